What follows belongs to an exercise in optimizing a design on an open flow for small area; a production flow would make more cautious choices. Where RTL was checked, it was by simulation tests only, not by an equivalence proof against the original. Order is by start time. A run may have started before the one above it ended, and the first run may already hold edits. Not every run is shown, and edits may drop behaviour that the tests do not exercise. No functional check of the RTL was part of runs 2 and 3. No activity file was given, so power comes from the tool's default toggle rates.

--- design/flow/config.mk ---
export PLATFORM = sky130hd
export DESIGN_NAME = ALU_microprocessor
export DESIGN_NICKNAME = ALU_microprocessor
export VERILOG_FILES = /design/flow/design.v
export SDC_FILE = /design/flow/constraint.sdc
export NUM_CORES = 4
export LEC_CHECK = 0
export CAP_MARGIN = 20
export CORE_MARGIN = 2
export CORE_UTILIZATION = 40
export SLEW_MARGIN = 20
--- design/flow/constraint.sdc ---
create_clock -name core_clock -period 7.0 [get_ports {alu_clk}]
set_input_delay 1.4000 -clock core_clock [delete_from_list [all_inputs] [get_ports {alu_clk}]]
set_output_delay 1.4000 -clock core_clock [all_outputs]
set_load 0.01 [all_outputs]
--- design/flow/design.v ---
`timescale 1ns / 1ps
module ALU_microprocessor (
  input      [ 5:0]   alu_ctrl  ,
  input      [31:0]   in_1      ,
  input      [31:0]   in_2      ,
  input               alu_clk   ,
  output reg [31:0]   alu_rslt  ,
  output     [ 4:0]   alu_checks             
);
reg             N;                           
reg             Z;                           
reg             C;                           
reg             V;                           
reg             P;                           
always @(posedge alu_clk) begin
  case(alu_ctrl)
    5'd0 :  begin   
      {C,alu_rslt} = in_1 + in_2;            
      Z            = (alu_rslt==32'b0);
      N            = alu_rslt[31];
      V            = in_1[31]&&(in_2[31])&&(!alu_rslt[31]) || (!in_1[31])&&(!in_2[31])&&alu_rslt[31];
      P            = ^alu_rslt;
    end
    5'd1 :  begin   
      {C,alu_rslt} = in_1 + (-in_2);         
      C            = !C;
      Z            = (alu_rslt==32'b0);
      N            = alu_rslt[31];
      V            = in_1[31]&&(!in_2[31])&&(!alu_rslt[31]) || (!in_1[31])&&(in_2[31])&&alu_rslt[31];
      P            = ^alu_rslt;
    end
    5'd2 :  begin
      alu_rslt = in_1;                       
      Z        = (alu_rslt==32'b0);
      N        = alu_rslt[31];
      V        = 0;    
      C        = 0;
      P        = ^alu_rslt;
    end
     5'd3 :  begin
      alu_rslt = in_2;                       
      Z        = (alu_rslt==32'b0);
      N        = alu_rslt[31];
      V        = 0;    
      C        = 0;
      P        = ^alu_rslt;
    end
     5'd4 :  begin
      {C,alu_rslt} = in_1 + 1;               
      Z        = (alu_rslt==32'b0);
      N        = alu_rslt[31];
      V        = 0;
      P        = ^alu_rslt;    
    end
    5'd5 :  begin
      {C,alu_rslt} = in_2 + 1;               
      Z        = (alu_rslt==32'b0);
      N        = alu_rslt[31];
      V        = 0;   
      P        = ^alu_rslt; 
    end
    5'd6 :  begin
      alu_rslt = in_1 - 1;                   
      Z        = (alu_rslt==32'b0);
      N        = alu_rslt[31];
      V        = 0;    
      C        = alu_rslt[31];
      P        = ^alu_rslt;
    end
    5'd7 :  begin
      alu_rslt = in_2 - 1;                   
      Z        = (alu_rslt==32'b0);
      N        = alu_rslt[31];
      V        = 0;    
      C        = alu_rslt[31];
      P        = ^alu_rslt;
    end
    5'd8 :  begin   
      alu_rslt = in_1 & in_2;                
      Z        = (alu_rslt==32'b0);
      N        = alu_rslt[31];
      C        = 0;                          
      V        = 0;                          
      P        = ^alu_rslt;
    end
    5'd9 :  begin  
      alu_rslt = in_1 | in_2;                
      Z        = (alu_rslt==32'b0);
      N        = alu_rslt[31];
      V        = 0;                          
      C        = 0;                          
      P        = ^alu_rslt;
    end
    5'd10:  begin  
      alu_rslt = ~(in_1 & in_2);             
      Z        = (alu_rslt==32'b0);
      N        = alu_rslt[31];
      V        = 0;                          
      C        = 0;                          
      P        = ^alu_rslt;
    end
    5'd11:  begin  
      alu_rslt = ~(in_1 | in_2);             
      Z        = (alu_rslt==32'b0);
      N        = alu_rslt[31];
      V        = 0;                          
      C        = 0;                          
      P        = ^alu_rslt;
    end
    5'd12:  begin  
      alu_rslt = ~(in_1 ^ in_2);             
      Z        = (alu_rslt==32'b0);
      N        = alu_rslt[31];
      V        = 0;                          
      C        = 0;                          
      P        = ^alu_rslt;
    end
    5'd13:  begin  
      alu_rslt = in_1 ^ in_2;                
      Z        = (alu_rslt==32'b0);
      N        = alu_rslt[31];
      V        = 0;                          
      C        = 0;                          
      P        = ^alu_rslt;
    end
    5'd14:  begin  
      alu_rslt = ~in_1;                      
      Z        = (alu_rslt==32'b0);
      N        = alu_rslt[31];
      V        = 0;                          
      C        = 0;                          
      P        = ^alu_rslt;
    end
    5'd15:  begin  
      alu_rslt = ~in_2;                      
      Z        = (alu_rslt==32'b0);
      N        = alu_rslt[31];
      V        = 0;                          
      C        = 0;                          
      P        = ^alu_rslt;
    end
    5'd16:  begin
      alu_rslt = in_1 << 1;                  
      Z        = (alu_rslt==32'b0);
      N        = alu_rslt[31];
      V        = 0;                          
      C        = alu_rslt[31];
      P        = ^alu_rslt;
    end
    5'd17:  begin
      alu_rslt = in_2 << 1;                  
      Z        = (alu_rslt==32'b0);
      N        = alu_rslt[31];
      V        = 0;                          
      C        = alu_rslt[31];
      P        = ^alu_rslt;
    end
    5'd18:  begin
      alu_rslt = in_1 >> 1;                  
      Z        = (alu_rslt==32'b0);
      N        = alu_rslt[31];
      V        = 0;                          
      C        = alu_rslt[0];
      P        = ^alu_rslt;
    end
    5'd19:  begin
      alu_rslt = in_1 >> 1;                  
      Z        = (alu_rslt==32'b0);
      N        = alu_rslt[31];
      V        = 0;                          
      C        = alu_rslt[0];
      P        = ^alu_rslt;
    end
    5'd20:  begin
      alu_rslt = {in_1[30:0], in_1[31]};     
      Z        = (alu_rslt==32'b0);
      N        = 0;                          
      V        = 0;                          
      C        = 0;                          
      P        = ^alu_rslt;
    end
    5'd21:  begin
      alu_rslt = {in_2[30:0], in_2[31]};     
      Z        = (alu_rslt==32'b0);
      N        = 0;                          
      V        = 0;                          
      C        = 0;                          
      P        = ^alu_rslt;
    end
    5'd22:  begin
      alu_rslt = {in_1[0], in_1[31:1]};      
      Z        = (alu_rslt==32'b0);
      N        = 0;                          
      V        = 0;                          
      C        = 0;                          
      P        = ^alu_rslt;
    end
    5'd23:  begin
      alu_rslt = {in_2[0], in_2[31:1]};      
      Z        = (alu_rslt==32'b0);
      N        = 0;                          
      V        = 0;                          
      C        = 0;                          
      P        = ^alu_rslt;
    end
    default:  begin                          
      alu_rslt = 0; 
      {P,N,Z,C,V}= 5'b00100;                    
    end
  endcase  
end  
assign alu_checks = {P,V,Z,C,N};               
endmodule  
--- design/flow/run.sh ---
#!/bin/bash
# synth_recipe.tcl (not shown) runs the flow's synth.tcl, then flattens the netlist and writes it again
# the make line also repeats each setting of config.mk as NAME=value (left out here)
make -C /OpenROAD-flow-scripts/flow DESIGN_CONFIG=/design/flow/config.mk WORK_HOME=/design/flow/orfs CLKGATE_MAP_FILE= SYNTH_SCRIPT=/design/flow/synth_recipe.tcl finish
==> impl_metrics.csv, run 1 <==
group,metric,value,unit
status,outcome,"no timing/DRC/antenna violations",
clock_network,cts_tree,"yes",
timing,relSlewSlack,21.1,%
power_and_ir_drop,p_per_area,161,nW/um^2
synth,seq_area_frac_synth,4.10,%
clock_network,cts_sinks,37,
timing,finalSetupViolCount,0,
clock_network,cts_resized,0,
grt,grt_start_max_net_pins,34,
detailed_routing,vias,20302,
timing,worst_pin_slew,1180,ps
detailed_routing,via_per_inst,6.57,
critical_path,crit_type,"input port to register",
layout,design_area,20800,um^2
placed_design,dp_hpwl,88.7,mm
grt,grt_pass1_vias,19267,
timing,fmax,149,MHz
synth,netlist_instances,2342,
floorplan,die-height,216,um
layout,finalNonFillerCells,3088,
grt,grt_pass1_wl,146,mm
synth,synth_area,18100,um^2
synth,synthArstFlopShare,0,%
critical_path,cp-startpoint,"in_2[1]",
detailed_routing,route.detailed.drc,0,
detailed_routing,first_pass_iters,10,
clock_network,holdBufCountCts,0,
floorplan,core,44400,um^2
clock_network,cts_max_path_buffers,2,
clock_network,clk_pin_slew,80,ps
layout,fin_util,46.7,%
timing,rsz0062_at_grt,"false",
clock_network,h-tree-depth,2,
layout,fillCellCount,4533,
floorplan,die_w,216,um
timing,hold_viol,0,
timing,fin_crit_sh,95.8,%
timing,fin_tns_setup,0,ps
detailed_routing,wl_per_cell,34.4,um
clock_network,cts-root-buf,"clkbuf_16",
placed_design,placedInstanceArea,20600,um^2
job,maxCapViolCount,0,
synth,synth_seq_cells,37,
clock_network,post_cts_buffers,0,
synth,yosysUniqueCellTypes,95,
critical_path,start_kind,"input port",
synth,ys.flop_type,"dfxtp_1",
layout,nets,3004,
timing,min_period,6700,ps
grt,antenna_found_initial,6,
detailed_routing,drt_iter0_drc,3062,
critical_path,cp.arrival,6900,ps
min_path,hold_path.class,"input port to register",
grt,overflow,0,
placed_design,place.gp.congestion,1.04,
floorplan,ioPinCount,108,
layout,drive_gt1_share,8.74,%
clock_network,cts_buffers,5,
detailed_routing,wl,106,mm
critical_path,critPathMaxFanout,8,
placed_design,dp_cells,3079,
power_and_ir_drop,vdd_drop_max,141,uV
critical_path,required,7190,ps
placed_design,pre_cts_ws,207,ps
critical_path,critPathCapture,"P$_DFF_P_",
power_and_ir_drop,finalPower,3.34,mW
placed_design,place.port_buffers,107,
synth,synth.avg_cell_area,7.71,um^2
floorplan,rows,77,
grt,grt_usage,44.0,%
layout,syn_to_final_growth,14.9,%
critical_path,endpoint_kind,"register",
timing,drv_slew,0,
floorplan,initial_core_util,40.7,%
power_and_ir_drop,power_leakage,8.73,nW
floorplan,dieArea,46900,um^2
synth,synth_edf_count,0,
synth,yosysWarnings,1,
detailed_routing,ant_nets,0,
timing,fin_ws,295,ps
timing,holdWs,1730,ps
==> final cells by class <==
| type | instances | area [um^2] | share of cell area, % |
|---|---|---|---|
| antenna | 1 | 2.50 | 0.0121 |
| clock buffer | 6 | 139 | 0.669 |
| clock inverter | 2 | 13.8 | 0.0663 |
| inverter | 186 | 698 | 3.36 |
| multi-input combinational | 1996 | 16100 | 77.8 |
| sequential | 37 | 741 | 3.57 |
| tap | 592 | 741 | 3.57 |
| timing repair buffer | 268 | 2270 | 10.9 |
==> worst min-delay path by stage <==
| stage | start | end | slack (ps) | cells past startpoint |
|---|---|---|---|---|
| 3_3_place_gp | alu_ctrl[1] | alu_rslt[1]$_DFF_P_ | 2040 | 4 |
| 3_5_place_dp | alu_ctrl[1] | alu_rslt[1]$_DFF_P_ | 2050 | 4 |
| 2_1_floorplan | in_1[1] | alu_rslt[1]$_DFF_P_ | 1540 | 2 |
| 5_1_grt | alu_ctrl[1] | alu_rslt[1]$_DFF_P_ | 1730 | 4 |
| 6_report | alu_ctrl[1] | alu_rslt[1]$_DFF_P_ | 1730 | 4 |
| 4_1_cts | alu_ctrl[1] | alu_rslt[1]$_DFF_P_ | 1730 | 4 |
==> metal layers <==
layer / share of wire, % / vias to the layer above / global-route usage, %
met5: 0.021 / - / 0
met4: 6.0 / 4 / 22.1
met3: 13 / 264 / 14.0
met2: 41 / 1509 / 65.2
met1: 40 / 9788 / 57.1
li1: - / 8737 / -
==> state kept, by name, indices dropped and copies added, names as in the netlist <==
signal and flops:
alu_rslt 32, C 1, N 1, P 1
V 1, Z 1
==> cells in the final DEF (no fill, tap or decap), types with 43 or more instances in the layout <==
| master | n |
|---|---|
| nand3_1 | 59 |
| ha_1 | 437 |
| nand2_1 | 170 |
| a21oi_1 | 103 |
| inv_1 | 175 |
| o21ai_0 | 103 |
| clkdlybuf4s50_1 | 105 |
| o22ai_1 | 43 |
| buf_4 | 161 |
| nor3_1 | 45 |
| nor2_1 | 130 |
| nand4_1 | 75 |
| xnor2_1 | 379 |
==> critical path, cell delays in order <==
cell and delay (ps):
clkdlybuf4s50_1 650, buf_4 200, inv_1 200, ha_1 560
a211o_1 180, o211ai_1 110, o31ai_1 620, o211ai_1 230
a21oi_1 320, nor2b_1 120, o21ai_0 260, xnor2_1 200
ha_1 280, xnor2_1 200, xnor2_1 160, xnor2_1 160
xnor2_1 140, a32oi_1 210, o21ai_0 130, nor4_1 400
o211ai_2 160
==> cell families (layout without fill, tap and decap cells) <==
kind of cell,Yosys count,in the layout,share of synthesized area [%]
adders and majority gates,439,439,30.5
xor gates and xnor gates,409,409,20.0
AOI/OAI and AO/OA,522,522,20.7
muxes,28,28,1.55
and+or+nand+nor,598,598,16.3
other,0,1,0
DFF,37,37,4.10
buffers and inverters,309,462,6.87
==> power breakdown <==
part / internal [mW] / leakage [nW] / switching [mW] / total, mW
sequential: 0.238 / 0.308 / 0.00856 / 0.246
clock: 0.143 / 0.0768 / 0.131 / 0.275
combinational: 1.14 / 8.34 / 1.68 / 2.81
total: 1.52 / 8.73 / 1.82 / 3.34
==> synth_stat cells (37+ instances only) <==
cell type  number  area share, %
o22ai_1        43            1.5
dfxtp_1        37            4.1
o221ai_1       38            1.8
inv_1         175            3.6
nand3_1        59            1.6
nor2_1        133            2.8
nand2_1       170            3.5
ha_1          437             30
a21oi_1       103            2.9
clkbuf_1       64            1.3
o21ai_0       103            2.9
nand4_1        75            2.6
xnor2_1       379             18
nor3_1         47            1.3
==> run 2, diff against run 1 <==
==> design/flow/design.v (replaced) <==
module ALU_microprocessor (
  input      [ 5:0]   alu_ctrl  ,
  input      [31:0]   in_1      ,
  input      [31:0]   in_2      ,
  input               alu_clk   ,
  output     [31:0]   alu_rslt  ,
  output     [ 4:0]   alu_checks
);
  wire [31:0] a = in_1, b = in_2;
  wire [5:0] op = alu_ctrl;
  reg [3:0] pt; reg xa, xb, ra, rb, rora, rorb, c_one, c_a31, c_b31, c_a1, c_b1;
  reg csel_c, csel_r31, csel_r0, vsel;
  always @* begin
    pt = 4'b0000; xa = 0; xb = 0; ra = 0; rb = 0; rora = 0; rorb = 0;
    c_one = 0; c_a31 = 0; c_b31 = 0; c_a1 = 0; c_b1 = 0;
    csel_c = 0; csel_r31 = 0; csel_r0 = 0; vsel = 0;
    case (op)
      6'd0: begin pt = 4'b0110; xa = 1; csel_c = 1; vsel = 1; end
      6'd1: begin pt = 4'b1001; xa = 1; c_one = 1; csel_c = 1; vsel = 1; end
      6'd2: pt = 4'b1100;
      6'd3: pt = 4'b1010;
      6'd4: begin pt = 4'b1100; xa = 1; c_one = 1; csel_c = 1; end
      6'd5: begin pt = 4'b1010; xb = 1; c_one = 1; csel_c = 1; end
      6'd6: begin pt = 4'b0011; xa = 1; csel_r31 = 1; end
      6'd7: begin pt = 4'b0101; xb = 1; csel_r31 = 1; end
      6'd8: pt = 4'b1000;
      6'd9: pt = 4'b1110;
      6'd10: pt = 4'b0111;
      6'd11: pt = 4'b0001;
      6'd12: pt = 4'b1001;
      6'd13: pt = 4'b0110;
      6'd14: pt = 4'b0011;
      6'd15: pt = 4'b0101;
      6'd16: begin xa = 1; csel_r31 = 1; end
      6'd17: begin xb = 1; csel_r31 = 1; end
      6'd18, 6'd19: begin ra = 1; c_a1 = 1; csel_r0 = 1; end
      6'd20: begin xa = 1; c_a31 = 1; end
      6'd21: begin xb = 1; c_b31 = 1; end
      6'd22: begin ra = 1; rora = 1; c_a1 = 1; end
      6'd23: begin rb = 1; rorb = 1; c_b1 = 1; end
      default: ;
    endcase
  end
  wire [31:0] s, pp, gg;    
  wire [32:0] c;             
  wire [32:0] cr;            
  assign c[0] = c_one | (c_a31 & a[31]) | (c_b31 & b[31]) | (c_a1 & a[1]) | (c_b1 & b[1]);
  wire [31:0] an = {1'b0, rora & a[0], a[31:2]};
  wire [31:0] bn = {1'b0, rorb & b[0], b[31:2]};
  wire [3:0] ptn = ~pt;
  genvar i;
  generate for (i = 0; i < 32; i = i + 1) begin : gb
    if (i % 2 == 0) begin : ev
      alu_bit_e u (.a(a[i]), .b(b[i]), .an(an[i]), .bn(bn[i]), .pt(pt), .xa(xa), .xb(xb),
                   .ra(ra), .rb(rb), .c(c[i]), .s(s[i]), .p(pp[i]), .g(gg[i]));
      alu_cc_e k (.p(pp[i]), .g(gg[i]), .c(c[i]), .cn(cr[i+1]));
    end else begin : od
      alu_bit_o u (.a(a[i]), .b(b[i]), .an(an[i]), .bn(bn[i]), .ptn(ptn), .xa(xa), .xb(xb),
                   .ra(ra), .rb(rb), .cn(c[i]), .s(s[i]), .pn(pp[i]), .gn(gg[i]));
      alu_cc_o k (.pn(pp[i]), .gn(gg[i]), .cn(c[i]), .c(cr[i+1]));
    end
  end endgenerate
  wire [22:11] gc10;
  assign gc10[11] = ~gg[10];
  alu_cc_o gk10_11 (.pn(pp[11]), .gn(gg[11]), .cn(gc10[11]), .c(gc10[12]));
  alu_cc_e gk10_12 (.p(pp[12]), .g(gg[12]), .c(gc10[12]), .cn(gc10[13]));
  alu_cc_o gk10_13 (.pn(pp[13]), .gn(gg[13]), .cn(gc10[13]), .c(gc10[14]));
  alu_cc_e gk10_14 (.p(pp[14]), .g(gg[14]), .c(gc10[14]), .cn(gc10[15]));
  alu_cc_o gk10_15 (.pn(pp[15]), .gn(gg[15]), .cn(gc10[15]), .c(gc10[16]));
  alu_cc_e gk10_16 (.p(pp[16]), .g(gg[16]), .c(gc10[16]), .cn(gc10[17]));
  alu_cc_o gk10_17 (.pn(pp[17]), .gn(gg[17]), .cn(gc10[17]), .c(gc10[18]));
  alu_cc_e gk10_18 (.p(pp[18]), .g(gg[18]), .c(gc10[18]), .cn(gc10[19]));
  alu_cc_o gk10_19 (.pn(pp[19]), .gn(gg[19]), .cn(gc10[19]), .c(gc10[20]));
  alu_cc_e gk10_20 (.p(pp[20]), .g(gg[20]), .c(gc10[20]), .cn(gc10[21]));
  alu_cc_o gk10_21 (.pn(pp[21]), .gn(gg[21]), .cn(gc10[21]), .c(gc10[22]));
  wire pb10 = pp[10] & ~pp[11] & pp[12] & ~pp[13] & pp[14] & ~pp[15] & pp[16] & ~pp[17] & pp[18] & ~pp[19] & pp[20] & ~pp[21];
  assign c[1] = cr[1];
  assign c[2] = cr[2];
  assign c[3] = cr[3];
  assign c[4] = cr[4];
  assign c[5] = cr[5];
  assign c[6] = cr[6];
  assign c[7] = cr[7];
  assign c[8] = cr[8];
  assign c[9] = cr[9];
  assign c[10] = cr[10];
  assign c[11] = cr[11];
  assign c[12] = cr[12];
  assign c[13] = cr[13];
  assign c[14] = cr[14];
  assign c[15] = cr[15];
  assign c[16] = cr[16];
  assign c[17] = cr[17];
  assign c[18] = cr[18];
  assign c[19] = cr[19];
  assign c[20] = cr[20];
  assign c[21] = cr[21];
  alu_sk_t sk10 (.p(pb10), .g(gc10[22]), .c(c[10]), .co(c[22]));
  assign c[23] = cr[23];
  assign c[24] = cr[24];
  assign c[25] = cr[25];
  assign c[26] = cr[26];
  assign c[27] = cr[27];
  assign c[28] = cr[28];
  assign c[29] = cr[29];
  assign c[30] = cr[30];
  assign c[31] = cr[31];
  assign c[32] = cr[32];
  wire [31:0] rn = s;
  wire Cn = (csel_c & c[32]) | (csel_r31 & rn[31]) | (csel_r0 & rn[0]);
  wire Vn = vsel & ~(c[32] ^ c[31]);
  wire Nn = (op < 6'd20) & rn[31];
  reg [31:0] r; reg C, V, N;
  always @(posedge alu_clk) begin r <= rn; C <= Cn; V <= Vn; N <= Nn; end
  assign alu_rslt = r;
  wire par, zer;
  alu_par32 up (.r(r), .par(par));
  alu_zero32 uz (.r(r), .z(zer));
  assign alu_checks = {par, V, zer, C, N};
endmodule
module alu_bit_e (
  input a, b, an, bn,
  input [3:0] pt,
  input xa, xb, ra, rb, c,
  output s, p, g
);
  assign p = a ? (b ? pt[3] : pt[2]) : (b ? pt[1] : pt[0]);
  wire x = (a & xa) | (b & xb) | (an & ra) | (bn & rb);
  assign g = x & ~p;
  assign s = p ^ c;
endmodule
module alu_bit_o (
  input a, b, an, bn,
  input [3:0] ptn,
  input xa, xb, ra, rb, cn,
  output s, pn, gn
);
  assign pn = a ? (b ? ptn[3] : ptn[2]) : (b ? ptn[1] : ptn[0]);
  wire x = (a & xa) | (b & xb) | (an & ra) | (bn & rb);
  assign gn = ~(x & pn);
  assign s = pn ^ cn;
endmodule
module alu_par32 (input [31:0] r, output par);
  assign par = ^r;
endmodule
module alu_zero32 (input [31:0] r, output z);
  assign z = ~|r;
endmodule
module alu_cc_e (input p, g, c, output cn);
  assign cn = ~(g | (p & c));
endmodule
module alu_cc_o (input pn, gn, cn, output c);
  assign c = ~(gn & (pn | cn));
endmodule
module alu_sk_t (input p, g, c, output co);
  assign co = g | (p & c);
endmodule
module alu_sk_n (input p, gn, cn, output con);
  assign con = gn & (~p | cn);
endmodule
--- a/design/flow/config.mk
+++ b/design/flow/config.mk
@@ -9,3 +9,4 @@
 export CORE_MARGIN = 2
 export CORE_UTILIZATION = 40
 export SLEW_MARGIN = 20
+export SYNTH_HIERARCHICAL = 1
==> impl_metrics.csv, run 2 <==
group,metric,value,unit
synth,yosysUniqueCellTypes,44,
floorplan,ioPinCount,108,
detailed_routing,wl,12.4,mm
timing,drv_slew,0,
job,maxCapViolCount,0,
layout,diodes,0,
layout,largest_register_ffs,32,
placed_design,dp_hpwl,9.47,mm
synth,yosys-top-cells-count,"35 x dfxtp_1, 35 x xor2_1, 32 x a22oi_1, 32 x mux4_2, 30 x xnor2_1",
synth,synth_area_leader_cell,"mux4_2",
detailed_routing,wl_per_cell,19.3,um
synth,synth_seq_cells,35,
detailed_routing,via_per_inst,5.88,
layout,layout_commonest_cell,"clkdlybuf4s50_1",
min_path,hold_path.class,"input port to register",
clock_network,cts-root-buf,"clkbuf_8",
placed_design,dp_cells,620,
critical_path,critPathCapture,"C$_DFF_P_",
grt,grt_usage,24.8,%
critical_path,start_kind,"input port",
synth,ys.flop_type,"dfxtp_1",
synth,seq_area_frac_synth,19.4,%
synth,netlist_instances,358,
timing,holdWs,1500,ps
synth,synth.avg_cell_area,10.1,um^2
grt,grt_start_max_net_pins,22,
clock_network,cts_buffers,5,
critical_path,endpoint_kind,"register",
timing,relSlewSlack,58.3,%
placed_design,place.port_buffers,107,
detailed_routing,vias,3766,
power_and_ir_drop,vdd_drop_max,150,uV
layout,fillCellCount,751,
synth,yosysWarnings,7,
critical_path,cp-startpoint,"alu_ctrl[3]",
timing,hold_viol,0,
floorplan,rows,34,
timing,fin_ws,343,ps
synth,synth_area,3610,um^2
floorplan,die-height,99.0,um
critical_path,critPathMaxFanout,8,
detailed_routing,first_pass_iters,5,
timing,fin_tns_setup,0,ps
layout,drive_gt1_share,33.8,%
floorplan,initial_core_util,41.4,%
synth,synth.area.top_cells,"mux4_2 20%, dfxtp_1 19%, xor2_1 8.5%",
synth,synth_edf_count,0,
clock_network,holdBufCountCts,0,
layout,multi_input_area,2950,um^2
critical_path,crit_buf_inv,4,
critical_path,cp_top_family,"compound AO/OA/AOI/OAI gates",
layout,regArea,701,um^2
grt,grt_pass1_wl,19.2,mm
placed_design,place.gp.congestion,0.912,
synth,yosysTopAreaCellShare,19.9,%
grt,overflow,0,
floorplan,dieArea,9810,um^2
timing,fin_crit_sh,95.1,%
synth,synthArstFlopShare,0,%
critical_path,required,7210,ps
floorplan,die_w,99.0,um
placed_design,pre_cts_ws,-116,ps
layout,nets,609,
timing,worst_pin_slew,623,ps
clock_network,clk_pin_slew,70,ps
layout,syn_to_final_growth,52.6,%
floorplan,core,8720,um^2
detailed_routing,ant_nets,0,
clock_network,cts_max_path_buffers,2,
critical_path,cpMaxStageDelayCell,"clkdlybuf4s50_1",
power_and_ir_drop,power_leakage,2.05,nW
clock_network,h-tree-depth,2,
critical_path,critPathMaxStageDelay,680,ps
grt,antenna_found_initial,0,
layout,finalNonFillerCells,640,
critical_path,cp.arrival,6870,ps
timing,fmax,150,MHz
clock_network,cts_tree,"yes",
layout,final_cell_mix,"105 x clkdlybuf4s50_1, 65 x buf_4, 35 x dfxtp_1, 35 x xor2_1",
critical_path,crit_type,"input port to register",
status,outcome,"no timing/DRC/antenna violations",
detailed_routing,route.detailed.drc,0,
clock_network,cts_sinks,35,
detailed_routing,drt_iter0_drc,174,
timing,min_period,6660,ps
timing,finalSetupViolCount,0,
critical_path,cp_num_cells,32,
grt,grt_pass1_vias,3731,
power_and_ir_drop,p_per_area,180,nW/um^2
[run 2: what timing repair did]
action                                  CTS  global route
gates resized for setup                   0            35
endpoints found under the setup margin    0             6
setup buffers                             0            14
[run 2: tightest hold or removal path, cell delays in order]
cell,delay (ps)
dlymetal6s2s_1,110
buf_4,170
nor2_1,50
[run 2: stage by stage]
step	area [um^2]	total power, mW	util [%]
global route	5520	1.05	63.2
CTS	5310	0.979	60.8
global placement	5200	0.795	59.7
finish	5520	0.992	63.2
detailed placement	5200	0.797	59.7
floorplan	3630	0.578	-
[run 2: logic make-up (layout without fill, tap and decap cells)]
group           Yosys count  after routing  share of synthesized area (%)
mux                      33             33                           20.2
other cells               1              2                          0.104
xor+xnor                 66             66                           16.2
buf+inv                  15            188                           2.84
compound gates          153            153                           30.4
fa+ha+maj                 6              6                           2.08
flops                    35             35                           19.4
simple gates             49             49                           8.76
[run 2: power by group]
group          switching, mW  total [mW]  internal, mW  leakage (nW)
Clock                 0.0749       0.179         0.104        0.0513
Combinational          0.247       0.554         0.307          1.71
Sequential            0.0302       0.259         0.229         0.290
[run 2: worst min-delay path by stage]
stage                           start        end  slack (ps)  depth (start not counted)
after global routing      alu_ctrl[1]  V$_DFF_P_        1530                          3
after global placement    alu_ctrl[1]  V$_DFF_P_        2120                          3
after CTS                 alu_ctrl[1]  V$_DFF_P_        1820                          3
after floorplan           alu_ctrl[1]  V$_DFF_P_        1470                          1
after detailed placement  alu_ctrl[1]  V$_DFF_P_        2120                          3
final                     alu_ctrl[1]  V$_DFF_P_        1500                          3
[run 2: area by class of cell]
type / count / share of cell area (%)
well taps: 108 / 2.45
repair buffers: 175 / 29.1
clock buffers: 6 / 1.32
inverters: 6 / 0.408
clock inverters: 1 / 0.544
flip-flops and latches: 35 / 12.7
multi-input cells: 309 / 53.4
[run 2: metal layers]
metal  track usage (%)  wire length [um]
met1              34.9              5380
met2              39.8              6060
met3              2.91               772
met4              7.90               165
met5                 0                 0
[run 2: modules after synthesis (local to each module, per instance)]
| module | times used | flip-flops and latches |
|---|---|---|
| ALU_microprocessor | 1 | 35 |
| alu_par32 | 1 | 0 |
| alu_zero32 | 1 | 0 |
| alu_bit_o | 16 | 0 |
| alu_bit_e | 16 | 0 |
| alu_cc_e | 21 | 0 |
| alu_sk_t | 1 | 0 |
| alu_cc_o | 21 | 0 |
==> run 3, diff against run 2 <==
==> design/flow/flow/run.sh (new file) <==
#!/bin/bash
set -euo pipefail
export BUFFER_PORTS_ARGS="-buffer_cell sky130_fd_sc_hd__buf_1"
bash standard.sh > standard_flow.log 2>&1
==> design/flow/standard.sh (new file) <==
#!/bin/bash
# synth_recipe.tcl (not shown) runs the flow's synth.tcl, then flattens the netlist and writes it again
# the make line also repeats each setting of config.mk as NAME=value (left out here)
make -C /OpenROAD-flow-scripts/flow DESIGN_CONFIG=/design/flow/config.mk WORK_HOME=/design/flow/orfs CLKGATE_MAP_FILE= SYNTH_SCRIPT=/design/flow/synth_recipe.tcl "${@:-finish}"
removed: design/flow/run.sh
==> impl_metrics.csv, run 3 <==
group,metric,value,unit
critical_path,cp.arrival,6780,ps
floorplan,core,8720,um^2
critical_path,crit_buf_inv,3,
floorplan,die_w,99.0,um
status,outcome,"no timing/DRC/antenna violations",
synth,yosys-top-cells-count,"35 x dfxtp_1, 35 x xor2_1, 32 x a22oi_1, 32 x mux4_2, 30 x xnor2_1",
floorplan,ioPinCount,108,
timing,finalSetupViolCount,0,
clock_network,holdBufCountCts,0,
synth,synth.avg_cell_area,10.1,um^2
layout,layout_commonest_cell,"buf_1",
layout,final_cell_mix,"106 x buf_1, 35 x dfxtp_1, 34 x xor2_1",
synth,synth_seq_cells,35,
floorplan,die-height,99.0,um
timing,fin_crit_sh,93.6,%
power_and_ir_drop,finalPower,0.839,mW
critical_path,cp_top_family,"compound AO/OA/AOI/OAI gates",
timing,worst_pin_slew,532,ps
critical_path,critPathCapture,"C$_DFF_P_",
synth,synth_area,3610,um^2
clock_network,cts_buffers,5,
layout,largest_register_ffs,32,
synth,synthArstFlopShare,0,%
layout,drive_gt1_share,25.9,%
timing,min_period,6550,ps
placed_design,dp_hpwl,8.78,mm
synth,seq_area_frac_synth,19.4,%
timing,hold_viol,0,
grt,grt_start_max_net_pins,19,
grt,overflow,0,
clock_network,cts-root-buf,"clkbuf_8",
timing,fmax,153,MHz
clock_network,cts_max_path_buffers,2,
floorplan,dieArea,9810,um^2
job,maxCapViolCount,0,
layout,syn_to_final_growth,24.1,%
grt,grt_pass1_wl,17.8,mm
placed_design,place.gp.congestion,0.941,
synth,netlist_instances,358,
critical_path,required,7220,ps
clock_network,clk_pin_slew,80,ps
detailed_routing,via_per_inst,6.09,
synth,ys.flop_type,"dfxtp_1",
grt,grt_pass1_vias,3551,
layout,nets,574,
critical_path,cp-startpoint,"alu_ctrl[1]",
detailed_routing,route.detailed.drc,0,
synth,synth.area.top_cells,"mux4_2 20%, dfxtp_1 19%, xor2_1 8.5%",
critical_path,critPathMaxStageDelay,480,ps
floorplan,initial_core_util,41.4,%
synth,yosysUniqueCellTypes,44,
detailed_routing,wl,11.3,mm
synth,synth_area_leader_cell,"mux4_2",
grt,antenna_found_initial,0,
detailed_routing,vias,3692,
layout,fin_util,51.4,%
grt,grt_usage,22.7,%
critical_path,cpMaxStageDelayCell,"mux4_2",
critical_path,crit_type,"input port to register",
clock_network,cts_tree,"yes",
synth,yosysTopAreaCellShare,19.9,%
timing,drv_slew,0,
layout,diodes,0,
detailed_routing,ant_nets,0,
detailed_routing,drt_iter0_drc,244,
clock_network,h-tree-depth,2,
floorplan,rows,34,
critical_path,critPathMaxFanout,5,
layout,fillCellCount,847,
placed_design,place.port_buffers,107,
power_and_ir_drop,p_per_area,187,nW/um^2
clock_network,cts_sinks,35,
power_and_ir_drop,power_leakage,1.55,nW
synth,yosysWarnings,7,
min_path,hold_path.class,"input port to register",
critical_path,cp_num_cells,34,
critical_path,endpoint_kind,"register",
critical_path,start_kind,"input port",
power_and_ir_drop,vdd_drop_max,66.0,uV
detailed_routing,first_pass_iters,5,
detailed_routing,wl_per_cell,18.7,um
synth,synth_edf_count,0,
timing,relSlewSlack,64.2,%
critical_path,cp_common_cell,"a21oi_2",
[run 3: how the worst min path moves through the flow]
stage,slack (ps),end,depth (start not counted),start
4_1_cts,1440,V$_DFF_P_,3,alu_ctrl[1]
3_3_place_gp,1750,V$_DFF_P_,3,alu_ctrl[1]
3_5_place_dp,1750,V$_DFF_P_,3,alu_ctrl[1]
6_report,1450,V$_DFF_P_,3,alu_ctrl[1]
5_1_grt,1510,V$_DFF_P_,3,alu_ctrl[1]
2_1_floorplan,1470,V$_DFF_P_,1,alu_ctrl[1]
[run 3: per-layer routing]
| metal | vias up | wire length (um) | GRT usage [%] |
|---|---|---|---|
| met1 | 1795 | 4770 | 31.6 |
| met3 | 13 | 869 | 2.98 |
| met2 | 176 | 5500 | 37.2 |
| li1 | 1708 | - | - |
| met4 | 0 | 195 | 6.01 |
| met5 | - | 0 | 0 |
[run 3: power breakdown]
part / switching [mW] / internal (mW) / total, mW
combinational: 0.235 / 0.195 / 0.430
clock: 0.0831 / 0.0693 / 0.152
sequential: 0.0288 / 0.228 / 0.257
total: 0.347 / 0.493 / 0.839
[run 3: layout make-up]
type	count	area (um^2)	share of cell area [%]
clock buffer	5	68.8	1.53
clock inverter	3	20.0	0.446
inverter	6	22.5	0.502
multi-input combinational	309	2890	64.4
timing repair buffer	140	651	14.5
sequential	35	701	15.6
tap	108	135	3.01
[run 3: Yosys stat by module, one instance, submodules excluded]
module | copies in the design | flip-flops and latches | cells inside | area, um^2
alu_bit_e | 16 | 0 | 5 | 51.3
ALU_microprocessor | 1 | 35 | 113 | 1270
alu_cc_o | 21 | 0 | 1 | 5.00
alu_sk_t | 1 | 0 | 1 | 7.51
alu_cc_e | 21 | 0 | 1 | 8.76
alu_zero32 | 1 | 0 | 11 | 72.6
alu_par32 | 1 | 0 | 31 | 272
alu_bit_o | 16 | 0 | 5 | 55.1
[run 3: logic make-up after synthesis]
kind of cell,count (synthesis),share of synthesized area [%]
AO/OA/AOI/OAI,153,30.4
XOR/XNOR,66,16.2
adder cells (fa/ha/maj),6,2.08
buffers and inverters,15,2.84
flip-flops,35,19.4
multiplexers,33,20.2
other,1,0.104
AND/OR/NAND/NOR,49,8.76
[run 3: timing repair]
action,4_1_cts,5_1_grt
setup endpoints to repair,0,4
setup buffers,0,3
gates resized for setup,0,10
[run 3: metrics by stage]
stage	setup WS [ps]	instance area, um^2	instances	setup TNS [ps]	hold WS (ps)
final	447	4480	606	0	1450
after global routing	-46.4	4480	606	-46.4	1510
after CTS	227	4410	603	0	1440
after detailed placement	-62.2	4320	595	-62.2	1750
after global placement	79.5	4320	595	0	1750
after floorplan	31.0	3630	359	0	1470
[run 3: tightest hold or removal path, stage by stage]
cell	delay, ps
buf_1	90
buf_4	160
nor2_1	50
==> run 4, diff against run 3 <==
==> design/flow/design.v (replaced) <==
module ALU_microprocessor (
  input      [ 5:0]   alu_ctrl  ,
  input      [31:0]   in_1      ,
  input      [31:0]   in_2      ,
  input               alu_clk   ,
  output     [31:0]   alu_rslt  ,
  output     [ 4:0]   alu_checks
);
  wire [31:0] a = in_1, b = in_2;
  wire [3:0] pt, ptn;
  wire xa, xb, l, ln, r, rn, rrot, rol, c_one, csel_c, csel_r31, csel_r0, vsel, lt20;
  alu_dec ud (.op(alu_ctrl), .pt(pt), .ptn(ptn), .xa(xa), .xb(xb), .l(l), .ln(ln), .r(r), .rn(rn),
              .rrot(rrot), .rol(rol), .c_one(c_one), .csel_c(csel_c), .csel_r31(csel_r31),
              .csel_r0(csel_r0), .vsel(vsel), .lt20(lt20));
  wire [31:0] s;
  wire [31:0] pp, gg;    
  wire [31:0] xs;        
  wire [32:0] c;         
  wire [32:0] cr;        
  assign c[0] = c_one | (rol & ~xs[31]) | (r & ~xs[1]);
  genvar i;
  generate for (i = 0; i < 32; i = i + 1) begin : gb
    if (i % 2 == 0) begin : ev
      wire nb = (i < 30) ? xs[i+2] : xs[0];
      wire rr = (i < 30) ? r : rrot;
      alu_bit_e u (.a(a[i]), .b(b[i]), .pt(pt), .xa(xa), .xb(xb), .l(l), .r(rr), .xnb(nb),
                   .c(c[i]), .x1(xs[i]), .s(s[i]), .p(pp[i]), .g(gg[i]));
      alu_cc_e k (.p(pp[i]), .g(gg[i]), .c(c[i]), .cn(cr[i+1]));
    end else begin : od
      wire nb = (i < 30) ? xs[i+2] : 1'b1;
      alu_bit_o u (.a(a[i]), .b(b[i]), .ptn(ptn), .xa(xa), .xb(xb), .ln(ln), .rn(rn), .x1nnb(nb),
                   .cn(c[i]), .x1n(xs[i]), .s(s[i]), .pn(pp[i]), .gn(gg[i]));
      alu_cc_o k (.pn(pp[i]), .gn(gg[i]), .cn(c[i]), .c(cr[i+1]));
    end
  end endgenerate
  wire [22:11] gc10;
  assign gc10[11] = ~gg[10];
  alu_cc_o gk10_11 (.pn(pp[11]), .gn(gg[11]), .cn(gc10[11]), .c(gc10[12]));
  alu_cc_e gk10_12 (.p(pp[12]), .g(gg[12]), .c(gc10[12]), .cn(gc10[13]));
  alu_cc_o gk10_13 (.pn(pp[13]), .gn(gg[13]), .cn(gc10[13]), .c(gc10[14]));
  alu_cc_e gk10_14 (.p(pp[14]), .g(gg[14]), .c(gc10[14]), .cn(gc10[15]));
  alu_cc_o gk10_15 (.pn(pp[15]), .gn(gg[15]), .cn(gc10[15]), .c(gc10[16]));
  alu_cc_e gk10_16 (.p(pp[16]), .g(gg[16]), .c(gc10[16]), .cn(gc10[17]));
  alu_cc_o gk10_17 (.pn(pp[17]), .gn(gg[17]), .cn(gc10[17]), .c(gc10[18]));
  alu_cc_e gk10_18 (.p(pp[18]), .g(gg[18]), .c(gc10[18]), .cn(gc10[19]));
  alu_cc_o gk10_19 (.pn(pp[19]), .gn(gg[19]), .cn(gc10[19]), .c(gc10[20]));
  alu_cc_e gk10_20 (.p(pp[20]), .g(gg[20]), .c(gc10[20]), .cn(gc10[21]));
  alu_cc_o gk10_21 (.pn(pp[21]), .gn(gg[21]), .cn(gc10[21]), .c(gc10[22]));
  wire pb10;
  alu_and12 pa10 (.x({~pp[21], pp[20], ~pp[19], pp[18], ~pp[17], pp[16], ~pp[15], pp[14], ~pp[13], pp[12], ~pp[11], pp[10]}), .y(pb10));
  assign c[1] = cr[1];
  assign c[2] = cr[2];
  assign c[3] = cr[3];
  assign c[4] = cr[4];
  assign c[5] = cr[5];
  assign c[6] = cr[6];
  assign c[7] = cr[7];
  assign c[8] = cr[8];
  assign c[9] = cr[9];
  assign c[10] = cr[10];
  assign c[11] = cr[11];
  assign c[12] = cr[12];
  assign c[13] = cr[13];
  assign c[14] = cr[14];
  assign c[15] = cr[15];
  assign c[16] = cr[16];
  assign c[17] = cr[17];
  assign c[18] = cr[18];
  assign c[19] = cr[19];
  assign c[20] = cr[20];
  assign c[21] = cr[21];
  alu_sk_t sk10 (.p(pb10), .g(gc10[22]), .c(c[10]), .co(c[22]));
  assign c[23] = cr[23];
  assign c[24] = cr[24];
  assign c[25] = cr[25];
  assign c[26] = cr[26];
  assign c[27] = cr[27];
  assign c[28] = cr[28];
  assign c[29] = cr[29];
  assign c[30] = cr[30];
  assign c[31] = cr[31];
  assign c[32] = cr[32];
  wire Cn = (csel_c & c[32]) | (csel_r31 & s[31]) | (csel_r0 & s[0]);
  wire Vn = vsel & ~(c[32] ^ c[31]);
  wire Nn = lt20 & s[31];
  reg [31:0] rq; reg C, V, N;
  always @(posedge alu_clk) begin rq <= s; C <= Cn; V <= Vn; N <= Nn; end
  wire par, zer;
  alu_par32 up (.r(rq), .par(par));
  alu_zero32 uz (.r(rq), .z(zer));
  assign alu_rslt = rq;
  assign alu_checks = {par, V, zer, C, N};
endmodule
module alu_dec (
  input [5:0] op,
  output [3:0] pt, ptn,
  output xa, xb, l, r, rrot, rol, c_one, csel_c, csel_r31, csel_r0, vsel,
  output ln, rn, lt20
);
  alu_dec_pt u0 (.op(op), .pt(pt));
  assign ptn = ~pt;
  alu_dec_lr u1 (.op(op), .l(l), .r(r));
  assign ln = ~l;
  assign rn = ~r;
  alu_dec_x u2 (.op(op), .xa(xa), .xb(xb));
  alu_dec_c u3 (.op(op), .rrot(rrot), .rol(rol), .c_one(c_one), .csel_c(csel_c), .csel_r31(csel_r31),
                .csel_r0(csel_r0), .vsel(vsel), .lt20(lt20));
endmodule
module alu_dec_pt (input [5:0] op, output reg [3:0] pt);
  always @* begin
    case (op)
      6'd0:  pt = 4'b0110;
      6'd1:  pt = 4'b1001;
      6'd2:  pt = 4'b1100;
      6'd3:  pt = 4'b1010;
      6'd4:  pt = 4'b1100;
      6'd5:  pt = 4'b1010;
      6'd6:  pt = 4'b0011;
      6'd7:  pt = 4'b0101;
      6'd8:  pt = 4'b1000;
      6'd9:  pt = 4'b1110;
      6'd10: pt = 4'b0111;
      6'd11: pt = 4'b0001;
      6'd12: pt = 4'b1001;
      6'd13: pt = 4'b0110;
      6'd14: pt = 4'b0011;
      6'd15: pt = 4'b0101;
      default: pt = 4'b0000;
    endcase
  end
endmodule
module alu_dec_lr (input [5:0] op, output l, output r);
  assign l = (op == 6'd0) | (op == 6'd1) | (op == 6'd6) | (op == 6'd7) | (op == 6'd16) |
             (op == 6'd17) | (op == 6'd20) | (op == 6'd21);
  assign r = (op == 6'd18) | (op == 6'd19) | (op == 6'd22) | (op == 6'd23);
endmodule
module alu_dec_x (input [5:0] op, output xa, output xb);
  assign xb = op[0] & (op[4] ? (~op[1] | op[2]) : (op[1] & op[2]));
  assign xa = ~xb;
endmodule
module alu_dec_c (
  input [5:0] op,
  output rrot, rol, c_one, csel_c, csel_r31, csel_r0, vsel, lt20
);
  assign rrot = (op == 6'd22) | (op == 6'd23);
  assign rol = (op == 6'd20) | (op == 6'd21);
  assign c_one = (op == 6'd1) | (op == 6'd4) | (op == 6'd5);
  assign csel_c = (op == 6'd0) | (op == 6'd1) | (op == 6'd4) | (op == 6'd5);
  assign csel_r31 = (op == 6'd6) | (op == 6'd7) | (op == 6'd16) | (op == 6'd17);
  assign csel_r0 = (op == 6'd18) | (op == 6'd19);
  assign vsel = (op == 6'd0) | (op == 6'd1);
  assign lt20 = ~(op[4] & op[2]);
endmodule
module alu_bit_e (
  input a, b,
  input [3:0] pt,
  input xa, xb, l, r, xnb, c,
  output x1, s, p, g
);
  assign p = a ? (b ? pt[3] : pt[2]) : (b ? pt[1] : pt[0]);
  assign x1 = (a & xa) | (b & xb);
  wire x = (x1 & l) | (xnb & r);
  assign g = x & ~p;
  assign s = p ^ c;
endmodule
module alu_bit_o (
  input a, b,
  input [3:0] ptn,
  input xa, xb, ln, rn, x1nnb, cn,
  output x1n, s, pn, gn
);
  assign pn = a ? (b ? ptn[3] : ptn[2]) : (b ? ptn[1] : ptn[0]);
  assign x1n = ~((a & xa) | (b & xb));
  wire x = ~((x1n | ln) & (x1nnb | rn));
  assign gn = ~(x & pn);
  assign s = pn ^ cn;
endmodule
module alu_cc_e (input p, g, c, output cn);
  assign cn = ~(g | (p & c));
endmodule
module alu_cc_o (input pn, gn, cn, output c);
  assign c = ~(gn & (pn | cn));
endmodule
module alu_sk_t (input p, g, c, output co);
  assign co = g | (p & c);
endmodule
module alu_sk_n (input p, gn, cn, output con);
  assign con = gn & (~p | cn);
endmodule
module alu_par32 (input [31:0] r, output par);
  assign par = ^r;
endmodule
module alu_zero32 (input [31:0] r, output z);
  assign z = ~|r;
endmodule
module alu_and12 (input [11:0] x, output y);
  assign y = &x;
endmodule
==> design/flow/flow/run.sh (replaced) <==
#!/bin/bash
# The standard layout (standard.sh) with two changes: every port gets a plain
# buf_1 as its buffer, and clock tree synthesis adds no dummy load cells.
set -euo pipefail
export BUFFER_PORTS_ARGS="-buffer_cell sky130_fd_sc_hd__buf_1"
export CTS_ARGS="-sink_clustering_enable -repair_clock_nets -dont_use_dummy_load -buf_list {sky130_fd_sc_hd__clkbuf_2 sky130_fd_sc_hd__clkbuf_4}"
bash standard.sh > standard_flow.log 2>&1
--- a/design/flow/config.mk
+++ b/design/flow/config.mk
@@ -8,5 +8,7 @@
 export CAP_MARGIN = 20
 export CORE_MARGIN = 2
 export CORE_UTILIZATION = 40
+export CTS_BUF_LIST = sky130_fd_sc_hd__clkbuf_2 sky130_fd_sc_hd__clkbuf_4
+export GPL_TIMING_DRIVEN = 0
 export SLEW_MARGIN = 20
 export SYNTH_HIERARCHICAL = 1
==> impl_metrics.csv, run 4 <==
group,metric,value,unit
status,outcome,"no timing/DRC/antenna violations",
layout,drive_gt1_share,26.7,%
floorplan,dieArea,9420,um^2
placed_design,dp_hpwl,7.63,mm
power_and_ir_drop,vdd_drop_max,116,uV
layout,final_cell_mix,"104 x buf_1, 36 x xor2_1, 35 x dfxtp_1",
detailed_routing,drt_iter0_drc,245,
clock_network,cts_max_path_buffers,2,
critical_path,cpMaxStageDelayCell,"mux4_2",
critical_path,cp_common_cell,"a21oi_2",
layout,nets,564,
synth,yosysUniqueCellTypes,43,
grt,grt_start_max_net_pins,33,
clock_network,cts-root-buf,"clkbuf_4",
floorplan,initial_core_util,41.7,%
detailed_routing,wl,10.1,mm
synth,yosys-top-cells-count,"36 x xor2_1, 35 x dfxtp_1, 32 x a22oi_1, 32 x mux4_2, 31 x xnor2_1",
clock_network,cts_sinks,35,
detailed_routing,route.detailed.drc,0,
layout,diodes,0,
critical_path,critPathMaxFanout,12,
detailed_routing,via_per_inst,5.86,
synth,synth_xor_area_share,16.9,%
synth,synth_fa_ha_area_share,1.45,%
detailed_routing,vias,3467,
clock_network,clk_pin_slew,80,ps
layout,syn_to_final_growth,24.2,%
grt,overflow,0,
timing,finalSetupViolCount,0,
timing,fmax,152,MHz
synth,synthMuxAreaShare,21.2,%
layout,fillCellCount,826,
power_and_ir_drop,power_leakage,1.54,nW
critical_path,crit_type,"input port to register",
synth,synth.area.top_cells,"mux4_2 21%, dfxtp_1 20%, xor2_1 9.1%",
synth,synth_edf_count,0,
job,maxCapViolCount,0,
synth,seq_area_frac_synth,20.2,%
synth,ys.flop_type,"dfxtp_1",
critical_path,crit_buf_inv,5,
grt,grt_pass1_vias,3223,
synth,synthArstFlopShare,0,%
placed_design,place.gp.congestion,0.903,
critical_path,critPathMaxStageDelay,550,ps
layout,multi_input_area,2750,um^2
synth,synth_area_leader_cell,"mux4_2",
detailed_routing,ant_nets,0,
layout,largest_register_ffs,32,
synth,synth_top_family_by_area,"compound AO/OA/AOI/OAI gates",
clock_network,holdBufCountCts,0,
power_and_ir_drop,p_per_area,181,nW/um^2
layout,regArea,701,um^2
floorplan,die-height,97.1,um
grt,grt_pass1_wl,16.1,mm
synth,synth.avg_cell_area,9.70,um^2
placed_design,placedInstanceArea,4020,um^2
floorplan,core,8300,um^2
timing,fin_crit_sh,93.7,%
grt,grt_usage,20.8,%
critical_path,endpoint_kind,"register",
layout,fin_util,51.8,%
critical_path,required,7210,ps
critical_path,start_kind,"input port",
synth,synth.most_common_cell,"xor2_1",
grt,antenna_found_initial,0,
timing,hold_viol,0,
min_path,hold_path.class,"input port to register",
critical_path,cp.arrival,6770,ps
detailed_routing,wl_per_cell,17.1,um
synth,netlist_instances,357,
detailed_routing,first_pass_iters,5,
timing,rsz0062_at_grt,"false",
clock_network,h-tree-depth,2,
timing,worst_pin_slew,518,ps
timing,relSlewSlack,65.4,%
critical_path,cp_top_family,"compound AO/OA/AOI/OAI gates",
clock_network,cts_buffers,5,
synth,synth_seq_cells,35,
synth,synth_compound_area_share,24.9,%
layout,design_area,4300,um^2
timing,drv_slew,0,
synth,yosysWarnings,8,
floorplan,ioPinCount,108,
clock_network,cts_tree,"yes",
timing,min_period,6560,ps
floorplan,die_w,97.1,um
floorplan,rows,33,
synth,synth_area,3460,um^2
placed_design,place.port_buffers,107,
layout,layout_commonest_cell,"buf_1",
synth,yosys.area_share.simple,11.7,%
synth,yosysTopAreaCellShare,20.8,%
-- run 4: changes by cell type after synthesis, moves of 14 or more --
cell	delta
a21oi_1	-18
a22o_1	-17
inv_1	+14
nand2_1	+20
nor2_1	+15
o21ai_0	-19
o22ai_1	+16
-- run 4: final cells by class --
cell class | instances | area share [%]
timing repair buffer | 125 | 12.6
inverter | 19 | 2.01
multi-input combinational | 297 | 64.0
tap | 105 | 3.05
buffer | 6 | 1.13
sequential | 35 | 16.3
clock buffer | 5 | 0.873
-- run 4: Yosys stat by module, one instance, submodules excluded, a selection --
module              copies in the design  flops+latches
alu_dec_pt                             1              0
alu_sk_t                               1              0
alu_dec_lr                             1              0
alu_bit_e                             16              0
alu_par32                              1              0
alu_cc_e                              21              0
alu_and12                              1              0
ALU_microprocessor                     1             35
alu_dec_c                              1              0
alu_cc_o                              21              0
alu_zero32                             1              0
-- run 4: metrics by stage --
stage	TNS [ps]	hold WS, ps	setup WS (ps)	instances	total power, mW
after floorplan	0	1580	33.4	357	0.565
after global placement	-17750	1830	-1690	569	0.671
after detailed placement	-18050	1830	-1710	570	0.677
after CTS	0	1500	6.25	585	0.777
after global routing	0	1520	19.7	592	0.834
final	0	1530	438	592	0.778
-- run 4: final timing paths --
| check | start | to | slack, ps | cells past startpoint |
|---|---|---|---|---|
| setup / recovery | alu_ctrl[1] | C$_DFF_P_ | 440 | 34 |
| hold / removal | alu_ctrl[1] | V$_DFF_P_ | 1530 | 3 |
-- run 4: logic make-up after synthesis --
kind of cell    count (synthesis)
mux                            33
other cells                     1
compound gates                116
buf+inv                        25
simple gates                   76
flops                          35
xor+xnor                       67
fa+ha+maj                       4
-- run 4: power by group --
part           leakage (nW)  internal, mW  switching, mW  total [mW]
Combinational          1.22         0.216          0.220       0.437
Clock                0.0230        0.0335         0.0561      0.0896
Sequential            0.289         0.226         0.0250       0.251
Total                  1.54         0.476          0.301       0.778
-- run 4: metal layers --
| layer | track usage, % | routed length [um] |
|---|---|---|
| met5 | 0 | 0 |
| met3 | 2.81 | 612 |
| met2 | 34.7 | 4850 |
| met4 | 5.42 | 145 |
| met1 | 28.4 | 4530 |
-- run 4: what timing repair did --
| item | 4_1_cts | 5_1_grt |
|---|---|---|
| gates resized for setup | 15 | 15 |
| pin swaps | 3 | 2 |
| setup endpoints to repair | 16 | 8 |
| setup buffers | 10 | 7 |
==> run 5, diff against run 4 <==
--- a/design/flow/design.v
+++ b/design/flow/design.v
@@ -80,16 +80,25 @@
   assign c[30] = cr[30];
   assign c[31] = cr[31];
   assign c[32] = cr[32];
-  wire Cn = (csel_c & c[32]) | (csel_r31 & s[31]) | (csel_r0 & s[0]);
-  wire Vn = vsel & ~(c[32] ^ c[31]);
-  wire Nn = lt20 & s[31];
-  reg [31:0] rq; reg C, V, N;
-  always @(posedge alu_clk) begin rq <= s; C <= Cn; V <= Vn; N <= Nn; end
-  wire par, zer;
-  alu_par32 up (.r(rq), .par(par));
-  alu_zero32 uz (.r(rq), .z(zer));
+  wire p31 = ~pp[31], g31 = ~gg[31];
+  wire c_ci0 = (csel_c & g31) | (csel_r31 & p31) | (csel_r0 & s[0]);           
+  wire c_ci1 = (csel_c & (g31 | p31)) | (csel_r31 & ~p31) | (csel_r0 & s[0]);  
+  wire v_ci0 = vsel & g31;
+  wire v_ci1 = vsel & ~(g31 | p31);
+  wire n_ci0 = lt20 & p31;
+  wire n_ci1 = lt20 & ~p31;
+  wire Cn, Vn, Nn;
+  alu_fsel fc (.cn(c[31]), .d0n(~c_ci0), .d1n(~c_ci1), .y(Cn));
+  alu_fsel fv (.cn(c[31]), .d0n(~v_ci0), .d1n(~v_ci1), .y(Vn));
+  alu_fsel fn (.cn(c[31]), .d0n(~n_ci0), .d1n(~n_ci1), .y(Nn));
+  reg [31:0] rq; reg [4:0] chk;
+  always @(posedge alu_clk) begin rq <= s; chk[3] <= Vn; chk[1] <= Cn; chk[0] <= Nn; end
+  alu_par32 up (.r(rq), .par(alu_checks[4]));
+  alu_zero32 uz (.r(rq), .z(alu_checks[2]));
   assign alu_rslt = rq;
-  assign alu_checks = {par, V, zer, C, N};
+  assign alu_checks[3] = chk[3];
+  assign alu_checks[1] = chk[1];
+  assign alu_checks[0] = chk[0];
 endmodule
 module alu_dec (
   input [5:0] op,
@@ -106,49 +115,37 @@
   alu_dec_c u3 (.op(op), .rrot(rrot), .rol(rol), .c_one(c_one), .csel_c(csel_c), .csel_r31(csel_r31),
                 .csel_r0(csel_r0), .vsel(vsel), .lt20(lt20));
 endmodule
-module alu_dec_pt (input [5:0] op, output reg [3:0] pt);
-  always @* begin
-    case (op)
-      6'd0:  pt = 4'b0110;
-      6'd1:  pt = 4'b1001;
-      6'd2:  pt = 4'b1100;
-      6'd3:  pt = 4'b1010;
-      6'd4:  pt = 4'b1100;
-      6'd5:  pt = 4'b1010;
-      6'd6:  pt = 4'b0011;
-      6'd7:  pt = 4'b0101;
-      6'd8:  pt = 4'b1000;
-      6'd9:  pt = 4'b1110;
-      6'd10: pt = 4'b0111;
-      6'd11: pt = 4'b0001;
-      6'd12: pt = 4'b1001;
-      6'd13: pt = 4'b0110;
-      6'd14: pt = 4'b0011;
-      6'd15: pt = 4'b0101;
-      default: pt = 4'b0000;
-    endcase
-  end
+module alu_dec_pt (input [5:0] op, output [3:0] pt);
+  assign pt[3] = (op == 6'd1) | (op == 6'd2) | (op == 6'd3) | (op == 6'd4) | (op == 6'd5) |
+                 (op == 6'd8) | (op == 6'd9) | (op == 6'd12);
+  assign pt[2] = (op == 6'd0) | (op == 6'd2) | (op == 6'd4) | (op == 6'd7) | (op == 6'd9) |
+                 (op == 6'd10) | (op == 6'd13) | (op == 6'd15);
+  assign pt[1] = (op == 6'd0) | (op == 6'd3) | (op == 6'd5) | (op == 6'd6) | (op == 6'd9) |
+                 (op == 6'd10) | (op == 6'd13) | (op == 6'd14);
+  assign pt[0] = (op == 6'd1) | (op == 6'd6) | (op == 6'd7) | (op == 6'd10) | (op == 6'd11) |
+                 (op == 6'd12) | (op == 6'd14) | (op == 6'd15);
 endmodule
 module alu_dec_lr (input [5:0] op, output l, output r);
-  assign l = (op == 6'd0) | (op == 6'd1) | (op == 6'd6) | (op == 6'd7) | (op == 6'd16) |
-             (op == 6'd17) | (op == 6'd20) | (op == 6'd21);
-  assign r = (op == 6'd18) | (op == 6'd19) | (op == 6'd22) | (op == 6'd23);
+  assign l = ~op[5] & ~op[3] & ~(op[4] & op[1]);
+  assign r = ~op[5] & op[4] & ~op[3] & op[1];
 endmodule
 module alu_dec_x (input [5:0] op, output xa, output xb);
-  assign xb = op[0] & (op[4] ? (~op[1] | op[2]) : (op[1] & op[2]));
+  assign xb = (op[0] & op[2]) | (op[0] & op[1] & ~op[4]) | (op[0] & ~op[1] & op[4]);
   assign xa = ~xb;
 endmodule
 module alu_dec_c (
   input [5:0] op,
   output rrot, rol, c_one, csel_c, csel_r31, csel_r0, vsel, lt20
 );
-  assign rrot = (op == 6'd22) | (op == 6'd23);
-  assign rol = (op == 6'd20) | (op == 6'd21);
-  assign c_one = (op == 6'd1) | (op == 6'd4) | (op == 6'd5);
-  assign csel_c = (op == 6'd0) | (op == 6'd1) | (op == 6'd4) | (op == 6'd5);
-  assign csel_r31 = (op == 6'd6) | (op == 6'd7) | (op == 6'd16) | (op == 6'd17);
-  assign csel_r0 = (op == 6'd18) | (op == 6'd19);
-  assign vsel = (op == 6'd0) | (op == 6'd1);
+  wire lo3 = ~op[5] & ~op[4] & ~op[3];    
+  wire hi = ~op[5] & op[4] & ~op[3];      
+  assign rrot = hi & op[2] & op[1];
+  assign rol = hi & op[2] & ~op[1];
+  assign c_one = lo3 & ~op[1] & (op[2] | op[0]);
+  assign csel_c = lo3 & ~op[1];
+  assign csel_r31 = (lo3 & op[2] & op[1]) | (hi & ~op[2] & ~op[1]);
+  assign csel_r0 = hi & ~op[2] & op[1];
+  assign vsel = lo3 & ~op[2] & ~op[1];
   assign lt20 = ~(op[4] & op[2]);
 endmodule
 module alu_bit_e (
@@ -187,6 +184,9 @@
 module alu_sk_n (input p, gn, cn, output con);
   assign con = gn & (~p | cn);
 endmodule
+module alu_fsel (input cn, d0n, d1n, output y);
+  assign y = ~(cn ? d0n : d1n);
+endmodule
 module alu_par32 (input [31:0] r, output par);
   assign par = ^r;
 endmodule
--- a/design/flow/config.mk
+++ b/design/flow/config.mk
@@ -7,8 +7,7 @@
 export LEC_CHECK = 0
 export CAP_MARGIN = 20
 export CORE_MARGIN = 2
-export CORE_UTILIZATION = 40
+export CORE_UTILIZATION = 65
 export CTS_BUF_LIST = sky130_fd_sc_hd__clkbuf_2 sky130_fd_sc_hd__clkbuf_4
-export GPL_TIMING_DRIVEN = 0
 export SLEW_MARGIN = 20
 export SYNTH_HIERARCHICAL = 1
==> impl_metrics.csv, run 5 <==
group,metric,value,unit
detailed_routing,route.detailed.drc,0,
synth,yosysUniqueCellTypes,34,
timing,worst_pin_slew,602,ps
min_path,holdCritStartpoint,"in_1[1]",
power_and_ir_drop,p_per_area,190,nW/um^2
min_path,min_path_cells,3,
floorplan,rows,26,
timing,fin_tns_setup,0,ps
synth,synth_seq_cells,35,
layout,largest_register_ffs,32,
timing,hold_viol,0,
detailed_routing,wl_per_cell,17.4,um
layout,nets,542,
timing,fmax,151,MHz
layout,layout_commonest_cell,"buf_1",
critical_path,endpoint_kind,"register",
grt,antenna_found_initial,0,
critical_path,required,7200,ps
grt,grt_usage,31.5,%
detailed_routing,drt_iter0_drc,309,
critical_path,cp.arrival,6820,ps
layout,drive_gt1_share,21.1,%
grt,busiest_layer,"met2",
synth,yosysWarnings,7,
detailed_routing,wl,9.36,mm
placed_design,place.port_buffers,107,
timing,fin_crit_sh,94.5,%
floorplan,die-height,75.9,um
synth,ys.flop_type,"dfxtp_1",
grt,grt_start_max_net_pins,24,
synth,synth.avg_cell_area,9.79,um^2
timing,rsz0062_at_grt,"false",
layout,fillCellCount,386,
synth,yosysTopAreaCellShare,21.5,%
critical_path,start_kind,"input port",
grt,met3_usage,3.04,%
grt,use_met1,44.8,%
min_path,holdPathEnd,"rq[1]$_DFF_P_",
floorplan,core,5040,um^2
synth,netlist_instances,343,
grt,overflow,0,
floorplan,die_w,75.9,um
floorplan,dieArea,5760,um^2
status,outcome,"no timing/DRC/antenna violations",
power_and_ir_drop,finalPower,0.762,mW
critical_path,crit_type,"input port to register",
clock_network,cts_max_path_buffers,2,
min_path,hold_path.class,"input port to register",
clock_network,clk_pin_slew,90,ps
timing,min_period,6610,ps
detailed_routing,ant_nets,0,
layout,final_cell_mix,"104 x buf_1, 37 x xor2_1, 35 x dfxtp_1",
timing,relSlewSlack,59.5,%
job,maxCapViolCount,0,
grt,grt_pass1_vias,2925,
clock_network,cts_sinks,35,
synth,synth.most_common_cell,"xor2_1",
power_and_ir_drop,vdd_drop_max,174,uV
clock_network,cts-root-buf,"clkbuf_4",
synth,synth.area.top_cells,"mux4_2 21%, dfxtp_1 21%, xor2_1 9.6%",
power_and_ir_drop,power_leakage,1.44,nW
synth,synth_area,3360,um^2
floorplan,initial_core_util,66.6,%
grt,use_met2,51.1,%
layout,multi_input_area,2600,um^2
synth,seq_area_frac_synth,20.9,%
detailed_routing,vias,3501,
clock_network,cts_tree,"yes",
timing,drv_slew,0,
synth,synth_area_leader_cell,"mux4_2",
synth,synth_edf_count,0,
critical_path,critPathMaxFanout,23,
layout,regArea,701,um^2
placed_design,dp_hpwl,7.52,mm
floorplan,ioPinCount,108,
synth,synthArstFlopShare,0,%
layout,syn_to_final_growth,19.2,%
synth,yosys-top-cells-count,"37 x xor2_1, 35 x dfxtp_1, 32 x a22oi_1, 32 x mux4_2, 30 x xnor2_1",
placed_design,place.gp.congestion,0.951,
grt,grt_pass1_wl,13.6,mm
clock_network,cts_buffers,5,
timing,finalSetupViolCount,0,
detailed_routing,first_pass_iters,5,
layout,diodes,0,
clock_network,h-tree-depth,2,
detailed_routing,via_per_inst,6.50,
[run 5: report_power, final]
group / internal, mW / switching, mW
logic: 0.194 / 0.225
registers: 0.229 / 0.0265
clock network: 0.0335 / 0.0541
[run 5: layout make-up]
type	instances	area share (%)
Tap cell	70	2.19
Inverter	17	1.59
Multi-Input combinational cell	291	65.0
Clock buffer	5	0.938
Sequential cell	35	17.5
Timing Repair Buffer	121	12.8
[run 5: metal layers]
metal  share of wire, %  vias to the layer above
li1                   -                     1633
met1                 42                     1622
met2                 47                      226
met3                8.8                       20
met4                1.9                        0
met5                  0                        -
[run 5: per-stage QoR]
step	hold slack (ps)	utilization, %	cells	area, um^2	worst slack (ps)
finish	1550	79.4	539	4000	386
global route	1540	79.4	539	4000	8.12
CTS	1530	79.3	539	4000	426
detailed placement	1790	78.6	534	3960	98.0
global placement	1790	78.6	534	3960	407
floorplan	1590	-	343	3360	192
[run 5: how the worst max path moves through the flow]
stage,from,to,cells past startpoint
floorplan,alu_ctrl[3],rq[21]$_DFF_P_,26
global placement,alu_ctrl[1],rq[31]$_DFF_P_,30
global route,alu_ctrl[4],rq[31]$_DFF_P_,27
finish,alu_ctrl[4],rq[31]$_DFF_P_,27
CTS,alu_ctrl[1],rq[31]$_DFF_P_,26
detailed placement,alu_ctrl[2],rq[31]$_DFF_P_,26
[run 5: logic make-up (layout without fill, tap and decap cells)]
| logic type | count (synthesis) | in the layout | share of synthesized area (%) |
|---|---|---|---|
| mux | 36 | 36 | 22.7 |
| xor+xnor | 67 | 67 | 17.5 |
| flops | 35 | 35 | 20.9 |
| simple gates | 70 | 70 | 10.8 |
| other cells | 1 | 1 | 0.112 |
| buf+inv | 17 | 143 | 1.90 |
| compound gates | 117 | 117 | 26.2 |
[run 5: worst max-delay path, cell delays in order]
cell and delay (ps):
buf_1 410, xor2_1 180, o21ai_2 440, buf_4 360
a22oi_1 170, o22ai_1 160, nand2_1 70, o21ai_1 160
a21oi_2 110, o21ai_1 250, a21oi_2 100, o21ai_1 240
a21oi_2 100, o21ai_1 230, a21oi_2 100, o21ai_1 290
a21o_1 240, a21oi_2 90, o21ai_1 270, a21oi_2 110
o21ai_1 270, a21oi_2 110, o21ai_1 240, a21oi_2 110
o21ai_1 250, a21oi_2 150, xor2_1 200
[run 5: what timing repair did]
action	CTS	global route
gates resized for setup	0	3
setup endpoints to repair	0	5
hold buffers	0	0
setup buffers	0	0
[run 5: modules after synthesis, one instance, submodules excluded]
| module | cells inside | flops+latches |
|---|---|---|
| ALU_microprocessor | 55 | 35 |
| alu_par32 | 31 | 0 |
| alu_dec_pt | 15 | 0 |
| alu_dec_c | 11 | 0 |
| alu_zero32 | 11 | 0 |
| alu_bit_e | 5 | 0 |
| alu_bit_o | 5 | 0 |
| alu_and12 | 4 | 0 |
| alu_dec | 6 | 0 |
| alu_dec_x | 3 | 0 |
| alu_dec_lr | 2 | 0 |
| alu_fsel | 1 | 0 |
| alu_cc_e | 1 | 0 |
| alu_sk_t | 1 | 0 |
| alu_cc_o | 1 | 0 |
==> run 6, diff against run 5 <==
--- a/design/flow/design.v
+++ b/design/flow/design.v
@@ -33,21 +33,28 @@
       alu_cc_o k (.pn(pp[i]), .gn(gg[i]), .cn(c[i]), .c(cr[i+1]));
     end
   end endgenerate
-  wire [22:11] gc10;
-  assign gc10[11] = ~gg[10];
-  alu_cc_o gk10_11 (.pn(pp[11]), .gn(gg[11]), .cn(gc10[11]), .c(gc10[12]));
-  alu_cc_e gk10_12 (.p(pp[12]), .g(gg[12]), .c(gc10[12]), .cn(gc10[13]));
-  alu_cc_o gk10_13 (.pn(pp[13]), .gn(gg[13]), .cn(gc10[13]), .c(gc10[14]));
-  alu_cc_e gk10_14 (.p(pp[14]), .g(gg[14]), .c(gc10[14]), .cn(gc10[15]));
-  alu_cc_o gk10_15 (.pn(pp[15]), .gn(gg[15]), .cn(gc10[15]), .c(gc10[16]));
-  alu_cc_e gk10_16 (.p(pp[16]), .g(gg[16]), .c(gc10[16]), .cn(gc10[17]));
-  alu_cc_o gk10_17 (.pn(pp[17]), .gn(gg[17]), .cn(gc10[17]), .c(gc10[18]));
-  alu_cc_e gk10_18 (.p(pp[18]), .g(gg[18]), .c(gc10[18]), .cn(gc10[19]));
-  alu_cc_o gk10_19 (.pn(pp[19]), .gn(gg[19]), .cn(gc10[19]), .c(gc10[20]));
-  alu_cc_e gk10_20 (.p(pp[20]), .g(gg[20]), .c(gc10[20]), .cn(gc10[21]));
-  alu_cc_o gk10_21 (.pn(pp[21]), .gn(gg[21]), .cn(gc10[21]), .c(gc10[22]));
-  wire pb10;
-  alu_and12 pa10 (.x({~pp[21], pp[20], ~pp[19], pp[18], ~pp[17], pp[16], ~pp[15], pp[14], ~pp[13], pp[12], ~pp[11], pp[10]}), .y(pb10));
+  wire [16:9] gc8;
+  assign gc8[9] = ~gg[8];
+  alu_cc_o gk8_9 (.pn(pp[9]), .gn(gg[9]), .cn(gc8[9]), .c(gc8[10]));
+  alu_cc_e gk8_10 (.p(pp[10]), .g(gg[10]), .c(gc8[10]), .cn(gc8[11]));
+  alu_cc_o gk8_11 (.pn(pp[11]), .gn(gg[11]), .cn(gc8[11]), .c(gc8[12]));
+  alu_cc_e gk8_12 (.p(pp[12]), .g(gg[12]), .c(gc8[12]), .cn(gc8[13]));
+  alu_cc_o gk8_13 (.pn(pp[13]), .gn(gg[13]), .cn(gc8[13]), .c(gc8[14]));
+  alu_cc_e gk8_14 (.p(pp[14]), .g(gg[14]), .c(gc8[14]), .cn(gc8[15]));
+  alu_cc_o gk8_15 (.pn(pp[15]), .gn(gg[15]), .cn(gc8[15]), .c(gc8[16]));
+  wire pb8;
+  alu_and8 pa8 (.x({~pp[15], pp[14], ~pp[13], pp[12], ~pp[11], pp[10], ~pp[9], pp[8]}), .y(pb8));
+  wire [24:17] gc16;
+  assign gc16[17] = ~gg[16];
+  alu_cc_o gk16_17 (.pn(pp[17]), .gn(gg[17]), .cn(gc16[17]), .c(gc16[18]));
+  alu_cc_e gk16_18 (.p(pp[18]), .g(gg[18]), .c(gc16[18]), .cn(gc16[19]));
+  alu_cc_o gk16_19 (.pn(pp[19]), .gn(gg[19]), .cn(gc16[19]), .c(gc16[20]));
+  alu_cc_e gk16_20 (.p(pp[20]), .g(gg[20]), .c(gc16[20]), .cn(gc16[21]));
+  alu_cc_o gk16_21 (.pn(pp[21]), .gn(gg[21]), .cn(gc16[21]), .c(gc16[22]));
+  alu_cc_e gk16_22 (.p(pp[22]), .g(gg[22]), .c(gc16[22]), .cn(gc16[23]));
+  alu_cc_o gk16_23 (.pn(pp[23]), .gn(gg[23]), .cn(gc16[23]), .c(gc16[24]));
+  wire pb16;
+  alu_and8 pa16 (.x({~pp[23], pp[22], ~pp[21], pp[20], ~pp[19], pp[18], ~pp[17], pp[16]}), .y(pb16));
   assign c[1] = cr[1];
   assign c[2] = cr[2];
   assign c[3] = cr[3];
@@ -63,15 +70,15 @@
   assign c[13] = cr[13];
   assign c[14] = cr[14];
   assign c[15] = cr[15];
-  assign c[16] = cr[16];
+  alu_sk_t sk8 (.p(pb8), .g(gc8[16]), .c(c[8]), .co(c[16]));
   assign c[17] = cr[17];
   assign c[18] = cr[18];
   assign c[19] = cr[19];
   assign c[20] = cr[20];
   assign c[21] = cr[21];
-  alu_sk_t sk10 (.p(pb10), .g(gc10[22]), .c(c[10]), .co(c[22]));
+  assign c[22] = cr[22];
   assign c[23] = cr[23];
-  assign c[24] = cr[24];
+  alu_sk_t sk16 (.p(pb16), .g(gc16[24]), .c(c[16]), .co(c[24]));
   assign c[25] = cr[25];
   assign c[26] = cr[26];
   assign c[27] = cr[27];
@@ -193,6 +200,6 @@
 module alu_zero32 (input [31:0] r, output z);
   assign z = ~|r;
 endmodule
-module alu_and12 (input [11:0] x, output y);
+module alu_and8 (input [7:0] x, output y);
   assign y = &x;
 endmodule
==> design/flow/flow/run.sh (replaced) <==
#!/bin/bash
# The standard layout (standard.sh) with three changes: every port gets a plain
# buf_1 as its buffer, clock tree synthesis adds no dummy load cells, and after global
# routing the resizer downsizes gates off the critical paths (RECOVER_POWER).
set -euo pipefail
export BUFFER_PORTS_ARGS="-buffer_cell sky130_fd_sc_hd__buf_1"
export CTS_ARGS="-sink_clustering_enable -repair_clock_nets -dont_use_dummy_load -buf_list {sky130_fd_sc_hd__clkbuf_2 sky130_fd_sc_hd__clkbuf_4}"
export RECOVER_POWER=100
bash standard.sh > standard_flow.log 2>&1
==> impl_metrics.csv, run 6 <==
group,metric,value,unit
status,outcome,"no timing/DRC/antenna violations",
timing,holdWs,1510,ps
timing,relSlewSlack,54.5,%
power_and_ir_drop,power_leakage,1.45,nW
clock_network,holdBufCountCts,0,
power_and_ir_drop,p_per_area,194,nW/um^2
grt,antenna_found_initial,0,
floorplan,initial_core_util,66.9,%
floorplan,die_w,76.3,um
power_and_ir_drop,finalPower,0.777,mW
layout,finalNonFillerCells,545,
critical_path,start_kind,"input port",
synth,seq_area_frac_synth,20.6,%
synth,synth_area,3390,um^2
detailed_routing,wl,9.78,mm
clock_network,h-tree-depth,2,
synth,synthArstFlopShare,0,%
detailed_routing,vias,3547,
synth,synth_area_leader_cell,"mux4_2",
min_path,holdCritStartpoint,"in_1[29]",
layout,syn_to_final_growth,18.2,%
clock_network,cts_buffers,5,
timing,rsz0062_at_grt,"false",
timing,hold_viol,0,
critical_path,critPathMaxFanout,16,
synth,yosys-top-cells-count,"37 x xor2_1, 35 x dfxtp_1, 32 x a22oi_1, 32 x mux4_2, 30 x xnor2_1",
layout,layout_commonest_cell,"buf_1",
synth,synth.avg_cell_area,9.67,um^2
critical_path,cp-startpoint,"alu_ctrl[1]",
min_path,holdPathEnd,"rq[29]$_DFF_P_",
min_path,hold_path.class,"input port to register",
synth,netlist_instances,351,
timing,fin_crit_sh,90.6,%
timing,fin_ws,657,ps
placed_design,dp_cells,540,
timing,fmax,158,MHz
synth,yosysWarnings,7,
layout,fin_util,79.0,%
timing,min_period,6340,ps
clock_network,cts-root-buf,"clkbuf_4",
layout,fillCellCount,369,
grt,grt_usage,33.8,%
synth,synth_edf_count,0,
layout,diodes,0,
grt,grt_pass1_vias,3402,
synth,synth.most_common_cell,"xor2_1",
floorplan,die-height,76.3,um
floorplan,core,5070,um^2
detailed_routing,first_pass_iters,5,
clock_network,cts_max_path_buffers,2,
placed_design,dp_hpwl,7.56,mm
placed_design,pre_cts_ws,477,ps
grt,grt_pass1_wl,15.8,mm
floorplan,rows,26,
layout,nets,548,
detailed_routing,wl_per_cell,17.9,um
detailed_routing,via_per_inst,6.51,
synth,yosysTopAreaCellShare,21.2,%
grt,grt_start_max_net_pins,18,
placed_design,place.port_buffers,107,
grt,overflow,0,
clock_network,post_cts_buffers,0,
synth,synth.area.top_cells,"mux4_2 21%, dfxtp_1 21%, xor2_1 9.5%",
synth,ys.flop_type,"dfxtp_1",
clock_network,cts_sinks,35,
layout,largest_register_ffs,32,
clock_network,cts_tree,"yes",
layout,design_area,4010,um^2
floorplan,dieArea,5820,um^2
detailed_routing,ant_nets,0,
clock_network,cts_resized,0,
clock_network,clk_pin_slew,120,ps
detailed_routing,route.detailed.drc,0,
synth,yosysUniqueCellTypes,34,
critical_path,required,7280,ps
detailed_routing,drt_iter0_drc,289,
min_path,min_path_cells,3,
power_and_ir_drop,vdd_drop_max,198,uV
synth,synth_seq_cells,35,
critical_path,endpoint_kind,"register",
timing,worst_pin_slew,676,ps
critical_path,cp.arrival,6620,ps
job,maxCapViolCount,0,
placed_design,placedInstanceArea,3990,um^2
layout,drive_gt1_share,19.2,%
layout,final_cell_mix,"106 x buf_1, 37 x xor2_1, 35 x dfxtp_1",
timing,fin_tns_setup,0,ps
timing,finalSetupViolCount,0,
critical_path,crit_type,"input port to register",
placed_design,place.gp.congestion,1.02,
timing,drv_slew,0,
floorplan,ioPinCount,108,
==> run 6: cells by family (layout without fill, tap and decap cells) <==
logic type / Yosys count / after routing / share of synthesized area (%)
compound gates: 120 / 120 / 26.5
simple gates: 72 / 72 / 10.8
xor+xnor: 67 / 67 / 17.3
mux: 36 / 36 / 22.4
flops: 35 / 35 / 20.6
buf+inv: 20 / 144 / 2.21
other cells: 1 / 1 / 0.110
==> run 6: layout make-up <==
cell class | instances | area (um^2) | area share [%]
well taps | 70 | 87.6 | 2.18
repair buffers | 119 | 492 | 12.3
flip-flops and latches | 35 | 701 | 17.5
multi-input cells | 296 | 2620 | 65.3
clock buffers | 5 | 37.5 | 0.936
inverters | 20 | 75.1 | 1.87
==> run 6: where the power goes <==
group	internal, mW	total [mW]	switching, mW	leakage [nW]
logic	0.193	0.424	0.231	1.14
clock network	0.0336	0.0986	0.0649	0.0230
registers	0.229	0.254	0.0253	0.290
total	0.455	0.777	0.321	1.45
==> run 6: critical path: stages <==
cell and delay (ps):
clkbuf_1 440, xor2_1 190, o21a_1 420, a22oi_1 340, inv_1 70, a221o_1 390, a21oi_1 260, o21ai_0 210
a21oi_2 210, o21ai_1 150, a21oi_2 190, o21ai_1 130, a21oi_2 180, o21ai_1 140, a21o_1 230, a21o_1 200
a21oi_2 160, o21ai_1 130, a21oi_2 170, o21ai_1 130, a21oi_2 180, o21ai_1 130, a21oi_2 320, mux2i_1 240
==> run 6: how the worst max path moves through the flow <==
stage / endpoint / cells after the start
floorplan: rq[31]$_DFF_P_ / 23
global placement: rq[31]$_DFF_P_ / 25
global route: alu_checks[3]$_DFF_P_ / 24
CTS: rq[31]$_DFF_P_ / 25
finish: alu_checks[3]$_DFF_P_ / 24
detailed placement: rq[31]$_DFF_P_ / 25
==> run 6: routing by layer <==
metal / wire (um) / vias to the layer above / global-route usage, %
met5: 0 / - / 0
met4: 223 / 0 / 11.6
met3: 1060 / 32 / 4.50
met2: 4740 / 248 / 57.8
met1: 3760 / 1622 / 44.3
li1: - / 1645 / -
==> run 6: modules after synthesis, one instance, submodules excluded, a selection <==
module              flops+latches  times used  cells inside  area (um^2)
ALU_microprocessor             35           1            58          807
alu_and8                        0           2             3         16.3
alu_bit_e                       0          16             5         52.6
alu_cc_o                        0          21             1         5.00
alu_dec                         0           1             6         22.5
alu_dec_lr                      0           1             2         20.0
alu_dec_pt                      0           1            15          109
alu_fsel                        0           3             1         10.0
alu_par32                       0           1            31          272
==> run 7, diff against run 6 <==
==> design/flow/design.v: back to that of run 5 <==
==> impl_metrics.csv, run 7 <==
group,metric,value,unit
synth,yosys.area_share.simple,10.8,%
grt,antenna_found_initial,0,
critical_path,start_kind,"input port",
clock_network,cts-root-buf,"clkbuf_4",
detailed_routing,wl_per_cell,17.4,um
critical_path,critPathMaxStageDelay,410,ps
grt,grt_usage,31.5,%
synth,synth_seq_cells,35,
synth,netlist_instances,343,
timing,fin_tns_setup,0,ps
power_and_ir_drop,finalPower,0.761,mW
grt,grt_pass1_wl,13.6,mm
placed_design,dp_hpwl,7.52,mm
power_and_ir_drop,vdd_drop_max,174,uV
placed_design,dp_cells,534,
synth,seq_area_frac_synth,20.9,%
timing,fin_crit_sh,94.6,%
synth,synth_fa_ha_area_share,0,%
synth,synth_compound_area_share,26.2,%
synth,synthArstFlopShare,0,%
detailed_routing,ant_nets,0,
timing,worst_pin_slew,634,ps
clock_network,cts_max_path_buffers,2,
grt,grt_pass1_vias,2925,
timing,drv_slew,0,
synth,synth_edf_count,0,
min_path,hold_path.class,"input port to register",
synth,synth_top_family_by_area,"compound AO/OA/AOI/OAI gates",
power_and_ir_drop,p_per_area,191,nW/um^2
placed_design,place.gp.congestion,0.951,
layout,finalNonFillerCells,539,
layout,final_cell_mix,"103 x buf_1, 37 x xor2_1, 35 x dfxtp_1",
synth,synth_area,3360,um^2
placed_design,place.port_buffers,107,
floorplan,ioPinCount,108,
placed_design,placedInstanceArea,3960,um^2
status,outcome,"no timing/DRC/antenna violations",
floorplan,dieArea,5760,um^2
synth,yosysWarnings,7,
synth,synth_area_leader_cell,"mux4_2",
floorplan,core,5040,um^2
synth,yosysUniqueCellTypes,34,
synth,yosys-top-cells-count,"37 x xor2_1, 35 x dfxtp_1, 32 x a22oi_1, 32 x mux4_2, 30 x xnor2_1",
clock_network,clk_pin_slew,90,ps
layout,design_area,3990,um^2
floorplan,die_w,75.9,um
layout,diodes,0,
timing,min_period,6620,ps
detailed_routing,route.detailed.drc,0,
critical_path,required,7240,ps
detailed_routing,wl,9.36,mm
clock_network,holdBufCountCts,0,
clock_network,h-tree-depth,2,
synth,yosysTopAreaCellShare,21.5,%
job,maxCapViolCount,0,
clock_network,cts_resized,0,
timing,holdWs,1540,ps
floorplan,initial_core_util,66.6,%
detailed_routing,drt_iter0_drc,277,
synth,synthMuxAreaShare,22.7,%
timing,finalSetupViolCount,0,
grt,grt_start_max_net_pins,24,
floorplan,rows,26,
placed_design,pre_cts_ws,98.0,ps
power_and_ir_drop,power_leakage,1.43,nW
layout,largest_register_ffs,32,
clock_network,cts_buffers,5,
timing,fmax,151,MHz
synth,synth_xor_area_share,17.5,%
layout,nets,542,
synth,synth.most_common_cell,"xor2_1",
clock_network,cts_tree,"yes",
critical_path,cpMaxStageDelayCell,"clkbuf_1",
layout,layout_commonest_cell,"buf_1",
critical_path,crit_type,"input port to register",
timing,rsz0062_at_grt,"false",
grt,overflow,0,
clock_network,cts_sinks,35,
synth,synth.area.top_cells,"mux4_2 21%, dfxtp_1 21%, xor2_1 9.6%",
clock_network,post_cts_buffers,0,
critical_path,endpoint_kind,"register",
timing,hold_viol,0,
critical_path,critPathMaxFanout,12,
timing,fin_ws,379,ps
detailed_routing,first_pass_iters,5,
layout,fin_util,79.1,%
timing,relSlewSlack,57.3,%
synth,ys.flop_type,"dfxtp_1",
layout,syn_to_final_growth,18.7,%
critical_path,cp.arrival,6870,ps
floorplan,die-height,75.9,um
detailed_routing,vias,3506,
detailed_routing,via_per_inst,6.50,
synth,synth.avg_cell_area,9.79,um^2
layout,drive_gt1_share,20.3,%
run 7: cells by family after synthesis:
logic type | Yosys count
compound gates | 117
xor+xnor | 67
buf+inv | 17
flops | 35
mux | 36
other cells | 1
simple gates | 70
run 7: path summary, 6_finish.rpt:
kind	from	end	slack [ps]	depth (start not counted)
min	in_1[1]	rq[1]$_DFF_P_	1540	3
max	alu_ctrl[4]	rq[31]$_DFF_P_	380	27
run 7: modules after synthesis, one instance, submodules excluded:
module | cells | flip-flops and latches
alu_par32 | 31 | 0
alu_dec_lr | 2 | 0
alu_zero32 | 11 | 0
alu_bit_e | 5 | 0
alu_fsel | 1 | 0
alu_cc_e | 1 | 0
alu_sk_t | 1 | 0
alu_cc_o | 1 | 0
alu_and12 | 4 | 0
ALU_microprocessor | 55 | 35
alu_bit_o | 5 | 0
alu_dec_x | 3 | 0
alu_dec_c | 11 | 0
alu_dec_pt | 15 | 0
alu_dec | 6 | 0
run 7: worst max-delay path, delay by kind of cell:
family,cells,cell delay (ps)
xor+xnor,2,410
buf+inv,2,490
compound gates,23,4550
run 7: power breakdown:
group	internal [mW]	switching [mW]
registers	0.229	0.0266
clock network	0.0335	0.0539
logic	0.193	0.224
run 7: area by class of cell:
cell class,instances,area (um^2)
well taps,70,87.6
clock buffers,5,37.5
inverters,17,63.8
fillers,392,1050
repair buffers,121,510
flip-flops and latches,35,701
multi-input cells,291,2590
run 7: per-layer routing:
layer	part of all wire, %	wire, um	track usage [%]
met5	0	0	0
met4	1.7	155	9.55
met3	9.9	928	3.04
met2	47	4410	51.1
met1	41	3860	44.8
==> run 8, diff against run 7 <==
--- a/design/flow/design.v
+++ b/design/flow/design.v
@@ -27,27 +27,34 @@
                    .c(c[i]), .x1(xs[i]), .s(s[i]), .p(pp[i]), .g(gg[i]));
       alu_cc_e k (.p(pp[i]), .g(gg[i]), .c(c[i]), .cn(cr[i+1]));
     end else begin : od
-      wire nb = (i < 30) ? xs[i+2] : 1'b1;
+      wire nb = (i < 30) ? xs[i+2] : ln;   
       alu_bit_o u (.a(a[i]), .b(b[i]), .ptn(ptn), .xa(xa), .xb(xb), .ln(ln), .rn(rn), .x1nnb(nb),
                    .cn(c[i]), .x1n(xs[i]), .s(s[i]), .pn(pp[i]), .gn(gg[i]));
       alu_cc_o k (.pn(pp[i]), .gn(gg[i]), .cn(c[i]), .c(cr[i+1]));
     end
   end endgenerate
-  wire [22:11] gc10;
-  assign gc10[11] = ~gg[10];
-  alu_cc_o gk10_11 (.pn(pp[11]), .gn(gg[11]), .cn(gc10[11]), .c(gc10[12]));
-  alu_cc_e gk10_12 (.p(pp[12]), .g(gg[12]), .c(gc10[12]), .cn(gc10[13]));
-  alu_cc_o gk10_13 (.pn(pp[13]), .gn(gg[13]), .cn(gc10[13]), .c(gc10[14]));
-  alu_cc_e gk10_14 (.p(pp[14]), .g(gg[14]), .c(gc10[14]), .cn(gc10[15]));
-  alu_cc_o gk10_15 (.pn(pp[15]), .gn(gg[15]), .cn(gc10[15]), .c(gc10[16]));
-  alu_cc_e gk10_16 (.p(pp[16]), .g(gg[16]), .c(gc10[16]), .cn(gc10[17]));
-  alu_cc_o gk10_17 (.pn(pp[17]), .gn(gg[17]), .cn(gc10[17]), .c(gc10[18]));
-  alu_cc_e gk10_18 (.p(pp[18]), .g(gg[18]), .c(gc10[18]), .cn(gc10[19]));
-  alu_cc_o gk10_19 (.pn(pp[19]), .gn(gg[19]), .cn(gc10[19]), .c(gc10[20]));
-  alu_cc_e gk10_20 (.p(pp[20]), .g(gg[20]), .c(gc10[20]), .cn(gc10[21]));
-  alu_cc_o gk10_21 (.pn(pp[21]), .gn(gg[21]), .cn(gc10[21]), .c(gc10[22]));
-  wire pb10;
-  alu_and12 pa10 (.x({~pp[21], pp[20], ~pp[19], pp[18], ~pp[17], pp[16], ~pp[15], pp[14], ~pp[13], pp[12], ~pp[11], pp[10]}), .y(pb10));
+  wire [16:9] gc8;
+  assign gc8[9] = ~gg[8];
+  alu_cc_o gk8_9 (.pn(pp[9]), .gn(gg[9]), .cn(gc8[9]), .c(gc8[10]));
+  alu_cc_e gk8_10 (.p(pp[10]), .g(gg[10]), .c(gc8[10]), .cn(gc8[11]));
+  alu_cc_o gk8_11 (.pn(pp[11]), .gn(gg[11]), .cn(gc8[11]), .c(gc8[12]));
+  alu_cc_e gk8_12 (.p(pp[12]), .g(gg[12]), .c(gc8[12]), .cn(gc8[13]));
+  alu_cc_o gk8_13 (.pn(pp[13]), .gn(gg[13]), .cn(gc8[13]), .c(gc8[14]));
+  alu_cc_e gk8_14 (.p(pp[14]), .g(gg[14]), .c(gc8[14]), .cn(gc8[15]));
+  alu_cc_o gk8_15 (.pn(pp[15]), .gn(gg[15]), .cn(gc8[15]), .c(gc8[16]));
+  wire pb8;
+  alu_pblk8 pa8 (.pe({pp[14], pp[12], pp[10], pp[8]}), .pon({pp[15], pp[13], pp[11], pp[9]}), .y(pb8));
+  wire [24:17] gc16;
+  assign gc16[17] = ~gg[16];
+  alu_cc_o gk16_17 (.pn(pp[17]), .gn(gg[17]), .cn(gc16[17]), .c(gc16[18]));
+  alu_cc_e gk16_18 (.p(pp[18]), .g(gg[18]), .c(gc16[18]), .cn(gc16[19]));
+  alu_cc_o gk16_19 (.pn(pp[19]), .gn(gg[19]), .cn(gc16[19]), .c(gc16[20]));
+  alu_cc_e gk16_20 (.p(pp[20]), .g(gg[20]), .c(gc16[20]), .cn(gc16[21]));
+  alu_cc_o gk16_21 (.pn(pp[21]), .gn(gg[21]), .cn(gc16[21]), .c(gc16[22]));
+  alu_cc_e gk16_22 (.p(pp[22]), .g(gg[22]), .c(gc16[22]), .cn(gc16[23]));
+  alu_cc_o gk16_23 (.pn(pp[23]), .gn(gg[23]), .cn(gc16[23]), .c(gc16[24]));
+  wire pb16;
+  alu_pblk8 pa16 (.pe({pp[22], pp[20], pp[18], pp[16]}), .pon({pp[23], pp[21], pp[19], pp[17]}), .y(pb16));
   assign c[1] = cr[1];
   assign c[2] = cr[2];
   assign c[3] = cr[3];
@@ -63,15 +70,15 @@
   assign c[13] = cr[13];
   assign c[14] = cr[14];
   assign c[15] = cr[15];
-  assign c[16] = cr[16];
+  alu_sk_t sk8 (.p(pb8), .g(gc8[16]), .c(c[8]), .co(c[16]));
   assign c[17] = cr[17];
   assign c[18] = cr[18];
   assign c[19] = cr[19];
   assign c[20] = cr[20];
   assign c[21] = cr[21];
-  alu_sk_t sk10 (.p(pb10), .g(gc10[22]), .c(c[10]), .co(c[22]));
+  assign c[22] = cr[22];
   assign c[23] = cr[23];
-  assign c[24] = cr[24];
+  alu_sk_t sk16 (.p(pb16), .g(gc16[24]), .c(c[16]), .co(c[24]));
   assign c[25] = cr[25];
   assign c[26] = cr[26];
   assign c[27] = cr[27];
@@ -80,17 +87,9 @@
   assign c[30] = cr[30];
   assign c[31] = cr[31];
   assign c[32] = cr[32];
-  wire p31 = ~pp[31], g31 = ~gg[31];
-  wire c_ci0 = (csel_c & g31) | (csel_r31 & p31) | (csel_r0 & s[0]);           
-  wire c_ci1 = (csel_c & (g31 | p31)) | (csel_r31 & ~p31) | (csel_r0 & s[0]);  
-  wire v_ci0 = vsel & g31;
-  wire v_ci1 = vsel & ~(g31 | p31);
-  wire n_ci0 = lt20 & p31;
-  wire n_ci1 = lt20 & ~p31;
   wire Cn, Vn, Nn;
-  alu_fsel fc (.cn(c[31]), .d0n(~c_ci0), .d1n(~c_ci1), .y(Cn));
-  alu_fsel fv (.cn(c[31]), .d0n(~v_ci0), .d1n(~v_ci1), .y(Vn));
-  alu_fsel fn (.cn(c[31]), .d0n(~n_ci0), .d1n(~n_ci1), .y(Nn));
+  alu_flags uf (.pn(pp[31]), .gn(gg[31]), .cn(c[31]), .s0(s[0]), .csel_c(csel_c), .csel_r31(csel_r31),
+                .csel_r0(csel_r0), .vsel(vsel), .lt20(lt20), .cf(Cn), .vf(Vn), .nf(Nn));
   reg [31:0] rq; reg [4:0] chk;
   always @(posedge alu_clk) begin rq <= s; chk[3] <= Vn; chk[1] <= Cn; chk[0] <= Nn; end
   alu_par32 up (.r(rq), .par(alu_checks[4]));
@@ -184,6 +183,17 @@
 module alu_sk_n (input p, gn, cn, output con);
   assign con = gn & (~p | cn);
 endmodule
+module alu_flags (
+  input pn, gn, cn, s0, csel_c, csel_r31, csel_r0, vsel, lt20,
+  output cf, vf, nf
+);
+  wire p = ~pn, g = ~gn;
+  wire c_ci0 = (csel_c & g) | (csel_r31 & p) | (csel_r0 & s0);         
+  wire c_ci1 = (csel_c & (g | p)) | (csel_r31 & ~p) | (csel_r0 & s0);  
+  alu_fsel fc (.cn(cn), .d0n(~c_ci0), .d1n(~c_ci1), .y(cf));
+  alu_fsel fv (.cn(cn), .d0n(~(vsel & g)), .d1n(~(vsel & ~(g | p))), .y(vf));
+  alu_fsel fn (.cn(cn), .d0n(~(lt20 & p)), .d1n(~(lt20 & ~p)), .y(nf));
+endmodule
 module alu_fsel (input cn, d0n, d1n, output y);
   assign y = ~(cn ? d0n : d1n);
 endmodule
@@ -193,6 +203,6 @@
 module alu_zero32 (input [31:0] r, output z);
   assign z = ~|r;
 endmodule
-module alu_and12 (input [11:0] x, output y);
-  assign y = &x;
-endmodule
+module alu_pblk8 (input [3:0] pe, input [3:0] pon, output y);
+  assign y = (&pe) & ~(|pon);
+endmodule
==> impl_metrics.csv, run 8 <==
group,metric,value,unit
critical_path,crit_type,"input port to register",
layout,nets,536,
layout,regArea,701,um^2
synth,seq_area_frac_synth,20.7,%
grt,antenna_found_initial,0,
power_and_ir_drop,power_leakage,1.36,nW
critical_path,crit_buf_inv,2,
detailed_routing,ant_nets,0,
power_and_ir_drop,p_clk_share,12.6,%
timing,worst_pin_slew,732,ps
layout,syn_to_final_growth,16.9,%
min_path,min_path_cells,3,
grt,overflow,0,
synth,synth.avg_cell_area,9.89,um^2
timing,fmax,151,MHz
layout,diodes,0,
detailed_routing,drt_iter0_drc,363,
synth,netlist_instances,342,
timing,fin_crit_sh,94.8,%
floorplan,ioPinCount,108,
power_and_ir_drop,vdd_drop_max,225,uV
floorplan,die-height,76.1,um
detailed_routing,via_per_inst,6.64,
critical_path,cp_num_cells,24,
power_and_ir_drop,p_sw_share,41.6,%
timing,fin_tns_setup,0,ps
critical_path,cp_common_cell,"o21ai_1",
timing,relSlewSlack,51.1,%
clock_network,h-tree-depth,2,
layout,finalNonFillerCells,533,
timing,holdWs,1530,ps
placed_design,dp_cells,528,
job,maxCapViolCount,0,
floorplan,dieArea,5800,um^2
critical_path,cpMaxStageDelayCell,"mux4_2",
layout,design_area,3960,um^2
synth,yosysWarnings,7,
timing,drv_slew,0,
clock_network,cts_resized,0,
timing,min_period,6630,ps
clock_network,clk_pin_slew,110,ps
timing,rsz0062_at_grt,"false",
synth,synthArstFlopShare,0,%
clock_network,cts_tree,"yes",
placed_design,placedInstanceArea,3960,um^2
critical_path,cp_top_family,"compound AO/OA/AOI/OAI gates",
synth,synth_area_leader_cell,"mux4_2",
synth,synth.most_common_cell,"xor2_1",
power_and_ir_drop,comb_power_share,54.5,%
power_and_ir_drop,p_sw,0.324,mW
floorplan,core,5070,um^2
layout,largest_register_ffs,32,
floorplan,initial_core_util,66.7,%
detailed_routing,wl_per_cell,18.8,um
synth,yosysUniqueCellTypes,33,
critical_path,crit_chain,"clkbuf_1 -> o21ai_0 -> nand2_1 -> nor2_1 -> inv_1 -> mux4_2 -> nand2_1 -> o21ai_1 -> a21oi_1 -> o21ai_1 -> a21oi_1 -> o21ai_1 -> a21oi_1 -> o21ai_1 -> a21o_1 -> a21o_1 -> a21oi_1 -> o21ai_1 -> a21oi_2 -> o21ai_1 -> a21oi_2 -> o21ai_1 -> a21oi_2 -> mux2i_1",
placed_design,place.gp.congestion,0.896,
power_and_ir_drop,p_int,0.454,mW
clock_network,cts_max_path_buffers,2,
status,outcome,"no timing/DRC/antenna violations",
synth,yosys-top-cells-count,"37 x xor2_1, 35 x dfxtp_1, 32 x a22oi_1, 32 x mux4_2, 30 x xnor2_1",
critical_path,required,7270,ps
grt,grt_start_max_net_pins,18,
timing,finalSetupViolCount,0,
floorplan,rows,26,
synth,ys.flop_type,"dfxtp_1",
timing,hold_viol,0,
synth,yosysTopAreaCellShare,21.3,%
synth,synth_seq_cells,35,
grt,grt_pass1_vias,3378,
detailed_routing,first_pass_iters,5,
placed_design,place.port_buffers,107,
clock_network,cts_buffers,5,
power_and_ir_drop,seq_power_share,32.9,%
power_and_ir_drop,p_per_area,197,nW/um^2
layout,final_cell_mix,"105 x buf_1, 37 x xor2_1, 35 x dfxtp_1",
floorplan,die_w,76.1,um
clock_network,cts-root-buf,"clkbuf_4",
layout,multi_input_area,2620,um^2
detailed_routing,route.detailed.drc,0,
layout,layout_commonest_cell,"buf_1",
layout,drive_gt1_share,17.9,%
clock_network,post_cts_buffers,0,
critical_path,start_kind,"input port",
timing,fin_ws,366,ps
layout,fin_util,77.9,%
placed_design,dp_hpwl,7.69,mm
detailed_routing,vias,3538,
critical_path,endpoint_kind,"register",
critical_path,critPathMaxStageDelay,600,ps
power_and_ir_drop,finalPower,0.778,mW
grt,grt_pass1_wl,15.8,mm
critical_path,critPathMaxFanout,16,
min_path,hold_path.class,"input port to register",
critical_path,cp.arrival,6900,ps
synth,synth.area.top_cells,"mux4_2 21%, dfxtp_1 21%, xor2_1 9.6%",
grt,grt_usage,34.3,%
synth,synth_area,3380,um^2
clock_network,cts_sinks,35,
detailed_routing,wl,10.0,mm
layout,fillCellCount,395,
placed_design,pre_cts_ws,293,ps
synth,synth_edf_count,0,
clock_network,holdBufCountCts,0,
[run 8: worst paths after layout]
path | start | to
worst max-delay path | alu_ctrl[2] | alu_checks[0]$_DFF_P_
worst min-delay path | in_1[28] | rq[28]$_DFF_P_
[run 8: routing by layer]
| layer | routed length [um] | track usage (%) | share of wire (%) | up-vias |
|---|---|---|---|---|
| li1 | - | - | - | 1616 |
| met1 | 3830 | 43.9 | 38 | 1644 |
| met2 | 4920 | 59.5 | 49 | 252 |
| met3 | 1080 | 6.64 | 11 | 26 |
| met4 | 193 | 9.82 | 1.9 | 0 |
| met5 | 0 | 0 | 0 | - |
[run 8: modules after synthesis (local to each module, per instance), a selection]
module      cells  copies in the design  flip-flops and latches  cell area, um^2
alu_dec_lr      2                     1                       0             20.0
alu_zero32     11                     1                       0             72.6
alu_bit_o       5                    16                       0             48.8
alu_flags       9                     1                       0             47.5
alu_dec         6                     1                       0             22.5
alu_dec_c      11                     1                       0             73.8
alu_cc_e        1                    22                       0             8.76
[run 8: logic make-up (layout without fill, tap and decap cells)]
group | after synthesis | count (layout) | share of synthesized area [%]
and+or+nand+nor | 72 | 72 | 11.5
AOI/OAI and AO/OA | 120 | 120 | 26.6
xor gates and xnor gates | 67 | 67 | 17.3
DFF | 35 | 35 | 20.7
buffers and inverters | 12 | 133 | 1.33
muxes | 36 | 36 | 22.5
[run 8: worst min-delay path: stages]
cell and delay (ps):
buf_1 110, mux4_2 240, xor2_1 70
[run 8: area by class of cell]
class	instances	share of cell area, %
Clock buffer	5	0.949
Inverter	12	1.14
Multi-Input combinational cell	295	66.1
Sequential cell	35	17.7
Tap cell	70	2.21
Timing Repair Buffer	116	11.9
[run 8: power by group through the flow]
| stage | Sequential, mW | Clock, mW | Combinational [mW] |
|---|---|---|---|
| finish | 0.256 | 0.0984 | 0.424 |
| detailed placement | 0.260 | 0 | 0.421 |
| global route | 0.260 | 0.106 | 0.457 |
| floorplan | 0.271 | 0 | 0.284 |
| global placement | 0.258 | 0 | 0.412 |
| CTS | 0.256 | 0.0988 | 0.423 |

-- afterwards: timing with drivers on the ports --
No port has a modelled driver above. Below, the same layouts with a new extraction and two added sets of constraints. Step 1: set_driving_cell puts a clkbuf_16 on alu_clk and a buf_2 on each other input, an assumption about the parent block. Step 2, shift: input delay + t, output delay - t, t = (earliest + latest rising clock arrival at the registers) / 2. This alone moves slack from input paths to output paths. a / b / c = ideal ports / drivers / drivers and shift; a / b = the first two.
| run | shift t [ns] | slack for setup (ns) | cell pins on the clock port's net |
|---|---|---|---|
| run 1 | 0.378 | 0.295 / 0.332 / -0.045 | 1 |
| run 2 | 0.317 | 0.343 / 0.352 / 0.035 | 1 |
| run 3 | 0.323 | 0.447 / 0.457 / 0.134 | 1 |
| run 4 | 0.343 | 0.438 / 0.439 / 0.096 | 1 |
| run 5 | 0.338 | 0.386 / 0.385 / 0.047 | 1 |
| run 6 | 0.353 | 0.657 / 0.656 / 0.304 | 1 |
| run 7 | 0.338 | 0.379 / 0.376 / 0.038 | 1 |
| run 8 | 0.352 | 0.366 / 0.369 / 0.017 | 1 |
With both steps, setup timing fails in run 1, where it was met with ideal ports. For run 6, which loses most, drivers alone change the setup slack by -0.001 ns; drivers and shift together by -0.353 ns.
